Background: an optimization exercise with open tools, aiming at small area. Do not read the settings as production practice.
Only simulation tests tie the RTL to the original design; equivalence was not proved.
Order is by start time. A run may have started before the one above it ended, and the first run may already hold edits.
Some runs may be left out. An edit can pass the tests and still lose a function that they never use.
Power figures rest on the tool's default switching activity, not on a simulated workload.

--- run.sh ---
#!/bin/bash
# synth_recipe.tcl (not shown) runs the flow's synth.tcl, then flattens the netlist and writes it again
# the make line also repeats each setting of config.mk as NAME=value (left out here)
make -C /OpenROAD-flow-scripts/flow DESIGN_CONFIG=/design/flow/config.mk WORK_HOME=/design/flow/orfs CLKGATE_MAP_FILE= SYNTH_SCRIPT=/design/flow/synth_recipe.tcl finish
--- config.mk ---
export PLATFORM = sky130hd
export DESIGN_NAME = BitEpicness
export DESIGN_NICKNAME = BitEpicness
export VERILOG_FILES = /design/flow/design.v
export SDC_FILE = /design/flow/constraint.sdc
export NUM_CORES = 4
export LEC_CHECK = 0
export CAP_MARGIN = 20
export CORE_MARGIN = 2
export CORE_UTILIZATION = 40
export SLEW_MARGIN = 20
--- constraint.sdc ---
create_clock -name core_clock -period 9.0 [get_ports {clk}]
set_input_delay 1.8000 -clock core_clock [delete_from_list [all_inputs] [get_ports {clk}]]
set_output_delay 1.8000 -clock core_clock [all_outputs]
set_load 0.01 [all_outputs]
--- design.v ---
module BitEpicness(input clk, input Reset, input [31:0] INPUT_interupt, input [31:0] INPUT_PortData, output [31:0] OUTPUT_PortData, output OUTPUT_WritePort,
		output OUTPUT_ReadPort, output [4:0] OUTPUT_PortAddress, output [31:0] iAddress, input [15:0] iDataOut,
		output [31:0] dAddress, output [31:0] dDataIn, output dWrite, output d32bit, input [31:0] dDataOut,
		output [31:0] baseAddress, input externalStall);
	integer i;
	reg [31:0] PC;
	reg        lastLDI;                       
	reg        prevStallable, prevStall, prevExtStall;
	reg [15:7] R_Ih;
	reg [6:3]  R_Im;                          
	reg [2:0]  R_Il;
	reg [31:0] R_PC;
	reg        R_v, R_w;
	reg [15:7] E_Ih;
	reg [6:3]  E_Im;
	reg [2:0]  E_Il;
	reg [31:0] E_PC;
	reg        E_v, E_w, E_W;
	reg [3:0]  E_T;
	reg [31:0] E_A, E_B, E_C;
	reg [4:0]  M_op;
	reg [6:3]  M_ca;
	reg [2:0]  M_cf;
	reg [31:0] M_PC, M_out, M_A, M_C;
	reg        M_v, M_w, M_W, M_lt;
	reg [3:0]  M_T;
	reg [31:0] W_D;
	reg        W_W;
	reg [3:0]  W_T;
	reg [32*16-1:32] rf;
	reg [15:1] rf_v;
	reg [31:0] epc, cause, osTemp, mode, baseReg, imask;
	reg        epc_v, cause_v, osTemp_v, mode_v;
	reg [31:0] ibuf;
	reg [4:0]  icnt;                          
	reg [3:0]  idelay;
	reg        ienabled;
	wire [15:0] R_I = {R_Ih, R_Im, R_Il};
	wire [15:0] E_I = {E_Ih, E_Im, E_Il};
	wire [15:0] I  = iDataOut;
	wire [4:0]  fo = I[15:11];
	wire [3:0]  fA = I[15] ? I[11:8] : I[10:7];
	wire [3:0]  fB = I[15] ? I[7:4]  : I[6:3];
	wire [3:0]  fC = I[3:0];
	wire [4:0] ro = R_I[15:11];
	wire [3:0] rA = R_I[15] ? R_I[11:8] : R_I[10:7];
	wire [3:0] rB = R_I[15] ? R_I[7:4]  : R_I[6:3];
	wire [3:0] rC = R_I[3:0];
	wire J = R_w & (ro[4:1] == 4'b0000);                     
	wire r_rw = (ro[4:2] == 3'b000 & ro[0])                  
	          | (ro[4:2] == 3'b001)                          
	          | (ro[4:1] == 4'b0100 & (ro[0] | R_I[0]))      
	          | (ro[4:2] == 3'b011)                          
	          | (ro[4:3] == 2'b11 & ~ro[1]);                 
	wire [3:0] r_T = (ro[4:2] == 3'b011) ? 4'd14
	               : (ro[4:2] == 3'b000 & ro[0]) ? 4'd15
	               : rA;
	wire [4:0] eo = E_I[15:11];
	wire [2:0] ef = E_I[2:0];
	wire e_mem  = eo[4:3] == 2'b11;
	wire e_br   = eo[4:3] == 2'b10;
	wire e_move = eo == 5'b00100;
	wire e_neg  = eo == 5'b00110;
	wire e_not  = eo == 5'b00111;
	wire e_addi = eo == 5'b01100;
	wire e_ori  = eo == 5'b01101;
	wire e_alu  = eo == 5'b01110;
	wire e_sll  = eo == 5'b01111;
	wire selAB = E_v & (e_mem | e_move | e_neg | e_not);     
	wire sbImm = E_v & (e_addi | e_ori | e_sll);             
	wire sbB   = E_v & (e_not | e_neg | e_alu | e_br);       
	wire sbZ   = E_v & e_move;                               
	wire [2:0] aop = ~E_v ? 3'b000
	               : e_alu ? ef
	               : (e_move | e_ori) ? 3'b010
	               : e_neg ? 3'b100
	               : e_not ? 3'b101
	               : e_sll ? 3'b011
	               : e_br ? 3'b111
	               : 3'b000;
	wire eJR = E_w & (eo[4:1] == 4'b0001);                   
	wire [31:0] opA = selAB ? E_B : E_A;
	wire [31:0] opB = sbImm ? {{25{E_I[6]}}, E_I[6:0]} : sbB ? E_B : sbZ ? 32'd0 : E_C;
	wire zA  = aop[2:1] == 2'b10;                            
	wire iB  = aop[2];                                       
	wire cin = aop[2] & (aop[1] | ~aop[0]);                  
	wire [31:0] X = zA ? 32'd0 : opA;
	wire [31:0] Y = iB ? ~opB : opB;
	wire [33:0] S = {1'b0, X, 1'b1} + {1'b0, Y, cin};
	wire [31:0] sum = S[32:1];
	wire eq = &(X ^ Y);                                      
	wire lt = (opA[31] ^ opB[31]) ? opA[31] : ~S[33];        
	wire [4:0]  k  = opB[4:0];
	wire [31:0] q0 = k[0] ? {opA[30:0], opA[31]}    : opA;
	wire [31:0] q1 = k[1] ? {q0[29:0], q0[31:30]}   : q0;
	wire [31:0] q2 = k[2] ? {q1[27:0], q1[31:28]}   : q1;
	wire [31:0] q3 = k[3] ? {q2[23:0], q2[31:24]}   : q2;
	wire [31:0] q4 = k[4] ? {q3[15:0], q3[31:16]}   : q3;
	wire [31:0] hm = 32'hFFFFFFFF << k;
	wire [31:0] shres = q4 & (hm ^ {32{opB[5]}});
	wire [31:0] aluout = (aop == 3'b001) ? (X & Y)
	                   : (aop == 3'b010) ? (X | Y)
	                   : (aop == 3'b011) ? shres
	                   : (aop == 3'b111) ? {31'd0, eq}
	                   : sum;
	wire m_sys  = M_op == 5'b01000;
	wire en     = M_v & m_sys;                               
	wire isBranch = M_v & (M_op[4:3] == 2'b10);
	wire [1:0] BT = {~M_op[2], M_op[1]};                     
	assign dWrite = M_w & (M_op[4:3] == 2'b11) & M_op[1];    
	assign d32bit = M_v & (M_op[4:2] == 3'b110);             
	assign dAddress = M_out;
	assign dDataIn = M_A;
	wire writeReg  = en & (M_cf == 3'b000);
	wire readPort  = en & (M_cf == 3'b011);
	wire writePort = en & (M_cf == 3'b010);
	wire intEnable = en & (M_cf == 3'b101);
	wire swi       = en & (M_cf == 3'b110);
	wire intDisable = (en & (M_cf == 3'b100)) | swi;
	wire hwint = ienabled & ibuf[icnt];
	wire interupt = hwint | swi;
	assign OUTPUT_PortAddress = {1'b0, M_ca};
	assign OUTPUT_ReadPort = readPort;
	assign OUTPUT_WritePort = writePort;
	assign OUTPUT_PortData = M_A;
	assign baseAddress = baseReg;
	wire [31:0] regOut = ((M_ca == 4'd0 & epc_v) ? epc : 32'd0)
	                   | ((M_ca == 4'd1 & cause_v) ? cause : 32'd0)
	                   | ((M_ca == 4'd2) ? baseReg : 32'd0)
	                   | ((M_ca == 4'd3) ? imask : 32'd0)
	                   | ((M_ca == 4'd4 & osTemp_v) ? osTemp : 32'd0)
	                   | ((M_ca == 4'd5 & mode_v) ? mode : 32'd0);
	wire [31:0] copData = M_cf[2] ? 32'd0 : M_cf[1] ? INPUT_PortData : regOut;
	wire [31:0] imm16 = {(M_op[2] & E_I[15]) ? 16'hFFFF : 16'h0000, E_I};
	wire m_imm = (M_op[3:2] == 2'b01 & M_op[1:0] == 2'b01) | (M_op[3:2] == 2'b10 & M_op[0]);
	wire [31:0] wbdata = M_op[4] ? dDataOut
	                   : (M_op[3:2] == 2'b00) ? M_PC + 32'd1
	                   : m_imm ? imm16
	                   : (M_op[3:2] == 2'b10) ? copData
	                   : M_out;
	wire E = M_out[0], L = M_lt;
	wire willBranch = isBranch & ((BT == 2'b00) ? E : (BT == 2'b01) ? ~E : (BT == 2'b10) ? ~(L | E) : L);
	wire stallIn  = prevStallable & ~prevStall & ((rA == fA) | (rA == fB) | (rA == fC));
	wire stallOut = externalStall & (~lastLDI | prevExtStall);
	wire stall = stallIn | stallOut;
	wire memmask = willBranch | interupt;
	wire exmask  = memmask | eJR;
	wire regmask = exmask | J | stall;
	wire [31:0] pcnext = interupt ? 32'd9
	                   : willBranch ? M_C
	                   : eJR ? E_A
	                   : J ? {21'd0, R_I[10:0]}
	                   : stall ? PC
	                   : PC + 32'd1;
	assign iAddress = PC;
	wire isStallable = ~regmask & (((fo[4:3] == 2'b11) & ~fo[1]) | (fo == 5'b01000));
	reg [31:0] rdA, rdB, rdC;
	always @* begin
		rdA = 32'd0; rdB = 32'd0; rdC = 32'd0;
		for (i = 1; i < 16; i = i + 1) begin
			rdA = rdA | ({32{rf_v[i] & (rA == i)}} & rf[32*i +: 32]);
			rdB = rdB | ({32{rf_v[i] & (rB == i)}} & rf[32*i +: 32]);
			rdC = rdC | ({32{rf_v[i] & (rC == i)}} & rf[32*i +: 32]);
		end
	end
	wire [31:0] fwdA = (E_W & (E_T == rA)) ? aluout : (M_W & (M_T == rA)) ? wbdata : (W_W & (W_T == rA)) ? W_D : rdA;
	wire [31:0] fwdB = (E_W & (E_T == rB)) ? aluout : (M_W & (M_T == rB)) ? wbdata : (W_W & (W_T == rB)) ? W_D : rdB;
	wire [31:0] fwdC = (E_W & (E_T == rC)) ? aluout : (M_W & (M_T == rC)) ? wbdata : (W_W & (W_T == rC)) ? W_D : rdC;
	always @(posedge clk or posedge Reset)
		if (Reset) begin
			PC <= 32'd0;
			lastLDI <= 1'b0;
			prevStallable <= 1'b0;
			prevStall <= 1'b0;
			prevExtStall <= 1'b0;
			R_Im <= 4'd0;
			R_v <= 1'b0;
			R_w <= 1'b0;
			E_Im <= 4'd0;
			E_v <= 1'b0;
			E_w <= 1'b0;
			E_W <= 1'b0;
			E_A <= 32'd0;
			E_C <= 32'd0;
			M_ca <= 4'd0;
			M_v <= 1'b0;
			M_w <= 1'b0;
			M_W <= 1'b0;
			M_out <= 32'd0;
			W_W <= 1'b0;
			rf_v <= 15'd0;
			epc_v <= 1'b0;
			cause_v <= 1'b0;
			osTemp_v <= 1'b0;
			mode_v <= 1'b0;
			baseReg <= 32'd0;
			imask <= 32'hFFFFFFFF;
			ibuf <= 32'd0;
			icnt <= 5'd0;
			idelay <= 4'd0;
			ienabled <= 1'b0;
		end else begin
			PC <= pcnext;
			lastLDI <= (fo == 5'b00101 | fo == 5'b01001) & ~lastLDI & ~regmask;
			prevStallable <= isStallable;
			prevStall <= stall;
			prevExtStall <= externalStall;
			R_Im <= I[6:3];
			R_v <= ~regmask;
			R_w <= ~regmask & ~lastLDI;
			E_Im <= R_Im;
			E_v <= R_v & ~exmask;
			E_w <= R_w & ~exmask;
			E_W <= R_w & r_rw & (r_T != 4'd0) & ~exmask;
			E_A <= fwdA;
			E_C <= fwdC;
			M_ca <= E_Im;
			M_v <= E_v & ~memmask;
			M_w <= E_w & ~memmask;
			M_W <= E_W & ~memmask;
			M_out <= aluout;
			W_W <= M_W & ~interupt;
			for (i = 1; i < 16; i = i + 1)
				if (W_W & (W_T == i)) rf_v[i] <= 1'b1;
			if (interupt) epc_v <= 1'b1;
			if (interupt) cause_v <= 1'b1;
			if (writeReg & (M_ca == 4'd4)) osTemp_v <= 1'b1;
			if (writeReg & (M_ca == 4'd5)) mode_v <= 1'b1;
			if (interupt) baseReg <= 32'd256;
			else if (writeReg & (M_ca == 4'd2)) baseReg <= M_A;
			if (writeReg & (M_ca == 4'd3)) imask <= M_A;
			ibuf <= (ibuf | (INPUT_interupt & imask)) & ~({31'd0, ienabled} << icnt);
			icnt <= icnt + 5'd1;
			idelay <= {intEnable, idelay[3:1]};
			if (intDisable | hwint) ienabled <= 1'b0;
			else if (idelay[0]) ienabled <= 1'b1;
		end
	always @(posedge clk) begin
		R_Ih <= I[15:7];
		R_Il <= I[2:0];
		if (~(lastLDI | regmask) | exmask)
			R_PC <= memmask ? M_PC : exmask ? E_PC : PC;
		E_Ih <= R_Ih;
		E_Il <= R_Il;
		if (~(exmask & ~memmask))
			E_PC <= memmask ? M_PC : R_PC;
		E_T <= r_T;
		E_B <= fwdB;
		M_op <= E_I[15:11];
		M_cf <= E_I[2:0];
		if (~memmask) M_PC <= E_PC;
		M_lt <= lt;
		M_A <= E_A;
		M_C <= E_C;
		M_T <= E_T;
		W_D <= wbdata;
		W_T <= M_T;
		for (i = 1; i < 16; i = i + 1)
			if (W_W & (W_T == i)) rf[32*i +: 32] <= W_D;
		if (interupt) epc <= M_PC;
		if (hwint) cause <= {27'd0, icnt};
		else if (swi) cause <= M_A;
		if (writeReg & (M_ca == 4'd4)) osTemp <= M_A;
		if (writeReg & (M_ca == 4'd5)) mode <= M_A;
	end
endmodule
==> results of run 1 <==
routing by layer:
metal | vias up | track usage, % | wire length, um
met4 | 24 | 23.79 | 22950
met2 | 4516 | 54.16 | 120100
li1 | 21653 | - | -
met1 | 25653 | 45.83 | 103400
met5 | - | 0 | 154
met3 | 1183 | 11.14 | 37050
synth_stat cells (49+ instances only):
| master | n | share of area [%] |
|---|---|---|
| a22o_1 | 101 | 1.5 |
| inv_1 | 140 | 0.89 |
| nor3_1 | 53 | 0.45 |
| nand4_1 | 83 | 0.88 |
| clkbuf_1 | 394 | 2.5 |
| a222oi_1 | 114 | 1.9 |
| a31oi_1 | 49 | 0.52 |
| edfxtp_1 | 677 | 34 |
| a211oi_1 | 117 | 1.5 |
| and3_1 | 99 | 1.1 |
| xor2_1 | 59 | 0.88 |
| o21ai_0 | 237 | 2.0 |
| a221oi_1 | 155 | 2.3 |
| ha_1 | 67 | 1.4 |
| a22oi_1 | 419 | 5.3 |
| xnor2_1 | 133 | 2.0 |
| mux2_2 | 91 | 1.7 |
| dfrtp_1 | 245 | 10 |
| mux2i_1 | 118 | 2.0 |
| nand2_1 | 448 | 2.9 |
| nand3_1 | 189 | 1.6 |
| a21oi_1 | 389 | 3.3 |
| dfxtp_1 | 200 | 6.8 |
| nor2_1 | 382 | 2.4 |
logic make-up (layout without fill, tap and decap cells):
| group | after synthesis | count (layout) |
|---|---|---|
| AOI/OAI and AO/OA | 1873 | 1873 |
| xor gates and xnor gates | 192 | 192 |
| adders and majority gates | 69 | 69 |
| buffers and inverters | 641 | 805 |
| DFF | 1154 | 1154 |
| muxes | 225 | 225 |
| other | 1 | 9 |
| and+or+nand+nor | 1434 | 1434 |
power by group:
group	leakage, nW	internal, mW	total, mW	switching (mW)
registers	11.5	6.34	7.55	1.21
logic	11.7	1.73	4.76	3.03
clock network	2.19	3.31	5.60	2.28
how the worst max path moves through the flow:
stage | end | start | slack (ns) | cells after the start
after global routing | E_C[30] | E_Ih[14] | 1.85 | 17
after global placement | E_C[30] | E_Ih[14] | 2.38 | 17
final | E_C[30] | E_Ih[14] | 2.14 | 17
after floorplan | E_C[28] | E_Ih[13] | 3.53 | 21
after detailed placement | E_C[30] | E_Ih[14] | 2.33 | 17
after CTS | E_C[30] | E_Ih[14] | 2.25 | 17
cells in the final DEF (no fill, tap or decap), types with 24 or more instances in the layout:
cell,Yosys,layout
a21oi_1,389,387
a211oi_1,117,117
dfrtp_1,245,244
buf_4,40,149
o211ai_1,42,42
xor2_1,59,59
ha_1,67,67
xnor2_1,133,133
a21o_1,38,38
nor2b_1,29,27
or2_2,27,27
mux2_2,91,91
o22ai_1,25,25
edfxtp_1,677,677
nor2_1,382,365
a222oi_1,114,114
clkbuf_16,0,126
o41ai_1,25,24
and2_1,29,28
nor3_1,53,50
o21ai_0,237,232
a22o_1,101,101
nand2_1,448,446
a31oi_1,49,49
a22oi_1,419,419
nand4_1,83,83
nand3_1,189,187
clkdlybuf4s50_1,0,282
dfstp_2,32,32
inv_1,140,137
a221oi_1,155,154
and3_1,99,97
dfxtp_1,200,199
mux2i_1,118,118
layout make-up:
cell class / count / share of cell area (%)
clock buffers: 157 / 5.118
repair buffers: 433 / 5.856
well taps: 1917 / 3.528
clock inverters: 75 / 1.468
diodes: 8 / 0.02944
flip-flops and latches: 1154 / 46.05
inverters: 140 / 0.7802
multi-input cells: 3794 / 37.18
critical path: stages (launching register included):
cell and delay, ns:
dfxtp_1 0.68, o21ai_2 0.18, and3_1 0.30, buf_4 0.27
nor3_1 0.91, a221oi_4 0.14, xnor2_1 0.21, ha_1 0.40
a211oi_1 0.34, o211ai_1 0.16, a221oi_1 0.27, a21boi_1 0.42
o221ai_1 0.29, a311oi_1 0.66, a21oi_1 0.23, a41o_1 0.28
a31oi_1 0.72, a21oi_1 0.16
through the flow:
step | setup WS [ns] | utilization (%) | power, mW | instances | hold WS (ns)
after global placement | 2.376 | 43.51 | 12.18 | 7438 | 0.3322
after detailed placement | 2.330 | 43.51 | 12.18 | 7438 | 0.3435
after global routing | 1.849 | 46.59 | 18.36 | 7672 | 0.3502
final | 2.136 | 46.60 | 17.90 | 7678 | 0.3405
after CTS | 2.248 | 46.58 | 17.70 | 7670 | 0.3470
after floorplan | 3.527 | - | 9.555 | 5589 | 0.3290
==> flow_summary.yaml, run 1 <==
worst_setup_path:
  r2r-start: "E_Ih[14]"
  worst_ep_required_time_ns: 9.58
  ff2ff_path_depth: 17
  start_kind: "flip-flop"
  r2r_end: "E_C[30]"
  critical_path_class: "reg2reg"
  crit_fanout: 30
  cp.arrival_ns: 7.44
  r2r_slack_ns: 2.14
  critPathCaptureType: "flip-flop"
clock_tree:
  clockBufferDepth: 3
  clock_latency_ns: 0.79
  cts_num_sinks: 1154
  htree_levels: 3
  hold_buffers: 0
  clkSlewWorstSetupHoldPaths_ns: 0.07
  cts_tree: "built"
  post_cts_resized: 0
  cts_setup_buffers: 0
  root_buffer: "clkbuf_16"
  cts_buffers: 121
die:
  die-area_um2: 150400
  start_util_pct: 40.39
  rows: 140
  core_um2: 145900
  die_y_um: 387.9
  die_w_um: 387.9
  ios: 284
global_route:
  grt_pass1_vias: 50037
  antenna_found_initial: 30
  grt_overflow: 0
  grt_max_degree: 147
  grt_usage_pct: 36.43
  grt_pass1_wl_um: 392400
synth:
  synth_compound_area_share_pct: 22.41
  synth_top_family_by_area: "compound AO/OA/AOI/OAI gates"
  synthSimpleGateAreaFrac_pct: 11.35
  ys_seq_elements: 1154
  yosys_most_used_dff: "edfxtp_1"
  yosysWarnings: 1
  syn_area_um2: 58940
  synthXorXnorAreaFrac_pct: 2.853
  synthAdderAreaFrac_pct: 1.473
  muxShareOfSynthArea_pct: 4.339
  yosys.cell_types.count: 89
  async_flop_share_pct: 24.00
  synth_edf_count: 677
  syn_avg_cell_area_um2: 10.55
  ys_seq_area_share_pct: 53.11
  postSynthCellCount: 5589
final_layout:
  nNetsFinal: 5827
  fillers: 13386
  multi_input_area_um2: 25280
  area_delta_synth_final_pct: 15.36
  seqCellArea_um2: 31310
  largest_reg_flops: 480
  final_area_um2: 67990
  layout-drive-gt1-share_pct: 10.46
  regMostFlops: "rf"
sta:
  fin_skew_ns: 0.05931
  slew_headroom_pct: 16.47
  worst_slew_pin_slew_ns: 1.242
  fin_crit_ns: 6.864
  period_share_pct: 76.26
  setup-violations-final: 0
  rsz0062_at_grt: "no"
  tns_ns: 0
  fmax_mhz: 145.7
  slew_violations: 0
  hold_violations: 0
run_status:
  status: "timing/DRC/antenna clean"
drt:
  wl_per_cell_um: 36.94
  drt_iter0_markers: 9542
  totalWireLength_um: 283600
  drc: 0
  first_pass_iters: 11
  viasPerCell: 6.907
  route.vias.total: 53029
  ant_nets: 0
power_and_ir_drop:
  power_density_nw_per_um2: 263.3
  ir_drop_mv: 0.2563
  cellLeakagePower_nw: 25.32
worst_hold_path:
  hold_end: "M_C[30]"
  hold_depth: 0
  min_path_type: "reg2reg"
  hp-start: "E_C[30]"
placement:
  io_buffers: 282
  dpl.hpwl_um: 185800
  gp_congestion: 1.041
  dpl_cell_area_um2: 63490
flow_run:
  max_cap_violations: 0
==> inputs of run 2 (changes only) <==
--- a/design.v
+++ b/design.v
@@ -17,16 +17,14 @@
 	reg [31:0] E_PC;
 	reg        E_v, E_w, E_W;
 	reg [3:0]  E_T;
-	reg [31:0] E_A, E_B, E_C;
+	reg [31:0] E_opA, E_opB;                  
+	reg [3:0]  E_a3;                          
 	reg [4:0]  M_op;
 	reg [6:3]  M_ca;
 	reg [2:0]  M_cf;
-	reg [31:0] M_PC, M_out, M_A, M_C;
+	reg [31:0] M_PC, M_out, M_P;            
 	reg        M_v, M_w, M_W, M_lt;
 	reg [3:0]  M_T;
-	reg [31:0] W_D;
-	reg        W_W;
-	reg [3:0]  W_T;
 	reg [32*16-1:32] rf;
 	reg [15:1] rf_v;
 	reg [31:0] epc, cause, osTemp, mode, baseReg, imask;
@@ -55,6 +53,24 @@
 	wire [3:0] r_T = (ro[4:2] == 3'b011) ? 4'd14
 	               : (ro[4:2] == 3'b000 & ro[0]) ? 4'd15
 	               : rA;
+	wire xv = R_v & ~exmask;                                 
+	wire r_mem  = ro[4:3] == 2'b11;
+	wire r_br   = ro[4:3] == 2'b10;
+	wire r_move = ro == 5'b00100;
+	wire r_neg  = ro == 5'b00110;
+	wire r_not  = ro == 5'b00111;
+	wire r_addi = ro == 5'b01100;
+	wire r_ori  = ro == 5'b01101;
+	wire r_alu  = ro == 5'b01110;
+	wire r_sll  = ro == 5'b01111;
+	wire selAB = xv & (r_mem | r_move | r_neg | r_not);      
+	wire sbImm = xv & (r_addi | r_ori | r_sll);              
+	wire sbB   = xv & (r_not | r_neg | r_alu | r_br);        
+	wire sbZ   = xv & r_move;                                
+	wire [3:0] a1 = selAB ? rB : rA;
+	wire [3:0] a2 = sbB ? rB : rC;
+	wire [3:0] a3 = r_br ? rC : rA;
+	wire z2 = sbImm | sbZ;
 	wire [4:0] eo = E_I[15:11];
 	wire [2:0] ef = E_I[2:0];
 	wire e_mem  = eo[4:3] == 2'b11;
@@ -66,10 +82,6 @@
 	wire e_ori  = eo == 5'b01101;
 	wire e_alu  = eo == 5'b01110;
 	wire e_sll  = eo == 5'b01111;
-	wire selAB = E_v & (e_mem | e_move | e_neg | e_not);     
-	wire sbImm = E_v & (e_addi | e_ori | e_sll);             
-	wire sbB   = E_v & (e_not | e_neg | e_alu | e_br);       
-	wire sbZ   = E_v & e_move;                               
 	wire [2:0] aop = ~E_v ? 3'b000
 	               : e_alu ? ef
 	               : (e_move | e_ori) ? 3'b010
@@ -79,17 +91,32 @@
 	               : e_br ? 3'b111
 	               : 3'b000;
 	wire eJR = E_w & (eo[4:1] == 4'b0001);                   
-	wire [31:0] opA = selAB ? E_B : E_A;
-	wire [31:0] opB = sbImm ? {{25{E_I[6]}}, E_I[6:0]} : sbB ? E_B : sbZ ? 32'd0 : E_C;
+	wire [31:0] opA = E_opA;
+	wire [31:0] opB = E_opB;
 	wire zA  = aop[2:1] == 2'b10;                            
 	wire iB  = aop[2];                                       
 	wire cin = aop[2] & (aop[1] | ~aop[0]);                  
 	wire [31:0] X = zA ? 32'd0 : opA;
 	wire [31:0] Y = iB ? ~opB : opB;
-	wire [33:0] S = {1'b0, X, 1'b1} + {1'b0, Y, cin};
-	wire [31:0] sum = S[32:1];
+	reg [32:0] G, P;
+	integer l, j;
+	always @* begin
+		G = {X & Y, cin};
+		P = {X ^ Y, 1'b0};
+		for (l = 0; l < 5; l = l + 1)
+			for (j = (2 << l) - 1; j < 33; j = j + (2 << l)) begin
+				G[j] = G[j] | (P[j] & G[j - (1 << l)]);
+				P[j] = P[j] & P[j - (1 << l)];
+			end
+		for (l = 4; l >= 0; l = l - 1)
+			for (j = 3 * (1 << l) - 1; j < 33; j = j + (2 << l)) begin
+				G[j] = G[j] | (P[j] & G[j - (1 << l)]);
+				P[j] = P[j] & P[j - (1 << l)];
+			end
+	end
+	wire [31:0] sum = (X ^ Y) ^ G[31:0];
 	wire eq = &(X ^ Y);                                      
-	wire lt = (opA[31] ^ opB[31]) ? opA[31] : ~S[33];        
+	wire lt = (opA[31] ^ opB[31]) ? opA[31] : ~G[32];        
 	wire [4:0]  k  = opB[4:0];
 	wire [31:0] q0 = k[0] ? {opA[30:0], opA[31]}    : opA;
 	wire [31:0] q1 = k[1] ? {q0[29:0], q0[31:30]}   : q0;
@@ -110,7 +137,7 @@
 	assign dWrite = M_w & (M_op[4:3] == 2'b11) & M_op[1];    
 	assign d32bit = M_v & (M_op[4:2] == 3'b110);             
 	assign dAddress = M_out;
-	assign dDataIn = M_A;
+	assign dDataIn = M_P;
 	wire writeReg  = en & (M_cf == 3'b000);
 	wire readPort  = en & (M_cf == 3'b011);
 	wire writePort = en & (M_cf == 3'b010);
@@ -122,7 +149,7 @@
 	assign OUTPUT_PortAddress = {1'b0, M_ca};
 	assign OUTPUT_ReadPort = readPort;
 	assign OUTPUT_WritePort = writePort;
-	assign OUTPUT_PortData = M_A;
+	assign OUTPUT_PortData = M_P;
 	assign baseAddress = baseReg;
 	wire [31:0] regOut = ((M_ca == 4'd0 & epc_v) ? epc : 32'd0)
 	                   | ((M_ca == 4'd1 & cause_v) ? cause : 32'd0)
@@ -147,25 +174,30 @@
 	wire exmask  = memmask | eJR;
 	wire regmask = exmask | J | stall;
 	wire [31:0] pcnext = interupt ? 32'd9
-	                   : willBranch ? M_C
-	                   : eJR ? E_A
+	                   : willBranch ? M_P
+	                   : eJR ? E_opA
 	                   : J ? {21'd0, R_I[10:0]}
-	                   : stall ? PC
-	                   : PC + 32'd1;
+	                   : PC + {31'd0, ~stall};
 	assign iAddress = PC;
 	wire isStallable = ~regmask & (((fo[4:3] == 2'b11) & ~fo[1]) | (fo == 5'b01000));
-	reg [31:0] rdA, rdB, rdC;
+	wire rfwe = M_W & ~interupt;
+	wire h1E = E_W & (E_T == a1), h1M = M_W & (M_T == a1);
+	wire h2E = E_W & (E_T == a2), h2M = M_W & (M_T == a2);
+	wire h3M = M_W & (M_T == E_a3);
+	wire n1 = ~(h1E | h1M), n2 = ~(h2E | h2M | z2), n3 = ~h3M;
+	wire g2 = ~z2;
+	reg [31:0] nOpA, nOpB, nP;
 	always @* begin
-		rdA = 32'd0; rdB = 32'd0; rdC = 32'd0;
+		nOpA = ({32{h1E}} & aluout) | ({32{~h1E & h1M}} & wbdata);
+		nOpB = ({32{g2 & h2E}} & aluout) | ({32{g2 & ~h2E & h2M}} & wbdata)
+		     | ({32{sbImm}} & {{25{R_I[6]}}, R_I[6:0]});
+		nP   = {32{h3M}} & M_out;
 		for (i = 1; i < 16; i = i + 1) begin
-			rdA = rdA | ({32{rf_v[i] & (rA == i)}} & rf[32*i +: 32]);
-			rdB = rdB | ({32{rf_v[i] & (rB == i)}} & rf[32*i +: 32]);
-			rdC = rdC | ({32{rf_v[i] & (rC == i)}} & rf[32*i +: 32]);
+			nOpA = nOpA | ({32{n1 & rf_v[i] & (a1 == i)}} & rf[32*i +: 32]);
+			nOpB = nOpB | ({32{n2 & rf_v[i] & (a2 == i)}} & rf[32*i +: 32]);
+			nP   = nP   | ({32{n3 & rf_v[i] & (E_a3 == i)}} & rf[32*i +: 32]);
 		end
 	end
-	wire [31:0] fwdA = (E_W & (E_T == rA)) ? aluout : (M_W & (M_T == rA)) ? wbdata : (W_W & (W_T == rA)) ? W_D : rdA;
-	wire [31:0] fwdB = (E_W & (E_T == rB)) ? aluout : (M_W & (M_T == rB)) ? wbdata : (W_W & (W_T == rB)) ? W_D : rdB;
-	wire [31:0] fwdC = (E_W & (E_T == rC)) ? aluout : (M_W & (M_T == rC)) ? wbdata : (W_W & (W_T == rC)) ? W_D : rdC;
 	always @(posedge clk or posedge Reset)
 		if (Reset) begin
 			PC <= 32'd0;
@@ -180,14 +212,13 @@
 			E_v <= 1'b0;
 			E_w <= 1'b0;
 			E_W <= 1'b0;
-			E_A <= 32'd0;
-			E_C <= 32'd0;
+			E_opA <= 32'd0;
+			E_opB <= 32'd0;
 			M_ca <= 4'd0;
 			M_v <= 1'b0;
 			M_w <= 1'b0;
 			M_W <= 1'b0;
 			M_out <= 32'd0;
-			W_W <= 1'b0;
 			rf_v <= 15'd0;
 			epc_v <= 1'b0;
 			cause_v <= 1'b0;
@@ -212,23 +243,22 @@
 			E_v <= R_v & ~exmask;
 			E_w <= R_w & ~exmask;
 			E_W <= R_w & r_rw & (r_T != 4'd0) & ~exmask;
-			E_A <= fwdA;
-			E_C <= fwdC;
+			E_opA <= nOpA;
+			E_opB <= nOpB;
 			M_ca <= E_Im;
 			M_v <= E_v & ~memmask;
 			M_w <= E_w & ~memmask;
 			M_W <= E_W & ~memmask;
 			M_out <= aluout;
-			W_W <= M_W & ~interupt;
 			for (i = 1; i < 16; i = i + 1)
-				if (W_W & (W_T == i)) rf_v[i] <= 1'b1;
+				if (rfwe & (M_T == i)) rf_v[i] <= 1'b1;
 			if (interupt) epc_v <= 1'b1;
 			if (interupt) cause_v <= 1'b1;
 			if (writeReg & (M_ca == 4'd4)) osTemp_v <= 1'b1;
 			if (writeReg & (M_ca == 4'd5)) mode_v <= 1'b1;
 			if (interupt) baseReg <= 32'd256;
-			else if (writeReg & (M_ca == 4'd2)) baseReg <= M_A;
-			if (writeReg & (M_ca == 4'd3)) imask <= M_A;
+			else if (writeReg & (M_ca == 4'd2)) baseReg <= M_P;
+			if (writeReg & (M_ca == 4'd3)) imask <= M_P;
 			ibuf <= (ibuf | (INPUT_interupt & imask)) & ~({31'd0, ienabled} << icnt);
 			icnt <= icnt + 5'd1;
 			idelay <= {intEnable, idelay[3:1]};
@@ -245,22 +275,19 @@
 		if (~(exmask & ~memmask))
 			E_PC <= memmask ? M_PC : R_PC;
 		E_T <= r_T;
-		E_B <= fwdB;
+		E_a3 <= a3;
 		M_op <= E_I[15:11];
 		M_cf <= E_I[2:0];
 		if (~memmask) M_PC <= E_PC;
 		M_lt <= lt;
-		M_A <= E_A;
-		M_C <= E_C;
+		M_P <= nP;
 		M_T <= E_T;
-		W_D <= wbdata;
-		W_T <= M_T;
 		for (i = 1; i < 16; i = i + 1)
-			if (W_W & (W_T == i)) rf[32*i +: 32] <= W_D;
+			if (rfwe & (M_T == i)) rf[32*i +: 32] <= wbdata;
 		if (interupt) epc <= M_PC;
 		if (hwint) cause <= {27'd0, icnt};
-		else if (swi) cause <= M_A;
-		if (writeReg & (M_ca == 4'd4)) osTemp <= M_A;
-		if (writeReg & (M_ca == 4'd5)) mode <= M_A;
+		else if (swi) cause <= M_P;
+		if (writeReg & (M_ca == 4'd4)) osTemp <= M_P;
+		if (writeReg & (M_ca == 4'd5)) mode <= M_P;
 	end
 endmodule
==> run 2 against run 1 <==
Against the previous run:
- power shrank 8.5%
- utilization up 0.55 points
- sequential power down 5.2%
- die area fell by 8.2%
- synthesized cell count is 16% lower
- critical path type unchanged
- critical endpoint is now E_opB[30]
==> flow_summary.yaml, run 2 <==
clock_tree:
  clockBufferDepth: 3
  cts_tree: "built"
  root_buffer: "clkbuf_16"
  cts_setup_buffers: 0
  hold_buffers: 0
  clkSlewWorstSetupHoldPaths_ns: 0.06
  htree_levels: 3
  cts_buffers: 113
  post_cts_resized: 0
  clock_latency_ns: 0.79
  cts_num_sinks: 1057
worst_hold_path:
  min_path_type: "reg2reg"
worst_setup_path:
  critPathCaptureType: "flip-flop"
  critPathBufInv: 2
  r2r_slack_ns: 1.73
  crit_fanout: 35
  critical_path_class: "reg2reg"
  worst_ep_required_time_ns: 9.63
  path_delay_family: "compound AO/OA/AOI/OAI gates"
  crit_path_max_incr_delay_ns: 0.67
  start_kind: "flip-flop"
  slowest_stage: "or2_2"
  cp.arrival_ns: 7.90
power_and_ir_drop:
  p_seq_share_pct: 43.7
  cellLeakagePower_nw: 22.80
  ir_drop_mv: 0.1694
  p_int_mw: 10.50
  combPwrFrac_pct: 25.5
  power_density_nw_per_um2: 259.7
  power.switching_mw: 5.881
  clkPwrFrac_pct: 30.8
  p_sw_share_pct: 35.89
synth:
  ys_top_cells_by_area: "edfxtp_1, dfrtp_1, a221oi_1"
  ys_seq_elements: 1057
  ys_seq_area_share_pct: 54.32
  yosysMostFrequentCell: "edfxtp_1"
  yosys_most_used_dff: "edfxtp_1"
  yosysWarnings: 1
  synth_top_area_share_pct: 37.61
  synthTopCellsByCount: "edfxtp_1, nand2_1, a221oi_1"
  postSynthCellCount: 4673
  synth_largest_area_cell: "edfxtp_1"
  synth_edf_count: 677
  syn_area_um2: 54050
  syn_avg_cell_area_um2: 11.57
  yosys.cell_types.count: 82
  async_flop_share_pct: 26.11
sta:
  postLayoutSetupSlackWorst_ns: 1.731
  fin_skew_ns: 0.05191
  hold_violations: 0
  worst_slew_pin_slew_ns: 1.268
  slew_headroom_pct: 13.08
  setup-violations-final: 0
  fin_crit_ns: 7.269
  fmax_mhz: 137.6
  period_share_pct: 80.77
  rsz0062_at_grt: "no"
  tns_ns: 0
  slew_violations: 0
global_route:
  antenna_found_initial: 17
  grt_overflow: 0
  grt_pass1_wl_um: 363200
  grt_usage_pct: 37.57
  grt_max_degree: 113
  grt_pass1_vias: 45555
final_layout:
  regMostFlops: "rf"
  area_delta_synth_final_pct: 16.72
  largest_reg_flops: 480
  layout-drive-gt1-share_pct: 12.93
  final_common_cell: "edfxtp_1"
  final_cells: 6708
  nNetsFinal: 5027
  layout_common_cells: "edfxtp_1, nand2_1, a221oi_1"
drt:
  ant_nets: 0
  drc: 0
  wl_per_cell_um: 39.59
  first_pass_iters: 14
  totalWireLength_um: 265600
  drt_iter0_markers: 9164
  route.vias.total: 48320
  viasPerCell: 7.203
die:
  rows: 134
  die_w_um: 371.6
  start_util_pct: 40.40
  ios: 284
  die_y_um: 371.6
  core_um2: 133800
  die-area_um2: 138100
run_status:
  status: "timing/DRC/antenna clean"
placement:
  post-place-cells: 6481
  dpl.hpwl_um: 166300
  io_buffers: 282
  dp_slack_ns: 1.854
  gp_congestion: 1.022
flow_run:
  max_cap_violations: 0
run 2: metal layers:
| metal | part of all wire [%] | track usage, % | vias up |
|---|---|---|---|
| met5 | 0.068 | 0.5245 | - |
| met4 | 7.8 | 23.50 | 18 |
| met3 | 16 | 16.36 | 1241 |
| met2 | 41 | 53.21 | 4665 |
| met1 | 35 | 46.76 | 23606 |
| li1 | - | - | 18790 |
run 2: path summary, 6_finish.rpt:
check / start / end / depth (start not counted)
worst min register to register: idelay[2] / idelay[1] / 0
worst max register to register: E_Ih[15] / E_opB[30] / 26
max in group asynchronous: Reset / E_opB[1] / 4
worst min-delay path: idelay[2] / idelay[1] / 0
worst max-delay path: E_Ih[15] / E_opB[30] / 26
min in group asynchronous: Reset / E_opB[2] / 2
run 2: logic make-up (layout without fill, tap and decap cells):
group           count (synthesis)  after routing  share of synthesized area (%)
fa+ha+maj                      84             84                          2.162
buf+inv                       524            778                          4.102
flops                        1057           1057                          54.32
mux                           258            258                          6.183
xor+xnor                      158            158                          2.560
other cells                     1             14                       0.006938
compound gates               1446           1446                          19.89
simple gates                 1145           1145                          10.78
run 2: layout make-up:
class / count / area, um2
multi-input combinational: 3092 / 22920
clock inverter: 60 / 805.8
antenna: 13 / 32.53
sequential: 1057 / 29370
tap: 1768 / 2212
clock buffer: 153 / 3204
timing repair buffer: 448 / 4101
inverter: 117 / 445.4
fill: 11980 / 70710
run 2: power groups by stage:
stage	combinational (mW)	clock (mW)	sequential [mW]
floorplan	2.33	0	6.44
global placement	3.98	0	7.16
detailed placement	4.00	0	7.17
CTS	4.02	5.06	7.07
global route	4.39	5.26	7.15
finish	4.18	5.04	7.16
run 2: through the flow:
step / area, um2 / util, % / total power, mW / hold slack [ns]
after global placement: 59000 / 44.10 / 11.14 / 0.3324
final: 63090 / 47.15 / 16.38 / 0.3447
after floorplan: 54050 / - / 8.769 / 0.3290
after CTS: 63010 / 47.10 / 16.15 / 0.3472
after global routing: 63060 / 47.13 / 16.79 / 0.3575
after detailed placement: 59000 / 44.10 / 11.17 / 0.3356
==> inputs of run 3 (changes only) <==
--- a/design.v
+++ b/design.v
@@ -6,6 +6,7 @@
 	reg [31:0] PC;
 	reg        lastLDI;                       
 	reg        prevStallable, prevStall, prevExtStall;
+	reg        fz;                            
 	reg [15:7] R_Ih;
 	reg [6:3]  R_Im;                          
 	reg [2:0]  R_Il;
@@ -125,7 +126,8 @@
 	wire [31:0] q4 = k[4] ? {q3[15:0], q3[31:16]}   : q3;
 	wire [31:0] hm = 32'hFFFFFFFF << k;
 	wire [31:0] shres = q4 & (hm ^ {32{opB[5]}});
-	wire [31:0] aluout = (aop == 3'b001) ? (X & Y)
+	wire [31:0] aluout = fz ? 32'd0
+	                   : (aop == 3'b001) ? (X & Y)
 	                   : (aop == 3'b010) ? (X | Y)
 	                   : (aop == 3'b011) ? shres
 	                   : (aop == 3'b111) ? {31'd0, eq}
@@ -212,8 +214,7 @@
 			E_v <= 1'b0;
 			E_w <= 1'b0;
 			E_W <= 1'b0;
-			E_opA <= 32'd0;
-			E_opB <= 32'd0;
+			fz <= 1'b1;
 			M_ca <= 4'd0;
 			M_v <= 1'b0;
 			M_w <= 1'b0;
@@ -243,8 +244,7 @@
 			E_v <= R_v & ~exmask;
 			E_w <= R_w & ~exmask;
 			E_W <= R_w & r_rw & (r_T != 4'd0) & ~exmask;
-			E_opA <= nOpA;
-			E_opB <= nOpB;
+			fz <= 1'b0;
 			M_ca <= E_Im;
 			M_v <= E_v & ~memmask;
 			M_w <= E_w & ~memmask;
@@ -276,6 +276,8 @@
 			E_PC <= memmask ? M_PC : R_PC;
 		E_T <= r_T;
 		E_a3 <= a3;
+		E_opA <= nOpA;
+		E_opB <= nOpB;
 		M_op <= E_I[15:11];
 		M_cf <= E_I[2:0];
 		if (~memmask) M_PC <= E_PC;
==> flow/run.sh (new file) <==
#!/bin/bash
# Own layout flow: the standard flow (standard.sh: ORFS from the standard
# synthesis to the routed layout) with two changes:
#  - the input and output port buffers are the smallest buffer, buf_1;
#  - clock tree synthesis inserts no dummy loads and builds the tree from
#    clkbuf_4 cells.
# make's output goes to flow.log here; ORFS keeps each step's log in orfs/logs/.
set -euo pipefail
export BUFFER_PORTS_ARGS="-buffer_cell sky130_fd_sc_hd__buf_1"
export CTS_ARGS="-sink_clustering_enable -repair_clock_nets -dont_use_dummy_load -buf_list sky130_fd_sc_hd__clkbuf_4"
bash standard.sh finish > flow.log 2>&1
==> standard.sh (new file) <==
#!/bin/bash
# synth_recipe.tcl (not shown) runs the flow's synth.tcl, then flattens the netlist and writes it again
# the make line also repeats each setting of config.mk as NAME=value (left out here)
make -C /OpenROAD-flow-scripts/flow DESIGN_CONFIG=/design/flow/config.mk WORK_HOME=/design/flow/orfs CLKGATE_MAP_FILE= SYNTH_SCRIPT=/design/flow/synth_recipe.tcl "${@:-finish}"
removed: run.sh
==> run 3 against run 2 <==
Against the previous run:
- global-route usage increased by 2.0 points
- largest cell class unchanged
- setup slack better by 0.33 ns
- via count rose by 5.3%
- still clean
- area after synthesis is 0.40% lower
- critical path depth stayed put
- highest routed layer unchanged
- register-to-register slack better by 0.33 ns
- power fell by 15%
- first-iteration DRC count up 8.3%
- sequential power fell by 3.6%
- routed wire length increased by 5.1%
==> flow_summary.yaml, run 3 <==
run_status:
  status: "timing/DRC/antenna clean"
power_and_ir_drop:
  p_sw_share_pct: 38.65
  cellLeakagePower_nw: 21.54
  ir_drop_mv: 0.09782
  power_density_nw_per_um2: 232.7
  p_int_mw: 8.496
  combPwrFrac_pct: 25.4
  clkPwrFrac_pct: 24.8
  p_seq_share_pct: 49.8
  power.switching_mw: 5.352
final_layout:
  final_cells: 6955
  nNetsFinal: 5359
  final_common_cell: "edfxtp_1"
  largest_reg_flops: 480
  fin_util_pct: 44.59
  layout_common_cells: "edfxtp_1, nand2_1, clkbuf_4"
  fillers: 12523
  layout-drive-gt1-share_pct: 14.43
  regMostFlops: "rf"
  area_delta_synth_final_pct: 10.53
sta:
  slew_headroom_pct: 16.54
  fin_skew_ns: 0.1488
  fin_crit_ns: 6.937
  rsz0062_at_grt: "no"
  tns_ns: 0
  period_share_pct: 77.07
  slew_violations: 0
  worst_slew_pin_slew_ns: 1.252
  setup-violations-final: 0
  holdWs_ns: 0.3515
  hold_violations: 0
  fmax_mhz: 144.2
drt:
  ant_nets: 0
  route.vias.total: 50863
  drt_iter0_markers: 9922
  viasPerCell: 7.313
  first_pass_iters: 15
  wl_per_cell_um: 40.14
  totalWireLength_um: 279200
  drc: 0
clock_tree:
  cts_buffers: 302
  htree_levels: 5
  cts_setup_buffers: 0
  cts_tree: "built"
  root_buffer: "clkbuf_4"
  cts_num_sinks: 1058
  clkSlewWorstSetupHoldPaths_ns: 0.06
  clock_latency_ns: 1.36
  hold_buffers: 0
  clockBufferDepth: 4
  post_cts_resized: 0
synth:
  ys_seq_elements: 1058
  syn_avg_cell_area_um2: 11.20
  synth_compound_area_share_pct: 20.52
  yosysWarnings: 1
  yosys_most_used_dff: "edfxtp_1"
  syn_area_um2: 53830
  synthSimpleGateAreaFrac_pct: 11.57
  async_flop_share_pct: 20.13
  synth_largest_area_cell: "edfxtp_1"
  yosys.cell_types.count: 89
  postSynthCellCount: 4805
  synthTopCellsByCount: "edfxtp_1, nand2_1, clkbuf_1"
  synth_top_area_share_pct: 37.76
  synth_top_family_by_area: "compound AO/OA/AOI/OAI gates"
  ys_top_cells_by_area: "edfxtp_1, dfrtp_1, dfxtp_1"
  yosysMostFrequentCell: "edfxtp_1"
  synthAdderAreaFrac_pct: 2.213
  synthXorXnorAreaFrac_pct: 2.568
  ys_seq_area_share_pct: 53.99
  muxShareOfSynthArea_pct: 5.044
  synth_edf_count: 677
worst_setup_path:
  ff2ff_path_depth: 26
  crit_path_max_incr_delay_ns: 0.63
  path_delay_family: "compound AO/OA/AOI/OAI gates"
  worst_ep_required_time_ns: 10.13
  critPathCaptureType: "flip-flop"
  cpMostUsedCell: "o21ai_0"
  r2r_end: "E_opB[28]"
  slowest_stage: "a221oi_1"
  r2r-start: "E_Ih[15]"
  critical_path_class: "reg2reg"
  crit_fanout: 32
  r2r_slack_ns: 2.06
  start_kind: "flip-flop"
  cp.arrival_ns: 8.07
  critPathBufInv: 1
die:
  start_util_pct: 40.34
  die_y_um: 370.9
  die_w_um: 370.9
  ios: 284
  rows: 134
  die-area_um2: 137500
  core_um2: 133500
placement:
  post-place-cells: 6623
  dpl.hpwl_um: 181500
  gp_congestion: 1.030
  io_buffers: 282
global_route:
  antenna_found_initial: 21
  grt_overflow: 0
  grt_pass1_wl_um: 379200
  grt_pass1_vias: 47633
  grt_max_degree: 109
  grt_usage_pct: 39.53
worst_hold_path:
  hold_end: "idelay[1]"
  hp-start: "idelay[2]"
  hold_depth: 0
  min_path_type: "reg2reg"
flow_run:
  max_cap_violations: 0
-- run 3: cell count changes after synthesis, moves of 45 or more --
| cell | change |
|---|---|
| o21ai_0 | +45 |
| a222oi_1 | +48 |
| nor2_1 | +46 |
| a22oi_1 | -98 |
| nand2_1 | +81 |
| dfxtp_1 | +64 |
| dfrtp_1 | -64 |
-- run 3: worst max path at each step --
stage          slack (ns)         to  depth (start not counted)  startpoint
3_5_place_dp         2.07  E_opB[19]                         26    E_Ih[15]
5_1_grt              1.71  E_opB[28]                         26    E_Ih[15]
4_1_cts              1.98  E_opB[19]                         26    E_Ih[15]
6_report             2.06  E_opB[28]                         26    E_Ih[15]
2_1_floorplan        1.43    E_Im[3]                          1       Reset
3_3_place_gp         2.17  E_opB[19]                         26    E_Ih[15]
-- run 3: kinds of logic after synthesis --
kind of cell,after synthesis
AO/OA/AOI/OAI,1472
XOR/XNOR,157
adder cells (fa/ha/maj),85
buffers and inverters,535
flip-flops,1058
multiplexers,212
other,1
AND/OR/NAND/NOR,1285
-- run 3: cell type report --
class | count | area [um2] | area share (%)
Inverter | 129 | 494.2 | 0.8306
Multi-Input combinational cell | 3213 | 23000 | 38.65
Timing Repair Buffer | 455 | 2390 | 4.016
Tap cell | 1768 | 2212 | 3.718
Antenna cell | 30 | 75.07 | 0.1262
Clock buffer | 302 | 2267 | 3.810
Sequential cell | 1058 | 29070 | 48.85
-- run 3: routing by layer --
layer	vias to the layer above	part of all wire (%)	wire length (um)	GRT usage (%)
met5	-	0.018	51	0.9091
met1	24780	36	101300	49.43
met3	1336	15	42970	17.11
met4	10	7.6	21230	24.56
met2	5161	41	113600	55.82
li1	19576	-	-	-
-- run 3: power by group through the flow --
stage | Sequential [mW] | Combinational (mW) | Clock, mW
after global routing | 6.87 | 3.71 | 3.71
after detailed placement | 6.91 | 3.35 | 0
after global placement | 6.90 | 3.35 | 0
after CTS | 6.81 | 3.37 | 3.45
final | 6.90 | 3.52 | 3.43
after floorplan | 6.28 | 2.06 | 0
-- run 3: stage by stage --
step | area [um2] | power, mW | worst slack (ns)
after CTS | 59420 | 13.64 | 1.981
after detailed placement | 57150 | 10.26 | 2.072
after global placement | 57120 | 10.25 | 2.171
after global routing | 59460 | 14.29 | 1.712
final | 59500 | 13.85 | 2.063
after floorplan | 53840 | 8.340 | 1.432
==> inputs of run 4 (changes only) <==
--- a/design.v
+++ b/design.v
@@ -126,12 +126,17 @@
 	wire [31:0] q4 = k[4] ? {q3[15:0], q3[31:16]}   : q3;
 	wire [31:0] hm = 32'hFFFFFFFF << k;
 	wire [31:0] shres = q4 & (hm ^ {32{opB[5]}});
-	wire [31:0] aluout = fz ? 32'd0
-	                   : (aop == 3'b001) ? (X & Y)
-	                   : (aop == 3'b010) ? (X | Y)
-	                   : (aop == 3'b011) ? shres
-	                   : (aop == 3'b111) ? {31'd0, eq}
-	                   : sum;
+	wire a_and = ~fz & (aop == 3'b001);
+	wire a_or  = ~fz & (aop == 3'b010);
+	wire a_sh  = ~fz & (aop == 3'b011);
+	wire a_eq  = ~fz & (aop == 3'b111);
+	wire a_sum = ~fz & ~(a_and | a_or | a_sh | a_eq);
+	wire [31:0] Gx = X & Y, Px = X ^ Y;                      
+	wire [31:0] aluout = ({32{a_and | a_or}} & Gx)
+	                   | ({32{a_or}} & Px)
+	                   | ({32{a_sh}} & shres)
+	                   | {31'd0, a_eq & eq}
+	                   | ({32{a_sum}} & sum);
 	wire m_sys  = M_op == 5'b01000;
 	wire en     = M_v & m_sys;                               
 	wire isBranch = M_v & (M_op[4:3] == 2'b10);
@@ -153,20 +158,25 @@
 	assign OUTPUT_WritePort = writePort;
 	assign OUTPUT_PortData = M_P;
 	assign baseAddress = baseReg;
-	wire [31:0] regOut = ((M_ca == 4'd0 & epc_v) ? epc : 32'd0)
-	                   | ((M_ca == 4'd1 & cause_v) ? cause : 32'd0)
-	                   | ((M_ca == 4'd2) ? baseReg : 32'd0)
-	                   | ((M_ca == 4'd3) ? imask : 32'd0)
-	                   | ((M_ca == 4'd4 & osTemp_v) ? osTemp : 32'd0)
-	                   | ((M_ca == 4'd5 & mode_v) ? mode : 32'd0);
-	wire [31:0] copData = M_cf[2] ? 32'd0 : M_cf[1] ? INPUT_PortData : regOut;
 	wire [31:0] imm16 = {(M_op[2] & E_I[15]) ? 16'hFFFF : 16'h0000, E_I};
-	wire m_imm = (M_op[3:2] == 2'b01 & M_op[1:0] == 2'b01) | (M_op[3:2] == 2'b10 & M_op[0]);
-	wire [31:0] wbdata = M_op[4] ? dDataOut
-	                   : (M_op[3:2] == 2'b00) ? M_PC + 32'd1
-	                   : m_imm ? imm16
-	                   : (M_op[3:2] == 2'b10) ? copData
-	                   : M_out;
+	wire w_ld   = M_op[4];
+	wire w_link = ~M_op[4] & (M_op[3:2] == 2'b00);
+	wire w_imm  = ~M_op[4] & ((M_op[3:2] == 2'b01 & M_op[1:0] == 2'b01) | (M_op[3:2] == 2'b10 & M_op[0]));
+	wire w_sys  = ~M_op[4] & (M_op[3:2] == 2'b10) & ~M_op[0];
+	wire w_out  = ~M_op[4] & ((M_op[3:2] == 2'b11) | (M_op[3:2] == 2'b01 & M_op[1:0] != 2'b01));
+	wire w_port = w_sys & (M_cf[2:1] == 2'b01);
+	wire w_reg  = w_sys & (M_cf[2:1] == 2'b00);
+	wire [31:0] wbdata = ({32{w_ld}} & dDataOut)
+	                   | ({32{w_link}} & (M_PC + 32'd1))
+	                   | ({32{w_imm}} & imm16)
+	                   | ({32{w_out}} & M_out)
+	                   | ({32{w_port}} & INPUT_PortData)
+	                   | ({32{w_reg & (M_ca == 4'd0) & epc_v}} & epc)
+	                   | ({32{w_reg & (M_ca == 4'd1) & cause_v}} & cause)
+	                   | ({32{w_reg & (M_ca == 4'd2)}} & baseReg)
+	                   | ({32{w_reg & (M_ca == 4'd3)}} & imask)
+	                   | ({32{w_reg & (M_ca == 4'd4) & osTemp_v}} & osTemp)
+	                   | ({32{w_reg & (M_ca == 4'd5) & mode_v}} & mode);
 	wire E = M_out[0], L = M_lt;
 	wire willBranch = isBranch & ((BT == 2'b00) ? E : (BT == 2'b01) ? ~E : (BT == 2'b10) ? ~(L | E) : L);
 	wire stallIn  = prevStallable & ~prevStall & ((rA == fA) | (rA == fB) | (rA == fC));
@@ -175,11 +185,16 @@
 	wire memmask = willBranch | interupt;
 	wire exmask  = memmask | eJR;
 	wire regmask = exmask | J | stall;
-	wire [31:0] pcnext = interupt ? 32'd9
-	                   : willBranch ? M_P
-	                   : eJR ? E_opA
-	                   : J ? {21'd0, R_I[10:0]}
-	                   : PC + {31'd0, ~stall};
+	wire p_br  = ~interupt & willBranch;
+	wire p_jr  = ~interupt & ~willBranch & eJR;
+	wire p_j   = ~interupt & ~willBranch & ~eJR & J;
+	wire p_seq = ~interupt & ~willBranch & ~eJR & ~J;
+	wire [31:0] pcnext = {28'd0, interupt, 2'b00, interupt}
+	                   | ({32{p_br}} & M_P)
+	                   | ({32{p_jr}} & E_opA)
+	                   | ({32{p_j}} & {21'd0, R_I[10:0]})
+	                   | ({32{p_seq}} & (PC + {31'd0, ~stall}));
+	wire [31:0] pcHold = memmask ? M_PC : E_PC;
 	assign iAddress = PC;
 	wire isStallable = ~regmask & (((fo[4:3] == 2'b11) & ~fo[1]) | (fo == 5'b01000));
 	wire rfwe = M_W & ~interupt;
@@ -269,11 +284,10 @@
 		R_Ih <= I[15:7];
 		R_Il <= I[2:0];
 		if (~(lastLDI | regmask) | exmask)
-			R_PC <= memmask ? M_PC : exmask ? E_PC : PC;
+			R_PC <= exmask ? pcHold : PC;
 		E_Ih <= R_Ih;
 		E_Il <= R_Il;
-		if (~(exmask & ~memmask))
-			E_PC <= memmask ? M_PC : R_PC;
+		E_PC <= exmask ? pcHold : R_PC;
 		E_T <= r_T;
 		E_a3 <= a3;
 		E_opA <= nOpA;
==> flow/run.sh (replaced) <==
#!/bin/bash
# Own layout flow: the standard flow (standard.sh: ORFS from the standard
# synthesis to the routed layout) with two changes:
#  - the input and output port buffers are the smallest buffer, buf_1;
#  - clock tree synthesis inserts no dummy loads and builds the tree from
#    clkbuf_8 cells, with clusters of at most 14 sinks within 60 um.
# make's output goes to flow.log here; ORFS keeps each step's log in orfs/logs/.
set -euo pipefail
export BUFFER_PORTS_ARGS="-buffer_cell sky130_fd_sc_hd__buf_1"
export CTS_ARGS="-sink_clustering_enable -repair_clock_nets -dont_use_dummy_load -buf_list sky130_fd_sc_hd__clkbuf_8 -sink_clustering_size 14 -sink_clustering_max_diameter 60"
bash standard.sh finish > flow.log 2>&1
==> run 4 against run 3 <==
Against the previous run:
- cell count down 7.2%
- global-route usage down 0.34 points
- synthesized cell count down 5.6%
- routed wire length down 4.1%
- setup slack worse by 0.029 ns
- sequential cell count unchanged
- die area down 3.2%
- non-clock buffer count down 13
- final area down 4.5%
- clock power down 24%
- critical path depth down 2
==> flow_summary.yaml, run 4 <==
sta:
  period_share_pct: 77.40
  fmax_mhz: 143.6
  setup-violations-final: 0
  tns_ns: 0
  rsz0062_at_grt: "no"
  hold_violations: 0
  fin_skew_ns: 0.1230
  worst_slew_pin_slew_ns: 1.222
  slew_headroom_pct: 18.55
  slew_violations: 0
  fin_crit_ns: 6.966
clock_tree:
  hold_buffers: 0
  clkSlewWorstSetupHoldPaths_ns: 0.09
  root_buffer: "clkbuf_8"
  cts_tree: "built"
  post_cts_resized: 0
  clockBufferDepth: 3
  cts_setup_buffers: 0
  htree_levels: 3
  cts_buffers: 100
  cts_num_sinks: 1058
  clock_latency_ns: 0.86
final_layout:
  regMostFlops: "rf"
  layout_common_cells: "edfxtp_1, nand2_1, buf_1"
  layout-drive-gt1-share_pct: 11.46
  final_area_um2: 56810
  area_delta_synth_final_pct: 9.054
  largest_reg_flops: 480
  nNetsFinal: 4873
  final_common_cell: "edfxtp_1"
synth:
  ys_seq_area_share_pct: 54.56
  ys_top_cells_by_area: "edfxtp_1, dfxtp_1, dfrtp_1"
  syn_avg_cell_area_um2: 11.49
  synth_top_area_share_pct: 35.33
  async_flop_share_pct: 20.13
  yosysWarnings: 1
  synth_edf_count: 613
  postSynthCellCount: 4535
  yosysMostFrequentCell: "edfxtp_1"
  synthTopCellsByCount: "edfxtp_1, nand2_1, clkbuf_1"
  syn_area_um2: 52100
  yosys_most_used_dff: "edfxtp_1"
  ys_seq_elements: 1058
  yosys.cell_types.count: 88
  synth_largest_area_cell: "edfxtp_1"
global_route:
  grt_pass1_vias: 44412
  grt_usage_pct: 39.19
  grt_overflow: 0
  grt_max_degree: 114
  antenna_found_initial: 30
  grt_pass1_wl_um: 362200
placement:
  dpl.hpwl_um: 174300
  io_buffers: 282
  gp_congestion: 1.047
  dpl_cell_area_um2: 55370
drt:
  ant_nets: 0
  drt_iter0_markers: 10477
  viasPerCell: 7.409
  drc: 0
  totalWireLength_um: 267800
  route.vias.total: 47817
  first_pass_iters: 12
  wl_per_cell_um: 41.50
worst_setup_path:
  crit_path_max_incr_delay_ns: 0.50
  cpMostUsedCell: "o21ai_0"
  cp_cell_sequence: "or3b_2 -> a21oi_1 -> nand3_1 -> buf_4 -> and2_1 -> ha_1 -> nor2b_1 -> o21ai_0 -> a21boi_0 -> o21a_1 -> o21a_1 -> o21ai_0 -> a21boi_0 -> o21a_1 -> o21ai_0 -> inv_1 -> a21oi_1 -> o21ai_0 -> fa_1 -> a222oi_1 -> nand2_1 -> a221oi_1 -> nand4_1 -> or3_1"
  slowest_stage: "fa_1"
  critical_path_class: "reg2reg"
  cp.arrival_ns: 7.60
  worst_ep_required_time_ns: 9.64
  start_kind: "flip-flop"
  crit_fanout: 24
  critPathCaptureType: "flip-flop"
power_and_ir_drop:
  cellLeakagePower_nw: 19.79
  ir_drop_mv: 0.1049
  power_density_nw_per_um2: 223.5
die:
  die_y_um: 364.9
  core_um2: 129300
  die-area_um2: 133100
  ios: 284
  rows: 132
  start_util_pct: 40.29
  die_w_um: 364.9
flow_run:
  max_cap_violations: 0
worst_hold_path:
  min_path_type: "reg2reg"
run_status:
  status: "timing/DRC/antenna clean"
[run 4: path summary, 6_finish.rpt]
path / startpoint / endpoint / slack (ns) / depth (start not counted)
max: E_Ih[15] / E_opB[31] / 2.03 / 24
min: idelay[1] / idelay[0] / 0.35 / 0
max reg2reg: E_Ih[15] / E_opB[31] / 2.03 / 24
min reg2reg: idelay[1] / idelay[0] / 0.35 / 0
max in group asynchronous: Reset / M_out[2] / 6.34 / 3
min in group asynchronous: Reset / baseReg[27] / 1.09 / 2
[run 4: cells by family after synthesis]
kind of cell | count (synthesis) | synth area share (%)
AOI/OAI and AO/OA | 1441 | 21.35
xor gates and xnor gates | 125 | 2.101
adders and majority gates | 53 | 1.518
buffers and inverters | 458 | 3.739
DFF | 1058 | 54.56
muxes | 209 | 4.971
other | 1 | 0.007198
and+or+nand+nor | 1190 | 11.75
[run 4: metrics by stage]
step           setup slack, ns  hold WS (ns)  total power [mW]  util, %  instances
2_1_floorplan            1.432        0.3290             8.072        -       4536
3_3_place_gp             2.345        0.3350             9.878    42.76       6338
3_5_place_dp             2.247        0.3347             9.898    42.82       6343
4_1_cts                  2.095        0.3545             12.41    43.88       6443
5_1_grt                  1.502        0.3639             12.97    43.92       6448
6_report                 2.034        0.3545             12.70    43.93       6454
[run 4: power by group]
group / leakage (nW) / switching [mW] / internal, mW
combinational: 8.81 / 2.22 / 1.15
clock: 0.719 / 1.63 / 0.983
sequential: 10.3 / 1.04 / 5.67
total: 19.8 / 4.90 / 7.80
[run 4: cell type report]
type / instances / area (um2)
Clock buffer: 100 / 1376
Inverter: 83 / 320.3
Multi-Input combinational cell: 3020 / 22170
Sequential cell: 1058 / 28430
Timing Repair Buffer: 442 / 2317
Antenna cell: 9 / 22.52
Fill cell: 12040 / 72500
Tap cell: 1742 / 2180
[run 4: routing by layer]
layer	up-vias	wire length, um	GRT usage [%]
met5	-	596	2.723
met4	23	23450	26.78
met3	1409	42710	17.61
met2	4753	106100	54.37
met1	23380	95000	48.28
li1	18252	-	-
[run 4: worst max-delay path, delay by kind of cell (launching register included)]
family | cells | cell delay, ns
AOI/OAI and AO/OA | 13 | 3.12
adders and majority gates | 2 | 0.82
buffers and inverters | 2 | 0.52
DFF | 1 | 0.40
and+or+nand+nor | 7 | 1.86
==> inputs of run 5 (changes only) <==
==> flow/run.sh (replaced) <==
#!/bin/bash
# Own layout flow: the standard flow (standard.sh: ORFS from synthesis to
# the routed layout) with these changes:
#  - synthesis is the standard synthesis script with ABC's mapping script
#    replaced by the area-oriented flow/abc.script (see flow/synth.tcl); the
#    registers are mapped before ABC, so they are the standard ones;
#  - the input and output port buffers are the smallest buffer, buf_1;
#  - clock tree synthesis inserts no dummy loads and builds the tree from
#    clkbuf_8 cells, with clusters of at most 14 sinks within 60 um.
# make's output goes to flow.log here; ORFS keeps each step's log in orfs/logs/.
set -euo pipefail
here=$(pwd)
export BUFFER_PORTS_ARGS="-buffer_cell sky130_fd_sc_hd__buf_1"
export CTS_ARGS="-sink_clustering_enable -repair_clock_nets -dont_use_dummy_load -buf_list sky130_fd_sc_hd__clkbuf_8 -sink_clustering_size 14 -sink_clustering_max_diameter 60"
sed -E "s#SYNTH_SCRIPT=[^ ]+#SYNTH_SCRIPT=$here/flow/synth.tcl#" standard.sh > own_standard.sh
grep -q "SYNTH_SCRIPT=$here/flow/synth.tcl" own_standard.sh
bash own_standard.sh finish > flow.log 2>&1
==> flow/abc.script (new file) <==
&get -n
&st
&syn2
&dch -f
&nf -R 1000 -p
&st
&dch -f
&nf -R 1000 -p
&put
==> flow/synth.tcl (new file) <==
# The standard synthesis (synth_recipe.tcl) with one change: ABC maps with
# the area-oriented script abc.script beside this file instead of ORFS's
# abc_speed.script. Registers are mapped before ABC runs, so they are the
# standard synthesis's registers.
proc synth {args} { yosys synth -nofsm -noshare {*}$args }
set ::area_abc_script [file join [file dirname [file normalize [info script]]] abc.script]
proc abc {args} {
  set i [lsearch -exact $args -script]
  if { $i >= 0 } { lset args [expr {$i + 1}] $::area_abc_script }
  yosys abc {*}$args
}
source $::env(SCRIPTS_DIR)/synth.tcl
# left out here: clear keep_hierarchy, flatten, clean up, hide names made inside functions, write 1_2_yosys.v
==> run 5 against run 4 <==
Against the previous run:
- still clean on timing, DRC and antenna
- non-clock buffer count shrank 28
- worst hold slack improved by 0.00075 ns
- synthesized cell count shrank 12%
- critical path depth up 11
- global-route usage down 2.5 points
- critical path type unchanged
- largest cell class unchanged
- largest power group unchanged
==> flow_summary.yaml, run 5 <==
clock_tree:
  clockBufferDepth: 3
  clkSlewWorstSetupHoldPaths_ns: 0.09
  cts_buffers: 100
  post_cts_resized: 0
  htree_levels: 3
  cts_num_sinks: 1058
  clock_latency_ns: 0.84
  cts_setup_buffers: 0
  root_buffer: "clkbuf_8"
  cts_tree: "built"
  hold_buffers: 0
worst_setup_path:
  critPathCaptureType: "flip-flop"
  crit_fanout: 30
  slowest_stage: "fa_1"
  critical_path_class: "reg2reg"
  crit_path_max_incr_delay_ns: 0.50
  critPathBufInv: 3
  cp.arrival_ns: 8.75
  start_kind: "flip-flop"
  path_delay_family: "compound AO/OA/AOI/OAI gates"
  worst_ep_required_time_ns: 9.70
drt:
  ant_nets: 0
  totalWireLength_um: 233900
  wl_per_cell_um: 38.32
  met2_length_um: 96600
  wl_met1_um: 83290
  drt_iter0_markers: 9671
  wl_met3_um: 37100
  highest_layer: "met5"
  first_pass_iters: 17
  route.vias.total: 44288
  viasPerCell: 7.254
  drc: 0
die:
  ios: 284
  start_util_pct: 40.34
  die_y_um: 351.8
  die_w_um: 351.8
  die-area_um2: 123800
  core_um2: 120000
  rows: 127
sta:
  fin_crit_ns: 8.045
  setup-violations-final: 0
  fin_skew_ns: 0.08460
  postLayoutSetupSlackWorst_ns: 0.9550
  slew_violations: 0
  fmax_mhz: 124.3
  period_share_pct: 89.39
  tns_ns: 0
  worst_slew_pin_slew_ns: 1.313
  hold_violations: 0
  rsz0062_at_grt: "no"
  slew_headroom_pct: 11.53
  holdWs_ns: 0.3552
placement:
  gp_congestion: 0.9948
  dpl.hpwl_um: 147200
  io_buffers: 282
  dp_slack_ns: 0.5989
final_layout:
  final_common_cell: "edfxtp_1"
  largest_reg_flops: 480
  fin_util_pct: 45.01
  layout_common_cells: "edfxtp_1, a22oi_1, nand2_1"
  layout-drive-gt1-share_pct: 7.366
  regMostFlops: "rf"
  area_delta_synth_final_pct: 11.58
  fillers: 11130
  nNetsFinal: 4650
power_and_ir_drop:
  ir_drop_mv: 0.1066
  power_density_nw_per_um2: 225.4
  cellLeakagePower_nw: 17.91
  finalPower_mw: 12.17
synth:
  postSynthCellCount: 3999
  synth_edf_count: 613
  async_flop_share_pct: 20.13
  yosysWarnings: 1
  synthTopCellsByCount: "edfxtp_1, a22oi_1, nand2_1"
  syn_area_um2: 48400
  ys_top_cells_by_area: "edfxtp_1, dfxtp_1, dfrtp_1"
  syn_avg_cell_area_um2: 12.10
  ys_seq_area_share_pct: 58.73
  yosys_most_used_dff: "edfxtp_1"
  synth_largest_area_cell: "edfxtp_1"
  synth_top_area_share_pct: 38.04
  ys_seq_elements: 1058
  yosys.cell_types.count: 57
  yosysMostFrequentCell: "edfxtp_1"
global_route:
  antenna_found_initial: 19
  grt_max_degree: 119
  grt_usage_pct: 36.68
  grt_overflow: 0
  grt_pass1_wl_um: 320000
  grt_pass1_vias: 41505
flow_run:
  max_cap_violations: 0
worst_hold_path:
  min_path_type: "reg2reg"
run_status:
  status: "timing/DRC/antenna clean"
==> run 5: changes by cell type after synthesis, moves of 50 or more <==
cell      delta
clkbuf_1   -278
a222oi_1   +151
a22o_1     -151
a221oi_1   -119
mux2_1      +99
a22oi_1     +96
a21oi_1     +95
mux2_2      -89
clkinv_1    +83
inv_1       -81
and2_1      -55
o21ai_0     +51
mux2i_1     -50
==> run 5: cell families after synthesis <==
group,Yosys count,synth area share [%]
simple gates,1083,11.50
xor+xnor,101,1.828
flops,1058,58.73
mux,139,3.131
fa+ha+maj,53,1.634
compound gates,1447,22.00
other cells,1,0.007749
buf+inv,117,1.171
==> run 5: per-layer routing <==
| layer | GRT usage [%] | vias up |
|---|---|---|
| met3 | 15.93 | 1152 |
| li1 | - | 17444 |
| met1 | 45.62 | 21452 |
| met5 | 0.3140 | - |
| met2 | 52.83 | 4226 |
| met4 | 21.29 | 14 |
==> run 5: power breakdown <==
part	internal (mW)	total [mW]	switching, mW
Sequential	5.68	6.55	0.878
Clock	0.985	2.61	1.63
Combinational	1.00	3.01	2.00
Total	7.66	12.2	4.51
==> run 5: cell type report <==
type | instances | area [um2] | share of cell area, %
Timing Repair Buffer | 414 | 2125 | 3.934
Multi-Input combinational cell | 2825 | 19700 | 36.49
Clock buffer | 100 | 1376 | 2.549
Tap cell | 1612 | 2017 | 3.735
Sequential cell | 1058 | 28430 | 52.64
Antenna cell | 13 | 32.53 | 0.06024
Inverter | 83 | 319.1 | 0.5908
==> run 5: final timing paths <==
path	endpoint	cells past startpoint	startpoint	slack [ns]
hold reg to reg	idelay[1]	0	idelay[2]	0.36
min in group asynchronous	idelay[2]	2	Reset	1.17
hold / removal	idelay[1]	0	idelay[2]	0.36
setup / recovery	E_opB[31]	35	E_Ih[15]	0.96
setup reg to reg	E_opB[31]	35	E_Ih[15]	0.96
max in group asynchronous	PC[20]	3	Reset	6.51
==> run 5: metrics by stage <==
stage               cells  cell area [um2]
floorplan            4000            48400
global placement     5992            52570
detailed placement   5992            52570
CTS                  6092            53950
global route         6094            53970
finish               6105            54000
==> inputs of run 6 (changes only) <==
--- a/design.v
+++ b/design.v
@@ -71,6 +71,7 @@
 	wire [3:0] a1 = selAB ? rB : rA;
 	wire [3:0] a2 = sbB ? rB : rC;
 	wire [3:0] a3 = r_br ? rC : rA;
+	wire z1 = xv & (r_neg | r_not | (r_alu & R_I[2:1] == 2'b10));  
 	wire z2 = sbImm | sbZ;
 	wire [4:0] eo = E_I[15:11];
 	wire [2:0] ef = E_I[2:0];
@@ -94,10 +95,9 @@
 	wire eJR = E_w & (eo[4:1] == 4'b0001);                   
 	wire [31:0] opA = E_opA;
 	wire [31:0] opB = E_opB;
-	wire zA  = aop[2:1] == 2'b10;                            
 	wire iB  = aop[2];                                       
 	wire cin = aop[2] & (aop[1] | ~aop[0]);                  
-	wire [31:0] X = zA ? 32'd0 : opA;
+	wire [31:0] X = opA;
 	wire [31:0] Y = iB ? ~opB : opB;
 	reg [32:0] G, P;
 	integer l, j;
@@ -201,11 +201,11 @@
 	wire h1E = E_W & (E_T == a1), h1M = M_W & (M_T == a1);
 	wire h2E = E_W & (E_T == a2), h2M = M_W & (M_T == a2);
 	wire h3M = M_W & (M_T == E_a3);
-	wire n1 = ~(h1E | h1M), n2 = ~(h2E | h2M | z2), n3 = ~h3M;
-	wire g2 = ~z2;
+	wire n1 = ~(h1E | h1M | z1), n2 = ~(h2E | h2M | z2), n3 = ~h3M;
+	wire g1 = ~z1, g2 = ~z2;
 	reg [31:0] nOpA, nOpB, nP;
 	always @* begin
-		nOpA = ({32{h1E}} & aluout) | ({32{~h1E & h1M}} & wbdata);
+		nOpA = ({32{g1 & h1E}} & aluout) | ({32{g1 & ~h1E & h1M}} & wbdata);
 		nOpB = ({32{g2 & h2E}} & aluout) | ({32{g2 & ~h2E & h2M}} & wbdata)
 		     | ({32{sbImm}} & {{25{R_I[6]}}, R_I[6:0]});
 		nP   = {32{h3M}} & M_out;
==> run 6 against run 5 <==
Against the previous run:
- worst hold slack improved by 0.013 ns
- register-to-register slack got worse by 0.18 ns
- synthesized cell count decreased by 1.4%
- sequential power about the same
- critical path type unchanged
- non-clock buffer count increased by 11
- fmax decreased by 2.2%
- utilization decreased by 0.063 points
==> flow_summary.yaml, run 6 <==
clock_tree:
  clock_latency_ns: 0.86
  clockBufferDepth: 3
  hold_buffers: 0
  cts_setup_buffers: 0
  post_cts_resized: 0
  root_buffer: "clkbuf_8"
  cts_buffers: 95
  cts_tree: "built"
  htree_levels: 3
  clkSlewWorstSetupHoldPaths_ns: 0.10
  cts_num_sinks: 1058
drt:
  viasPerCell: 7.282
  met2_length_um: 97080
  drt_iter0_markers: 10111
  route.vias.total: 44033
  wl_met3_um: 36700
  wl_per_cell_um: 38.87
  first_pass_iters: 15
  wl_met1_um: 83820
  highest_layer: "met5"
  totalWireLength_um: 235100
  drc: 0
  ant_nets: 0
synth:
  yosysWarnings: 1
  yosys_most_used_dff: "edfxtp_1"
  synthTopCellsByCount: "edfxtp_1, nand2_1, a22oi_1"
  synth_top_area_share_pct: 38.20
  ys_top_cells_by_area: "edfxtp_1, dfxtp_1, dfrtp_1"
  postSynthCellCount: 3943
  async_flop_share_pct: 20.13
  yosys.cell_types.count: 57
  syn_area_um2: 48190
  ys_seq_elements: 1058
  synth_edf_count: 613
  synth_largest_area_cell: "edfxtp_1"
  syn_avg_cell_area_um2: 12.22
  yosysMostFrequentCell: "edfxtp_1"
  ys_seq_area_share_pct: 58.99
worst_setup_path:
  critical_path_class: "reg2reg"
  start_kind: "flip-flop"
  critPathCaptureType: "flip-flop"
  cp.arrival_ns: 8.95
  crit_fanout: 9
  r2r_slack_ns: 0.77
  slowest_stage: "fa_1"
  crit_path_max_incr_delay_ns: 0.49
  worst_ep_required_time_ns: 9.72
  cpMostUsedCell: "nor2_1"
sta:
  setup-violations-final: 0
  hold_violations: 0
  period_share_pct: 91.44
  postLayoutSetupSlackWorst_ns: 0.7708
  fmax_mhz: 121.5
  holdWs_ns: 0.3679
  slew_violations: 0
  slew_headroom_pct: 15.42
  worst_slew_pin_slew_ns: 1.269
  fin_skew_ns: 0.1147
  tns_ns: 0
  rsz0062_at_grt: "no"
  fin_crit_ns: 8.229
final_layout:
  largest_reg_flops: 480
  layout-drive-gt1-share_pct: 7.359
  nNetsFinal: 4600
  layout_common_cells: "edfxtp_1, nand2_1, a22oi_1"
  area_delta_synth_final_pct: 11.61
  final_cells: 6047
  final_common_cell: "edfxtp_1"
  regMostFlops: "rf"
die:
  ios: 284
  die_y_um: 351.1
  start_util_pct: 40.27
  die-area_um2: 123300
  rows: 127
  die_w_um: 351.1
  core_um2: 119700
global_route:
  antenna_found_initial: 15
  grt_max_degree: 109
  grt_overflow: 0
  grt_pass1_wl_um: 320000
  grt_usage_pct: 36.95
  grt_pass1_vias: 41223
run_status:
  status: "timing/DRC/antenna clean"
placement:
  post-place-cells: 5947
  dp_slack_ns: 0.7374
  gp_congestion: 1.003
  dpl.hpwl_um: 146400
  io_buffers: 282
flow_run:
  max_cap_violations: 0
power_and_ir_drop:
  power_density_nw_per_um2: 221.5
  cellLeakagePower_nw: 17.98
  ir_drop_mv: 0.1076
worst_hold_path:
  min_path_type: "reg2reg"
-- run 6: path summary, 6_finish.rpt --
path	from	to	cells past startpoint
max in group asynchronous	Reset	M_out[20]	3
max reg2reg	E_Ih[15]	E_opB[31]	32
min reg2reg	idelay[3]	idelay[2]	0
min	idelay[3]	idelay[2]	0
min in group asynchronous	Reset	M_ca[4]	2
max	E_Ih[15]	E_opB[31]	32
-- run 6: through the flow --
stage	area [um2]	utilization [%]	total power, mW
after floorplan	48200	-	7.738
after global placement	52460	43.84	9.257
after detailed placement	52460	43.84	9.276
after CTS	53770	44.93	11.72
after global routing	53780	44.94	12.24
final	53780	44.95	11.91
-- run 6: final cells by class --
| type | count | area (um2) |
|---|---|---|
| Clock buffer | 95 | 1308 |
| Sequential cell | 1058 | 28430 |
| Antenna cell | 5 | 12.51 |
| Tap cell | 1612 | 2017 |
| Inverter | 74 | 285.3 |
| Timing Repair Buffer | 425 | 2232 |
| Fill cell | 11070 | 65870 |
| Multi-Input combinational cell | 2778 | 19500 |
-- run 6: kinds of logic (layout without fill, tap and decap cells) --
kind of cell	count (synthesis)	in the layout	share of synthesized area, %
buf+inv	108	594	1.106
compound gates	1426	1426	22.18
flops	1058	1058	58.99
xor+xnor	113	113	2.054
fa+ha+maj	53	53	1.641
mux	126	126	2.848
simple gates	1058	1058	11.17
other cells	1	7	0.007782
-- run 6: worst max-delay path, delay by kind of cell (launching register included) --
kind	cells	cell delay, ns
compound gates	17	4.95
flops	1	0.47
simple gates	11	1.36
fa+ha+maj	2	0.94
buf+inv	2	0.43
-- run 6: power by group --
group	internal [mW]	switching, mW
logic	0.935	1.88
clock network	0.937	1.61
registers	5.65	0.901
total	7.52	4.39
-- run 6: layer usage --
layer / vias to the layer above / global-route usage, %
met2: 4190 / 53.85
met3: 1174 / 15.21
met1: 21364 / 46.09
met5: - / 1.845
met4: 12 / 20.81
li1: 17293 / -
==> inputs of run 7 (changes only) <==
==> flow/run.sh (replaced) <==
#!/bin/bash
# Own layout flow: the standard flow (standard.sh: ORFS from synthesis to
# the routed layout) with these changes:
#  - synthesis is the standard synthesis script with ABC's mapping script
#    replaced by the area-oriented flow/abc.script (see flow/synth.tcl); the
#    registers are mapped before ABC, so they are the standard ones;
#  - the input and output port buffers are the smallest buffer, buf_1;
#  - clock tree synthesis inserts no dummy loads and builds the tree from
#    clkbuf_4 cells, with clusters of at most 8 sinks within 40 um.
# make's output goes to flow.log here; ORFS keeps each step's log in orfs/logs/.
set -euo pipefail
here=$(pwd)
export BUFFER_PORTS_ARGS="-buffer_cell sky130_fd_sc_hd__buf_1"
export CTS_ARGS="-sink_clustering_enable -repair_clock_nets -dont_use_dummy_load -buf_list sky130_fd_sc_hd__clkbuf_4 -sink_clustering_size 8 -sink_clustering_max_diameter 40"
sed -E "s#SYNTH_SCRIPT=[^ ]+#SYNTH_SCRIPT=$here/flow/synth.tcl#" standard.sh > own_standard.sh
grep -q "SYNTH_SCRIPT=$here/flow/synth.tcl" own_standard.sh
bash own_standard.sh finish > flow.log 2>&1
==> run 7 against run 6 <==
Against the previous run:
- still clean
- die area did not move
- non-clock buffer count did not move
- final area barely moved
- highest routed layer unchanged
==> flow_summary.yaml, run 7 <==
final_layout:
  layout-drive-gt1-share_pct: 8.839
  seqCellArea_um2: 28430
  final_common_cell: "edfxtp_1"
  fillers: 11157
  multi_input_area_um2: 19490
  regMostFlops: "rf"
  nNetsFinal: 4673
  layout_common_cells: "edfxtp_1, nand2_1, a22oi_1"
  area_delta_synth_final_pct: 11.54
  largest_reg_flops: 480
drt:
  drt_iter0_markers: 9697
  first_pass_iters: 15
  totalWireLength_um: 236000
  viasPerCell: 7.263
  drc: 0
  wl_per_cell_um: 38.52
  route.vias.total: 44493
  ant_nets: 0
worst_hold_path:
  hold_depth: 0
  min_path_type: "reg2reg"
worst_setup_path:
  worst_ep_required_time_ns: 10.07
  r2r_slack_ns: 0.71
  start_kind: "flip-flop"
  slowest_stage: "a2111oi_0"
  critical_path_class: "reg2reg"
  r2r_end: "E_opB[31]"
  critPathLaunch: "E_Ih[15]"
  cp.arrival_ns: 9.36
  ff2ff_path_depth: 32
  r2r-start: "E_Ih[15]"
  path_delay_family: "compound AO/OA/AOI/OAI gates"
  crit_path_max_incr_delay_ns: 0.49
  critPathCaptureType: "flip-flop"
  cp_num_cells: 32
  critPathBufInv: 2
  cpMostUsedCell: "nor2_1"
  cp-endpoint: "E_opB[31]"
  crit_fanout: 9
sta:
  fin_skew_ns: 0.1555
  slew_violations: 0
  worst_slew_pin_slew_ns: 1.327
  period_share_pct: 92.10
  hold_violations: 0
  setup-violations-final: 0
  slew_headroom_pct: 11.51
  rsz0062_at_grt: "no"
  postLayoutSetupSlackWorst_ns: 0.7108
  tns_ns: 0
  fin_crit_ns: 8.289
  fmax_mhz: 120.6
synth:
  postSynthCellCount: 3943
  yosys_most_used_dff: "edfxtp_1"
  ys_top_cells_by_area: "edfxtp_1, dfxtp_1, dfrtp_1"
  syn_avg_cell_area_um2: 12.22
  ys_seq_elements: 1058
  synthTopCellsByCount: "edfxtp_1, nand2_1, a22oi_1"
  synth_top_area_share_pct: 38.20
  ys_seq_area_share_pct: 58.99
  yosysWarnings: 1
  synth_edf_count: 613
  synth_largest_area_cell: "edfxtp_1"
  yosys.cell_types.count: 57
  async_flop_share_pct: 20.13
  yosysMostFrequentCell: "edfxtp_1"
  syn_area_um2: 48190
power_and_ir_drop:
  p_sw_share_pct: 37.37
  p_seq_share_pct: 55.2
  cellLeakagePower_nw: 18.07
  clkPwrFrac_pct: 21.1
  power.switching_mw: 4.437
  p_int_mw: 7.435
  power_density_nw_per_um2: 220.9
  combPwrFrac_pct: 23.7
  ir_drop_mv: 0.1241
flow_run:
  max_cap_violations: 0
die:
  die-area_um2: 123300
  core_um2: 119700
  ios: 284
  die_w_um: 351.1
  rows: 127
  die_y_um: 351.1
  start_util_pct: 40.27
clock_tree:
  post_cts_resized: 0
  hold_buffers: 0
  htree_levels: 4
  clock_latency_ns: 1.25
  clkSlewWorstSetupHoldPaths_ns: 0.09
  cts_tree: "built"
  cts_num_sinks: 1058
  cts_buffers: 168
  root_buffer: "clkbuf_4"
  cts_setup_buffers: 0
  clockBufferDepth: 3
global_route:
  grt_overflow: 0
  antenna_found_initial: 11
  grt_pass1_vias: 41644
  grt_usage_pct: 37.28
  grt_max_degree: 109
  grt_pass1_wl_um: 321600
run_status:
  status: "timing/DRC/antenna clean"
placement:
  io_buffers: 282
  gp_congestion: 1.003
  dp_slack_ns: 0.7374
  dpl.hpwl_um: 146400
==> run 7: cell count changes in the layout (fill, tap and decap cells not counted) <==
cell	delta
a211oi_1	+1
clkbuf_4	+168
a211oi_2	-1
diode_2	+6
clkbuf_8	-95
==> run 7: cells by family after synthesis <==
family,count (synthesis),synth area share (%)
xor gates and xnor gates,113,2.054
adders and majority gates,53,1.641
buffers and inverters,108,1.106
muxes,126,2.848
other,1,0.007782
and+or+nand+nor,1058,11.17
AOI/OAI and AO/OA,1426,22.18
DFF,1058,58.99
==> run 7: per-layer routing <==
metal | part of all wire, % | vias to the layer above | global-route usage, % | routed length, um
li1 | - | 17497 | - | -
met1 | 35 | 21528 | 45.99 | 83550
met2 | 42 | 4281 | 54.29 | 98030
met3 | 16 | 1175 | 16.20 | 36750
met4 | 7.4 | 12 | 20.89 | 17380
met5 | 0.12 | - | 1.962 | 284
==> run 7: worst min-delay path by stage <==
stage	from	end	slack, ns
after floorplan	idelay[1]	idelay[0]	0.33
after global placement	idelay[1]	idelay[0]	0.34
after detailed placement	idelay[1]	idelay[0]	0.34
after CTS	E_Il[0]	M_cf[0]	0.35
after global routing	E_Il[0]	M_cf[0]	0.36
final	E_Il[0]	M_cf[0]	0.33
==> run 7: cell type report <==
| cell class | instances | share of cell area [%] |
|---|---|---|
| inverter | 74 | 0.5308 |
| antenna | 11 | 0.05122 |
| timing repair buffer | 425 | 4.153 |
| sequential | 1058 | 52.89 |
| clock buffer | 168 | 2.347 |
| multi-input combinational | 2778 | 36.27 |
| tap | 1612 | 3.753 |
==> run 7: through the flow <==
stage	utilization (%)	power, mW	instance area (um2)	instances	hold slack (ns)
floorplan	-	7.738	48200	3944	0.3312
global placement	43.84	9.257	52460	5947	0.3354
detailed placement	43.84	9.276	52460	5947	0.3419
CTS	44.90	11.70	53720	6115	0.3528
global route	44.90	12.23	53730	6119	0.3569
finish	44.92	11.87	53750	6126	0.3254
==> run 7: power groups by stage <==
stage	Clock (mW)	Combinational [mW]	Sequential, mW
after floorplan	0	1.56	6.17
after global placement	0	2.66	6.59
after detailed placement	0	2.67	6.60
after CTS	2.52	2.68	6.50
after global routing	2.70	2.96	6.56
final	2.51	2.81	6.56
==> run 7: worst register-to-register path: cells and delay by family, from the launching register on <==
kind	cells	cell delay (ns)
AND/OR/NAND/NOR	11	1.34
adder cells (fa/ha/maj)	2	0.92
buffers and inverters	2	0.42
flip-flops	1	0.47
AO/OA/AOI/OAI	17	5.07

static timing again, ports no longer ideal:
Ports are ideal in the flow. The routed layouts listed here were re-timed in OpenROAD. Step 1 sets driving cells, clkbuf_16 on the clock port and buf_2 on the other inputs (assumed; they add their load-dependent delay and slew). Step 2 also shifts input and output timing later by t, the mid clock arrival at the registers, as if the neighbouring blocks saw the same clock. Slacks: ideal / step 1 / step 2; pairs: ideal / step 1.
run | shift t [ns] | slack for setup (ns) | slew at the worst register clock pin (ns)
run 1 | 0.836 | 2.136 / 2.136 / 2.136 | 0.07 / 0.07
run 2 | 0.844 | 1.731 / 1.731 / 1.731 | 0.07 / 0.07
run 3 | 1.365 | 2.063 / 2.063 / 2.063 | 0.07 / 0.07
run 4 | 0.882 | 2.034 / 2.034 / 2.034 | 0.10 / 0.10
run 5 | 0.869 | 0.955 / 0.955 / 0.955 | 0.11 / 0.11
run 6 | 0.874 | 0.771 / 0.771 / 0.771 | 0.10 / 0.10
run 7 | 1.248 | 0.711 / 0.711 / 0.711 | 0.10 / 0.10
After both steps every run listed still meets setup and hold.
